Context: an optimization exercise on an open-source flow, tuned for small area. The choices shown serve that exercise and are no tape-out recipe. At most, simulation tests tie the RTL to the original design; equivalence was not proved. Runs are listed by start time; runs that overlapped did not see each other's results, and the first one shown may already differ from the original design. The series may have gaps, and a smaller design here may also do less where the tests do not look. No functional check of the RTL was part of runs 5 and 6. Power is estimated from default activity; no workload was simulated.

==> flow/config.mk <==
export PLATFORM = sky130hd
export DESIGN_NAME = SDRAM_HAL_Base
export DESIGN_NICKNAME = SDRAM_HAL_Base
export VERILOG_FILES = /design/flow/design.v
export SDC_FILE = /design/flow/constraint.sdc
export NUM_CORES = 4
export LEC_CHECK = 0
export CAP_MARGIN = 20
export CORE_MARGIN = 2
export CORE_UTILIZATION = 40
export PLACE_DENSITY = 0.6
export SLEW_MARGIN = 20
==> flow/constraint.sdc <==
create_clock -name core_clock -period 5.0 [get_ports {CLOCK_50}]
set_input_delay 1.0000 -clock core_clock [delete_from_list [all_inputs] [get_ports {CLOCK_50}]]
set_output_delay 1.0000 -clock core_clock [all_outputs]
set_load 0.01 [all_outputs]
==> flow/design.v <==
module SDRAM_HAL_Base(CLOCK_50, reset_n, Ton_PWM, Latch_PWM, OE_PWM, GPIO_PWM, GPIO_DIV);
input CLOCK_50;
input reset_n;
input[9:0] Ton_PWM;
input[23:0] Latch_PWM;
input[23:0] OE_PWM;
output[23:0] GPIO_PWM;
output GPIO_DIV;
reg [5:0] d;
reg [9:0] cnt;
reg [23:0] lq;
reg [23:0] out;
reg [9:0] ton [0:23];
wire step = (d == 6'd48);
always @(posedge CLOCK_50) begin
	if (!reset_n) begin
		d <= 6'd0;
		cnt <= 10'd0;
	end else begin
		d <= step ? 6'd0 : d + 6'd1;
		if (step) cnt <= cnt + 10'd1;
	end
end
genvar i;
generate for (i = 0; i < 24; i = i + 1) begin: ch
	always @(posedge CLOCK_50) begin
		if (!reset_n) begin
			lq[i] <= 1'b0;
			ton[i] <= 10'd0;
			out[i] <= 1'b0;
		end else begin
			lq[i] <= Latch_PWM[i];
			if (lq[i] && !Latch_PWM[i]) ton[i] <= Ton_PWM;
			if (step) out[i] <= (cnt < ton[i]);
		end
	end
end endgenerate
assign GPIO_PWM = out & OE_PWM;
assign GPIO_DIV = (d >= 6'd24);
endmodule
==> flow/run.sh <==
#!/bin/bash
# synth_recipe.tcl (not shown) runs the flow's synth.tcl, then flattens the netlist and writes it again
# the make line also repeats each setting of config.mk as NAME=value (left out here)
make -C /OpenROAD-flow-scripts/flow DESIGN_CONFIG=/design/flow/config.mk WORK_HOME=/design/flow/orfs CLKGATE_MAP_FILE= SYNTH_SCRIPT=/design/flow/synth_recipe.tcl finish
==> out/metrics.csv, run 1 <==
stage;metric;value;unit
outcome;status;timing/DRC/antenna clean;
clocking;Clock Pin Slew Worst Setup and Hold Paths;0.05;ns
clocking;postcts setup bufs;0;
synth;post-synthesis register bit count;304;
clocking;number of hold buffers added after CTS;0;
grt;maximum number of pins on one net before global-route repair;135;
setup_path;kind of capture point of the worst setup path;output pin;
route;total routed wirelength;44600;um
synth;count of cell types in the netlist;42;
setup_path;maximum fanout along the worst path;1;
route;number of vias per cell;5.17;
setup_path;ordered cell list for the critical path;clkdlybuf4s50_1 -> and2_1 -> clkdlybuf4s50_1;
setup_path;Most common cell on crit path;sky130_fd_sc_hd__clkdlybuf4s50_1;
synth;number of enable-type register cells in the synthesized netlist;0;
sta;worst slew slack as a fraction of its limit;0.347;
clocking;Sink Count;304;
sta;Worst Max-Slew Pin Slew;0.978;ns
clocking;H-tree depth reported by CTS;2;
route;DRC violation count after routing;0;
route;number of vias in the routed layout;13798;
synth;FFs w/ async S/R, synth;0;
setup_path;data required time of the critical path;4.00;ns
sta;endpoints failing hold;0;
flow_run;maximum capacitance violations;0;
final_layout;relative area change from synthesis to final layout;14.1;%
clocking;number of buffers created by CTS;35;
clocking;# resized after CTS;0;
synth;syn nets;2371;
sta;Fin Setup TNS;0;ns
synth;sequential area share after synthesis;0.373;
final_layout;area taken by flip-flops and latches;0.00609;mm2
grt;vias in the first global route;13248;
sta;Final Cycle Share;0.621;
grt;first-pass GRT wire length;71100;um
floorplanning;cell row count;73;
power;static leakage;6.96;nW
final_layout;final-layout fill cell count;3907;
grt;Congestion Overflow GR;0;
synth;Ys Warns;2;
floorplanning;total core area;0.0400;mm2
sta;final number of setup-violating endpoints;0;
setup_path;slowest library cell on the worst path;sky130_fd_sc_hd__clkdlybuf4s50_1;
setup_path;arrival time reported for the critical path endpoint;2.11;ns
sta;Post-Route Skew;0.0113;ns
clocking;maximum number of buffers from clock root to sink;3;
final_layout;commonest cells after routing, fill and taps aside;sky130_fd_sc_hd__nand2_1, sky130_fd_sc_hd__dfxtp_1, sky130_fd_sc_hd__a21oi_1;
floorplanning;effective utilization at floorplan;0.408;
synth;most instantiated flip-flop cell in the synthesis netlist;sky130_fd_sc_hd__dfxtp_1;
clocking;clock latency reported for the late side of the worst-skew pair;0.53;ns
final_layout;Net count, final;2401;
sta;Post-Route Hold Slack;0.452;ns
grt;gr usage total;0.215;
route;initial detailed-routing violation count;826;
sta;highest clock rate;0.322;GHz
floorplanning;die extent in x;206;um
placement;number of cells after detailed placement;2610;
sta;number of max-slew violations in the final report;0;
placement;RePlAce Congestion;0.782;
floorplanning;die height;206;um
route;routed length per placed instance;16.7;um
power;Final Power;5.51;mW
floorplanning;Die Outline Area;0.0424;mm2
setup_path;peak per-stage delay on the critical path;0.53;ns
power;VDD IR-drop max;0.208;mV
sta;final period demand of the worst path;3.11;ns
final_layout;most common cell after layout, fill and taps aside;sky130_fd_sc_hd__nand2_1;
worst_hold_path;Worst Hold Class;flop to flop;
synth;mean post-synth cell area;7.79;um2
route;first-pass iteration count of the detailed router;5;
floorplanning;IO Pins;85;
final_layout;fraction of the core area covered by cells at the end of the flow;0.465;
placement;quantity of I/O buffers inserted on ports;84;
synth;post-synthesis cell count;2092;
final_layout;area of the multi-input gates;0.00885;mm2
power;cell area power density;296;mW/mm2
route;number of routed nets with antenna violations;0;
setup_path;critical path type;primary input to output pin;
grt;initial antenna violation count;1;
sta;unrepaired setup endpoints after global routing;no;
synth;Syn Std Cell Area;0.0163;mm2
clocking;clock tree from TritonCTS;yes;
final_layout;ratio of cells with drive above 1 in the final layout;0.0396;
final_layout;number of antenna repair diodes;0;
clocking;clk root buf;sky130_fd_sc_hd__clkbuf_16;
placement;HPWL after detailed placement;26700;um
final_layout;final standard cell count with taps included and fillers excluded;2671;
setup_path;startpoint kind of the worst setup timing path;primary input;
==> kinds of logic (layout without fill, tap and decap cells) <==
family | count (synthesis) | count (layout) | share of synthesized area
adder cells (fa/ha/maj) | 219 | 219 | 0.168
AO/OA/AOI/OAI | 444 | 444 | 0.162
buffers and inverters | 346 | 400 | 0.0839
AND/OR/NAND/NOR | 772 | 772 | 0.209
flip-flops | 304 | 304 | 0.373
XOR/XNOR | 7 | 7 | 0.00376
==> stage by stage <==
step,setup slack [ns],instance area [um2]
after floorplan,2.84,16300
after global placement,1.90,17500
after detailed placement,1.77,17500
after CTS,1.89,18600
after global routing,1.85,18600
final,1.89,18600
==> cell usage after synthesis (all sizes together) (2+ instances only) <==
| cell type | number | area share |
|---|---|---|
| clkbuf | 30 | 0.0069 |
| nand2b | 49 | 0.019 |
| a221oi | 15 | 0.0081 |
| buf | 81 | 0.023 |
| o2111ai | 9 | 0.0048 |
| nor2b | 24 | 0.0092 |
| xor2 | 5 | 0.0027 |
| or3 | 3 | 0.0012 |
| a2111o | 15 | 0.010 |
| a211o | 8 | 0.0043 |
| a211oi | 25 | 0.012 |
| nand2 | 535 | 0.12 |
| inv | 235 | 0.054 |
| nor2 | 14 | 0.0032 |
| a21o | 8 | 0.0037 |
| o21a | 8 | 0.0037 |
| o21ai | 54 | 0.017 |
| and2 | 49 | 0.019 |
| a21oi | 269 | 0.083 |
| nor3 | 24 | 0.0074 |
| nand3 | 39 | 0.012 |
| nand3b | 2 | 0.00092 |
| a2111oi | 8 | 0.0043 |
| a22oi | 15 | 0.0069 |
| nand4 | 26 | 0.010 |
| ha | 219 | 0.17 |
| o211ai | 8 | 0.0037 |
| dfxtp | 304 | 0.37 |
| xnor2 | 2 | 0.0011 |
==> report_power, final <==
group	leakage, nW	switching (mW)	internal [mW]
combinational	3.91	0.270	0.161
sequential	2.47	0.0358	2.50
clock	0.570	1.02	1.53
==> layer usage <==
| layer | global-route usage | wire length [um] | up-vias |
|---|---|---|---|
| met5 | 0 | 0 | - |
| met4 | 0.0622 | 997 | 0 |
| met3 | 0.0279 | 2150 | 65 |
| met2 | 0.372 | 20900 | 287 |
| met1 | 0.281 | 20500 | 6441 |
| li1 | - | - | 7005 |
==> state kept, by name, summed over array words and instances, names as in the netlist <==
| register | cells |
|---|---|
| ton | 240 |
| out | 24 |
| lq | 24 |
| cnt | 10 |
| d | 6 |
==> area by class of cell <==
type | instances | share of cell area
Sequential cell | 304 | 0.327
Inverter | 235 | 0.0477
Multi-Input combinational cell | 1442 | 0.476
Clock buffer | 56 | 0.0601
Tap cell | 525 | 0.0353
Clock inverter | 5 | 0.00155
Timing Repair Buffer | 104 | 0.0523
==> critical path: cells and delay by family <==
kind | cells | cell delay [ns]
and+or+nand+nor | 1 | 0.11
buffers and inverters | 2 | 0.99
==> worst paths after layout <==
path | from | to | slack (ns) | cells after the start
min reg2reg | ton[3][5] | ton[3][5] | 0.45 | 2
min | ton[3][5] | ton[3][5] | 0.45 | 2
max | OE_PWM[16] | GPIO_PWM[16] | 1.89 | 3
max reg2reg | cnt[8] | out[14] | 2.42 | 6
==> inputs of run 2 (changes only) <==
--- a/flow/design.v
+++ b/flow/design.v
@@ -23,14 +23,16 @@
 end
-genvar i;
+wire [9:0] tdata = Ton_PWM & {10{reset_n}};
+wire out_en = step | !reset_n;
+genvar i, k;
 generate for (i = 0; i < 24; i = i + 1) begin: ch
+	wire ld = (lq[i] & !Latch_PWM[i]) | !reset_n;
+	wire [10:0] lt;
+	assign lt[0] = 1'b0;
+	for (k = 0; k < 10; k = k + 1) begin: cmp
+		assign lt[k+1] = (ton[i][k] & lt[k]) | (!cnt[k] & (ton[i][k] | lt[k]));
+	end
 	always @(posedge CLOCK_50) begin
-		if (!reset_n) begin
-			lq[i] <= 1'b0;
-			ton[i] <= 10'd0;
-			out[i] <= 1'b0;
-		end else begin
-			lq[i] <= Latch_PWM[i];
-			if (lq[i] && !Latch_PWM[i]) ton[i] <= Ton_PWM;
-			if (step) out[i] <= (cnt < ton[i]);
-		end
+		lq[i] <= Latch_PWM[i] & reset_n;
+		if (ld) ton[i] <= tdata;
+		if (out_en) out[i] <= lt[10] & reset_n;
 	end
==> run 2 against run 1 <==
  * Still clean
  * Power rose by 9.0%
  * Cell area down 14%
  * Wire length down 32%
  * Clock skew grew 0.0018 ns
  * Core utilization increased by 1.5 points
  * First-iteration DRC count fell by 17%
  * Worst setup slack about the same
  * Worst hold slack better by 0.012 ns
  * Area after synthesis decreased by 17%
  * Count of clock-buffer cells in the layout shrank 9
  * Synthesized cell count is 49% lower
  * Critical endpoint is now GPIO_PWM[15]
==> out/metrics.csv, run 2 <==
stage;metric;value;unit
outcome;status;timing/DRC/antenna clean;
floorplanning;effective utilization at floorplan;0.404;
final_layout;Net count, final;1223;
final_layout;commonest cells after routing, fill and taps aside;sky130_fd_sc_hd__edfxtp_1, sky130_fd_sc_hd__inv_1, sky130_fd_sc_hd__clkdlybuf4s50_1;
final_layout;area of the multi-input gates;0.00371;mm2
worst_hold_path;Min-Delay Startpoint;d[0];
power;clock share of power;0.425;
placement;HPWL after detailed placement;15900;um
power;sequential share of power;0.502;
floorplanning;cell row count;67;
flow_run;maximum capacitance violations;0;
setup_path;worst reg2reg startpoint;cnt[9];
setup_path;Most common cell on crit path;sky130_fd_sc_hd__clkdlybuf4s50_1;
setup_path;internal reg-to-reg setup slack;2.53;ns
final_layout;relative area change from synthesis to final layout;18.8;%
grt;routing layer with the top usage in global route;met2;
synth;most instantiated flip-flop cell in the synthesis netlist;sky130_fd_sc_hd__edfxtp_1;
setup_path;critical path buffer and inverter count;2;
power;Sw Share;0.209;
power;static leakage;5.92;nW
clocking;clock tree from TritonCTS;yes;
synth;leading post-synthesis cells by cell area;sky130_fd_sc_hd__edfxtp_1, sky130_fd_sc_hd__dfxtp_1, sky130_fd_sc_hd__inv_1;
setup_path;slowest library cell on the worst path;sky130_fd_sc_hd__clkdlybuf4s50_1;
placement;pre-CTS setup slack;1.88;ns
grt;met1 track demand over resource in global routing;0.232;
power;net switching component of the power;1.25;mW
floorplanning;die height;188;um
synth;mean post-synth cell area;12.7;um2
clocking;clock latency reported for the late side of the worst-skew pair;0.50;ns
sta;final number of setup-violating endpoints;0;
placement;RePlAce Congestion;0.751;
clocking;number of buffers created by CTS;34;
synth;top cells by instance count after synthesis;sky130_fd_sc_hd__edfxtp_1, sky130_fd_sc_hd__inv_1, sky130_fd_sc_hd__o22ai_1;
route;initial detailed-routing violation count;686;
sta;Fin Setup TNS;0;ns
setup_path;Worst Reg-to-Reg Cells;5;
setup_path;peak per-stage delay on the critical path;0.53;ns
synth;Syn Std Cell Area;0.0135;mm2
route;routed length per placed instance;18.5;um
grt;met2 global-route usage;0.289;
synth;post-synthesis cell count;1064;
route;number of vias in the routed layout;8712;
clocking;number of hold buffers added after CTS;0;
clocking;postcts setup bufs;0;
sta;endpoints failing hold;0;
route;DRC violation count after routing;0;
setup_path;CP top delay family;buffers and inverters;
grt;initial antenna violation count;0;
synth;sequential area share after synthesis;0.648;
setup_path;kind of capture point of the worst setup path;output pin;
clocking;# resized after CTS;0;
synth;count of cell types in the netlist;42;
grt;maximum number of pins on one net before global-route repair;128;
setup_path;ordered cell list for the critical path;clkdlybuf4s50_1 -> and2_1 -> clkdlybuf4s50_1;
setup_path;startpoint kind of the worst setup timing path;primary input;
setup_path;arrival time reported for the critical path endpoint;2.11;ns
setup_path;maximum fanout along the worst path;1;
sta;highest clock rate;0.322;GHz
sta;worst slew slack as a fraction of its limit;0.285;
grt;Congestion Overflow GR;0;
synth;post-synthesis register bit count;304;
sta;Final Worst Setup Slack;1.89;ns
floorplanning;Die Outline Area;0.0352;mm2
clocking;H-tree depth reported by CTS;2;
placement;quantity of I/O buffers inserted on ports;84;
synth;top cell type by total area after synthesis;sky130_fd_sc_hd__edfxtp_1;
clocking;clk root buf;sky130_fd_sc_hd__clkbuf_16;
sta;Final Cycle Share;0.621;
grt;vias in the first global route;8666;
sta;final period demand of the worst path;3.11;ns
synth;Ys Warns;2;
floorplanning;IO Pins;85;
final_layout;flip-flop count of the largest register, all copies and words added;240;
final_layout;most common cell after layout, fill and taps aside;sky130_fd_sc_hd__edfxtp_1;
sta;Post-Route Skew;0.0131;ns
final_layout;number of antenna repair diodes;0;
power;part of the power in combinational logic;0.073;
route;total routed wirelength;30200;um
worst_hold_path;Worst Hold Class;flop to flop;
synth;syn nets;1127;
synth;FFs w/ async S/R, synth;0;
worst_hold_path;capture endpoint of the worst hold path;d[0];
sta;unrepaired setup endpoints after global routing;no;
final_layout;register with the highest flop count;ton;
grt;first-pass GRT wire length;47200;um
route;number of routed nets with antenna violations;0;
clocking;maximum number of buffers from clock root to sink;3;
setup_path;critical path type;primary input to output pin;
floorplanning;total core area;0.0334;mm2
final_layout;largest registers in the final layout;ton (240), lq (24), out (24);
floorplanning;die extent in x;188;um
final_layout;area taken by flip-flops and latches;0.00874;mm2
route;first-pass iteration count of the detailed router;7;
worst_hold_path;worst hold path cell count;1;
power;VDD IR-drop max;0.170;mV
grt;met3 Resource Use GR;0.0262;
route;number of vias per cell;5.34;
synth;count leader, synth;sky130_fd_sc_hd__edfxtp_1;
sta;Worst Max-Slew Pin Slew;1.07;ns
setup_path;data required time of the critical path;4.00;ns
synth;number of enable-type register cells in the synthesized netlist;264;
clocking;Clock Pin Slew Worst Setup and Hold Paths;0.06;ns
clocking;Sink Count;304;
power;internal power;4.76;mW
grt;gr usage total;0.172;
synth;top-area cell type share of the netlist area;0.589;
setup_path;reg-to-reg endpoint;out[0];
power;cell area power density;376;mW/mm2
final_layout;ratio of cells with drive above 1 in the final layout;0.139;
final_layout;final-layout fill cell count;2966;
sta;number of max-slew violations in the final report;0;
run 2: cell types whose count changed after synthesis, sizes merged, moves of 25 or more:
cell    before  now
a21oi      269    1
nand2      535   26
inv        235  175
o21ai       54   27
nand4       26    0
buf         81   29
ha         219    3
dfxtp      304   40
a211oi      25    0
a22oi       15   48
edfxtp       0  264
o22ai        0   72
run 2: layout make-up:
| type | count | area share |
|---|---|---|
| Clock buffer | 47 | 0.0601 |
| Clock inverter | 13 | 0.0124 |
| Inverter | 175 | 0.0411 |
| Multi-Input combinational cell | 519 | 0.232 |
| Sequential cell | 304 | 0.546 |
| Tap cell | 448 | 0.0350 |
| Timing Repair Buffer | 126 | 0.0734 |
run 2: how the worst max path moves through the flow:
stage               startpoint      endpoint  slack, ns  depth (start not counted)
global route        OE_PWM[22]  GPIO_PWM[22]       1.85                          3
detailed placement  OE_PWM[22]  GPIO_PWM[22]       1.88                          3
CTS                 OE_PWM[22]  GPIO_PWM[22]       1.88                          3
global placement     OE_PWM[8]   GPIO_PWM[8]       1.91                          3
floorplan              reset_n        out[0]       2.54                          2
finish              OE_PWM[15]  GPIO_PWM[15]       1.89                          3
run 2: cells by family after synthesis:
kind of cell               synth area share
DFF                                   0.648
AOI/OAI and AO/OA                     0.134
adders and majority gates            0.0224
buffers and inverters                0.0771
and+or+nand+nor                       0.111
xor gates and xnor gates            0.00780
run 2: worst reg2reg max path, stage by stage, from the launching register on:
cell and delay (ns):
sky130_fd_sc_hd__dfxtp_2 0.31, sky130_fd_sc_hd__buf_4 0.55, sky130_fd_sc_hd__inv_1 0.58, sky130_fd_sc_hd__buf_4 0.37
sky130_fd_sc_hd__o211ai_1 0.21, sky130_fd_sc_hd__nand3_1 0.17
run 2: metrics by stage:
step,std cells,area [um2],power [mW],util,hold slack [ns]
3_5_place_dp,1571,14800,3.51,0.444,0.467
4_1_cts,1631,16000,6.07,0.479,0.472
5_1_grt,1632,16000,6.24,0.480,0.480
2_1_floorplan,1064,13500,3.31,-,0.430
3_3_place_gp,1571,14800,3.49,0.444,0.449
6_report,1632,16000,6.01,0.480,0.465
run 2: per-layer routing:
| metal | wire length [um] | share of wire |
|---|---|---|
| met5 | 0 | 0 |
| met4 | 562 | 0.019 |
| met3 | 1630 | 0.054 |
| met2 | 14500 | 0.48 |
| met1 | 13400 | 0.45 |
run 2: power groups by stage:
stage	Clock, mW	Sequential (mW)	Combinational (mW)
after floorplan	0	3.06	0.260
after global placement	0	3.06	0.430
after detailed placement	0	3.07	0.439
after CTS	2.61	3.01	0.442
after global routing	2.73	3.03	0.486
final	2.56	3.01	0.438
==> inputs of run 3 (changes only) <==
==> flow/design.v (replaced) <==
module SDRAM_HAL_Base(CLOCK_50, reset_n, Ton_PWM, Latch_PWM, OE_PWM, GPIO_PWM, GPIO_DIV);
input CLOCK_50;
input reset_n;
input[9:0] Ton_PWM;
input[23:0] Latch_PWM;
input[23:0] OE_PWM;
output[23:0] GPIO_PWM;
output GPIO_DIV;
reg [2:0] a, b;
reg [9:0] cnt;
reg [23:0] lq;
reg [23:0] out;
reg [23:0] r;
reg [2:0] tlo [0:23];
reg [6:0] ring [0:23];
wire a6 = (a == 3'd6);
wire step = a6 && (b == 3'd6);
wire [2:0] an = a6 ? 3'd0 : a + 3'd1;
always @(posedge CLOCK_50) begin
	if (!reset_n) begin
		a <= 3'd0;
		b <= 3'd0;
		cnt <= 10'd0;
	end else begin
		a <= an;
		if (a6) b <= (b == 3'd6) ? 3'd0 : b + 3'd1;
		if (step) cnt <= cnt + 10'd1;
	end
end
wire [9:0] tdata = Ton_PWM & {10{reset_n}};
wire [13:0] tdd = {tdata[9:3], tdata[9:3]};
wire [6:0] trot = tdd >> an;
wire cbit = cnt[3 + a];
wire nc = !cbit;
wire first = (a == 3'd0);
wire [10:0] pl;
assign pl[0] = 1'b0;
genvar k;
generate for (k = 0; k < 10; k = k + 1) begin: pre
	assign pl[k+1] = (tdata[k] & !cnt[k]) | ((tdata[k] | !cnt[k]) & pl[k]);
end endgenerate
wire [6:0] pv = pl[10:4];
wire pload = pv[a];
wire out_en = step | !reset_n;
genvar i;
generate for (i = 0; i < 24; i = i + 1) begin: ch
	wire ld = (lq[i] & !Latch_PWM[i]) | !reset_n;
	wire [2:0] t = tlo[i];
	wire l1 = t[0] & !cnt[0];
	wire l2 = (t[1] & !cnt[1]) | ((t[1] | !cnt[1]) & l1);
	wire l3 = (t[2] & !cnt[2]) | ((t[2] | !cnt[2]) & l2);
	wire rin = first ? l3 : r[i];
	wire tb = ring[i][0];
	wire m = (tb & nc) | ((tb | nc) & rin);
	always @(posedge CLOCK_50) begin
		lq[i] <= Latch_PWM[i] & reset_n;
		if (ld) tlo[i] <= tdata[2:0];
		ring[i] <= ld ? trot : {ring[i][0], ring[i][6:1]};
		r[i] <= ld ? pload : m;
		if (out_en) out[i] <= m & reset_n;
	end
end endgenerate
assign GPIO_PWM = out & OE_PWM;
assign GPIO_DIV = (b > 3'd3) || (b == 3'd3 && a >= 3'd3);
endmodule
==> run 3 against run 2 <==
  * Core utilization rose by 0.58 points
  * Final cell count rose by 9.7%
  * Count of clock-buffer cells in the layout rose by 6
  * Clock power barely moved
  * Die area fell by 3.8%
  * Maximum frequency fell by 9.8%
  * Power rose by 11%
  * Synthesized cell count rose by 20%
  * First-iteration DRC count fell by 26%
  * Largest cell class unchanged
  * Global-route usage rose by 0.29 points
==> out/metrics.csv, run 3 <==
stage;metric;value;unit
sta;worst slew slack as a fraction of its limit;0.303;
power;net switching component of the power;1.64;mW
flow_run;maximum capacitance violations;0;
setup_path;data required time of the critical path;4.00;ns
synth;Syn Std Cell Area;0.0129;mm2
synth;syn nets;1337;
synth;sequential area share after synthesis;0.582;
final_layout;ratio of cells with drive above 1 in the final layout;0.102;
power;internal power;5.01;mW
sta;endpoints failing hold;0;
grt;vias in the first global route;8641;
setup_path;worst reg2reg startpoint;a[1];
floorplanning;IO Pins;85;
route;number of routed nets with antenna violations;0;
final_layout;area of all placed cells without fillers;0.0154;mm2
synth;count of cell types in the netlist;62;
final_layout;largest registers in the final layout;ring (168), tlo (72);
floorplanning;cell row count;65;
clocking;# resized after CTS;0;
setup_path;maximum fanout along the worst path;17;
grt;initial antenna violation count;0;
synth;post-synthesis cell count;1274;
sta;number of max-slew violations in the final report;0;
synth;leading post-synthesis cells by cell area;sky130_fd_sc_hd__dfxtp_1, sky130_fd_sc_hd__edfxtp_1, sky130_fd_sc_hd__o21ai_0;
power;VDD IR-drop max;0.203;mV
route;number of vias in the routed layout;9055;
sta;Fin Setup TNS;0;ns
setup_path;Worst Reg-to-Reg Cells;4;
setup_path;critical path type;flop to output pin;
setup_path;reg-to-reg endpoint;out[14];
setup_path;arrival time reported for the critical path endpoint;2.44;ns
setup_path;kind of capture point of the worst setup path;output pin;
route;number of vias per cell;5.06;
sta;Post-Route Hold Slack;0.419;ns
clocking;clock tree from TritonCTS;yes;
grt;maximum number of pins on one net before global-route repair;51;
setup_path;CP top delay family;flip-flops;
floorplanning;effective utilization at floorplan;0.408;
route;total routed wirelength;29100;um
clocking;clk root buf;sky130_fd_sc_hd__clkbuf_16;
placement;HPWL after detailed placement;17500;um
final_layout;number of antenna repair diodes;0;
floorplanning;die extent in x;184;um
clocking;H-tree depth reported by CTS;2;
final_layout;most common cell after layout, fill and taps aside;sky130_fd_sc_hd__dfxtp_1;
floorplanning;die height;184;um
synth;top cell type by total area after synthesis;sky130_fd_sc_hd__dfxtp_1;
setup_path;number of stages on the worst setup path;6;
clocking;maximum number of buffers from clock root to sink;3;
grt;Congestion Overflow GR;0;
route;routed length per placed instance;16.2;um
synth;FFs w/ async S/R, synth;0;
final_layout;Net count, final;1424;
power;clock share of power;0.384;
power;static leakage;6.13;nW
power;Final Power;6.65;mW
clocking;Clock Pin Slew Worst Setup and Hold Paths;0.06;ns
route;first-pass iteration count of the detailed router;5;
route;DRC violation count after routing;0;
placement;RePlAce Congestion;0.817;
floorplanning;Die Outline Area;0.0338;mm2
setup_path;critical path launch point;a[1];
route;initial detailed-routing violation count;511;
power;sequential share of power;0.485;
outcome;status;timing/DRC/antenna clean;
power;cell area power density;432;mW/mm2
grt;first-pass GRT wire length;46700;um
setup_path;critical path buffer and inverter count;2;
power;Sw Share;0.246;
clocking;Sink Count;328;
synth;top cells by instance count after synthesis;sky130_fd_sc_hd__dfxtp_1, sky130_fd_sc_hd__nand2_1, sky130_fd_sc_hd__o21ai_0;
grt;gr usage total;0.175;
floorplanning;total core area;0.0317;mm2
sta;final period demand of the worst path;3.44;ns
synth;most instantiated flip-flop cell in the synthesis netlist;sky130_fd_sc_hd__dfxtp_1;
clocking;clock latency reported for the late side of the worst-skew pair;0.52;ns
placement;quantity of I/O buffers inserted on ports;84;
power;part of the power in combinational logic;0.131;
final_layout;relative area change from synthesis to final layout;19.0;%
synth;mean post-synth cell area;10.2;um2
setup_path;internal reg-to-reg setup slack;1.88;ns
synth;top-area cell type share of the netlist area;0.359;
sta;Post-Route Skew;0.00966;ns
clocking;postcts setup bufs;0;
setup_path;startpoint kind of the worst setup timing path;flop;
sta;Worst Max-Slew Pin Slew;1.04;ns
synth;number of enable-type register cells in the synthesized netlist;96;
worst_hold_path;Worst Hold Class;flop to flop;
setup_path;endpoint of the worst setup timing path;GPIO_DIV;
final_layout;register with the highest flop count;ring;
final_layout;flip-flop count of the largest register, all copies and words added;168;
sta;final number of setup-violating endpoints;0;
clocking;number of hold buffers added after CTS;0;
synth;count leader, synth;sky130_fd_sc_hd__dfxtp_1;
clocking;number of buffers created by CTS;35;
final_layout;commonest cells after routing, fill and taps aside;sky130_fd_sc_hd__dfxtp_1, sky130_fd_sc_hd__nand2_1, sky130_fd_sc_hd__o21ai_0;
setup_path;ordered cell list for the critical path;nand2_4 -> inv_1 -> ha_1 -> nor2_1 -> a31oi_1 -> clkdlybuf4s50_1;
synth;Ys Warns;3;
sta;highest clock rate;0.290;GHz
sta;Final Cycle Share;0.689;
synth;post-synthesis register bit count;328;
placement;DP Area;0.0142;mm2
setup_path;slowest library cell on the worst path;sky130_fd_sc_hd__dfxtp_1;
setup_path;peak per-stage delay on the critical path;0.78;ns
sta;unrepaired setup endpoints after global routing;no;
## run 3: cell types whose count changed in the layout (fill, tap and decap cells not counted), sizes merged, moves of 63 or more
cell / before / now
nand2: 26 / 179
a21oi: 1 / 64
o22ai: 72 / 0
inv: 177 / 63
dfxtp: 40 / 232
edfxtp: 264 / 96
o21ai: 27 / 208
## run 3: worst min path at each step
| stage | start | to | slack, ns | depth (start not counted) |
|---|---|---|---|---|
| after floorplan | ring[0][1] | ring[0][0] | 0.40 | 2 |
| after global placement | ring[13][2] | ring[13][1] | 0.40 | 2 |
| after detailed placement | ring[19][4] | ring[19][3] | 0.41 | 2 |
| after CTS | ring[18][4] | ring[18][3] | 0.42 | 2 |
| after global routing | ring[15][2] | ring[15][1] | 0.44 | 2 |
| final | ring[18][4] | ring[18][3] | 0.42 | 2 |
## run 3: metrics by stage
step	util	setup slack (ns)	cells
CTS	0.485	1.56	1790
floorplan	-	2.57	1274
global route	0.485	1.42	1790
global placement	0.448	1.41	1726
finish	0.485	1.56	1790
detailed placement	0.448	1.35	1726
## run 3: cell type report
cell class	count	area, um2
multi-input combinational	806	4770
sequential	328	7530
clock inverter	11	73.8
tap	402	503
timing repair buffer	130	1200
inverter	60	225
clock buffer	53	1100
fill	2946	16300
## run 3: logic make-up (layout without fill, tap and decap cells)
group	Yosys count	count (layout)	synth area share
DFF	328	328	0.582
buffers and inverters	140	254	0.0506
adders and majority gates	53	53	0.0419
xor gates and xnor gates	9	9	0.00609
muxes	17	17	0.0182
and+or+nand+nor	356	356	0.128
AOI/OAI and AO/OA	371	371	0.174
## run 3: power groups by stage
stage          Sequential [mW]  Clock, mW  Combinational, mW
2_1_floorplan             3.24          0              0.600
3_3_place_gp              3.27          0              0.870
3_5_place_dp              3.28          0              0.879
4_1_cts                   3.23       2.62              0.885
5_1_grt                   3.26       2.74              0.982
6_report                  3.22       2.56              0.873
## run 3: routing by layer
metal / part of all wire / global-route usage / up-vias
met3: 0.051 / 0.0293 / 47
met4: 0.022 / 0.0522 / 0
li1: - / - / 4555
met2: 0.45 / 0.286 / 196
met1: 0.48 / 0.239 / 4257
met5: 0 / 0 / -
## run 3: worst reg2reg max path: stages (launching register included)
cell and delay, ns:
sky130_fd_sc_hd__dfxtp_1 0.78, sky130_fd_sc_hd__and3b_1 0.48, sky130_fd_sc_hd__and4b_1 0.50, sky130_fd_sc_hd__nand2b_1 0.57, sky130_fd_sc_hd__buf_4 0.44
==> inputs of run 4 (changes only) <==
--- a/flow/config.mk
+++ b/flow/config.mk
@@ -10,2 +10,3 @@
 export CORE_UTILIZATION = 40
+export CTS_BUF_LIST = sky130_fd_sc_hd__clkbuf_4
 export PLACE_DENSITY = 0.6
==> run 4 against run 3 <==
  * Worst setup slack lost 0.14 ns
  * Critical endpoint unchanged
  * Global-route usage is 0.43 points higher
  * Die area unchanged
  * Sequential share of layout area about the same
  * Cell area about the same
  * Worst hold slack worse by 0.021 ns
  * Critical path type unchanged
  * Via count grew 3.7%
  * Still clean
  * Final cell count is 5.0% higher
  * Clock skew rose by 0.027 ns
  * Register-to-register slack hardly changed
==> out/metrics.csv, run 4 <==
stage;metric;value;unit
power;clock share of power;0.374;
clocking;number of buffers created by CTS;84;
final_layout;most common cell after layout, fill and taps aside;sky130_fd_sc_hd__dfxtp_1;
sta;final number of setup-violating endpoints;0;
placement;HPWL after detailed placement;17500;um
sta;unrepaired setup endpoints after global routing;no;
sta;Final Cycle Share;0.717;
route;number of routed nets with antenna violations;0;
grt;Congestion Overflow GR;0;
clocking;# resized after CTS;0;
route;DRC violation count after routing;0;
synth;count of cell types in the netlist;62;
synth;top cell type by total area after synthesis;sky130_fd_sc_hd__dfxtp_1;
synth;post-synthesis cell count;1274;
floorplanning;die extent in x;184;um
power;VDD IR-drop max;0.222;mV
final_layout;commonest cells after routing, fill and taps aside;sky130_fd_sc_hd__dfxtp_1, sky130_fd_sc_hd__nand2_1, sky130_fd_sc_hd__o21ai_0;
synth;leading post-synthesis cells by cell area;sky130_fd_sc_hd__dfxtp_1, sky130_fd_sc_hd__edfxtp_1, sky130_fd_sc_hd__o21ai_0;
setup_path;kind of capture point of the worst setup path;output pin;
floorplanning;IO Pins;85;
route;routed length per placed instance;15.8;um
route;initial detailed-routing violation count;452;
floorplanning;total core area;0.0317;mm2
grt;routing layer with the top usage in global route;met2;
sta;final period demand of the worst path;3.59;ns
final_layout;final-layout fill cell count;3041;
setup_path;arrival time reported for the critical path endpoint;2.59;ns
grt;met2 global-route usage;0.288;
floorplanning;effective utilization at floorplan;0.408;
synth;Syn Std Cell Area;0.0129;mm2
power;Sw Share;0.256;
clocking;maximum number of buffers from clock root to sink;3;
floorplanning;cell row count;65;
clocking;Clock Pin Slew Worst Setup and Hold Paths;0.07;ns
setup_path;critical path type;flop to output pin;
synth;post-synthesis register bit count;328;
sta;worst slew slack as a fraction of its limit;0.286;
route;number of vias in the routed layout;9394;
clocking;postcts setup bufs;0;
final_layout;area taken by flip-flops and latches;0.00753;mm2
final_layout;area of the multi-input gates;0.00477;mm2
clocking;number of hold buffers added after CTS;0;
route;total routed wirelength;29600;um
synth;syn nets;1337;
grt;met3 Resource Use GR;0.0370;
placement;RePlAce Congestion;0.817;
sta;Post-Route Skew;0.0371;ns
clocking;H-tree depth reported by CTS;3;
grt;gr usage total;0.179;
synth;sequential area share after synthesis;0.582;
route;number of vias per cell;5.00;
floorplanning;Die Outline Area;0.0338;mm2
grt;vias in the first global route;9023;
final_layout;register with the highest flop count;ring;
grt;initial antenna violation count;1;
synth;top cells by instance count after synthesis;sky130_fd_sc_hd__dfxtp_1, sky130_fd_sc_hd__nand2_1, sky130_fd_sc_hd__o21ai_0;
route;first-pass iteration count of the detailed router;5;
grt;first-pass GRT wire length;47600;um
sta;highest clock rate;0.279;GHz
synth;top-area cell type share of the netlist area;0.359;
floorplanning;die height;184;um
sta;Worst Max-Slew Pin Slew;1.07;ns
flow_run;maximum capacitance violations;0;
sta;Post-Route Hold Slack;0.398;ns
sta;number of max-slew violations in the final report;0;
clocking;clock latency reported for the late side of the worst-skew pair;0.69;ns
power;static leakage;6.24;nW
clocking;clock tree from TritonCTS;yes;
synth;FFs w/ async S/R, synth;0;
setup_path;data required time of the critical path;4.00;ns
sta;Fin Setup TNS;0;ns
outcome;status;timing/DRC/antenna clean;
synth;Ys Warns;3;
synth;mean post-synth cell area;10.2;um2
final_layout;ratio of cells with drive above 1 in the final layout;0.150;
synth;count leader, synth;sky130_fd_sc_hd__dfxtp_1;
grt;met1 track demand over resource in global routing;0.237;
sta;endpoints failing hold;0;
clocking;clk root buf;sky130_fd_sc_hd__clkbuf_4;
grt;maximum number of pins on one net before global-route repair;51;
power;internal power;4.87;mW
power;part of the power in combinational logic;0.134;
setup_path;maximum fanout along the worst path;17;
power;net switching component of the power;1.68;mW
final_layout;relative area change from synthesis to final layout;19.0;%
clocking;Sink Count;328;
power;sequential share of power;0.492;
worst_hold_path;Worst Hold Class;flop to flop;
placement;quantity of I/O buffers inserted on ports;84;
final_layout;largest registers in the final layout;ring (168), tlo (72);
final_layout;Net count, final;1473;
power;cell area power density;425;mW/mm2
synth;most instantiated flip-flop cell in the synthesis netlist;sky130_fd_sc_hd__dfxtp_1;
setup_path;startpoint kind of the worst setup timing path;flop;
final_layout;flip-flop count of the largest register, all copies and words added;168;
synth;number of enable-type register cells in the synthesized netlist;96;
-- run 4: area by class of cell --
type	count	area share
flip-flops and latches	328	0.489
multi-input cells	806	0.310
repair buffers	130	0.0778
clock buffers	127	0.0619
well taps	402	0.0326
clock inverters	26	0.0146
inverters	60	0.0146
diodes	1	0.000162
-- run 4: worst paths after layout --
kind | start | endpoint | slack [ns] | depth (start not counted)
worst min-delay path | ring[13][1] | ring[13][0] | 0.40 | 2
worst min register to register | ring[13][1] | ring[13][0] | 0.40 | 2
worst max-delay path | a[1] | GPIO_DIV | 1.41 | 6
worst max register to register | a[1] | out[9] | 1.88 | 4
-- run 4: kinds of logic (layout without fill, tap and decap cells) --
kind of cell | count (synthesis) | after routing | share of synthesized area
AOI/OAI and AO/OA | 371 | 371 | 0.174
xor gates and xnor gates | 9 | 9 | 0.00609
adders and majority gates | 53 | 53 | 0.0419
buffers and inverters | 140 | 343 | 0.0506
DFF | 328 | 328 | 0.582
muxes | 17 | 17 | 0.0182
other | 0 | 1 | 0
and+or+nand+nor | 356 | 356 | 0.128
-- run 4: routing by layer --
metal | routed length (um) | part of all wire
met1 | 13800 | 0.47
met2 | 13400 | 0.45
met3 | 1680 | 0.057
met4 | 762 | 0.026
met5 | 0 | 0
-- run 4: power by group through the flow --
stage | combinational [mW] | sequential (mW) | clock (mW)
after floorplan | 0.600 | 3.24 | 0
after global placement | 0.870 | 3.27 | 0
after detailed placement | 0.879 | 3.28 | 0
after CTS | 0.886 | 3.22 | 2.53
after global routing | 0.982 | 3.26 | 2.68
final | 0.874 | 3.22 | 2.45
-- run 4: critical path: stages (launching register included) --
cell and delay, ns:
sky130_fd_sc_hd__dfxtp_1 0.76, sky130_fd_sc_hd__nand2_4 0.13, sky130_fd_sc_hd__inv_1 0.11, sky130_fd_sc_hd__ha_1 0.14, sky130_fd_sc_hd__nor2_1 0.04, sky130_fd_sc_hd__a31oi_1 0.18, sky130_fd_sc_hd__clkdlybuf4s50_1 0.55
-- run 4: metrics by stage --
stage          power, mW  cell area [um2]   util  setup WS (ns)  instances
2_1_floorplan       3.84            12900      -           2.57       1274
3_3_place_gp        4.14            14200  0.448           1.41       1726
3_5_place_dp        4.16            14200  0.448           1.35       1726
4_1_cts             6.64            15400  0.486           1.36       1879
5_1_grt             6.92            15400  0.486           1.21       1880
6_report            6.54            15400  0.486           1.41       1880
==> inputs of run 5 (changes only) <==
--- a/flow/design.v
+++ b/flow/design.v
@@ -10,2 +10,3 @@
 reg [9:0] cnt;
+reg z;
 reg [23:0] lq;
@@ -23,2 +24,3 @@
 		cnt <= 10'd0;
+		z <= 1'b1;
 	end else begin
@@ -26,3 +28,6 @@
 		if (a6) b <= (b == 3'd6) ? 3'd0 : b + 3'd1;
-		if (step) cnt <= cnt + 10'd1;
+		if (step) begin
+			cnt <= cnt + 10'd1;
+			z <= 1'b0;
+		end
 	end
@@ -43,3 +48,2 @@
 wire pload = pv[a];
-wire out_en = step | !reset_n;
 genvar i;
@@ -59,6 +63,6 @@
 		r[i] <= ld ? pload : m;
-		if (out_en) out[i] <= m & reset_n;
+		if (step) out[i] <= m;
 	end
 end endgenerate
-assign GPIO_PWM = out & OE_PWM;
+assign GPIO_PWM = out & OE_PWM & {24{!z}};
 assign GPIO_DIV = (b > 3'd3) || (b == 3'd3 && a >= 3'd3);
==> flow/flow/run.sh (new file) <==
#!/bin/bash
# Standard ORFS layout with smaller port buffers, smallest-drive logic cells
# after synthesis (repair steps upsize where needed) and a leaner clock tree.
set -euo pipefail
W=$PWD
cat >> config.mk <<CFG
export BUFFER_PORTS_ARGS = -buffer_cell sky130_fd_sc_hd__buf_1
export CTS_ARGS = -sink_clustering_enable -repair_clock_nets -dont_use_dummy_load -sink_clustering_size 16 -sink_clustering_max_diameter 50 -buf_list "sky130_fd_sc_hd__clkbuf_8"
export POST_FLOORPLAN_TCL = $W/flow/downsize.tcl
CFG
bash standard.sh finish > orfs_make.log 2>&1
==> flow/flow/downsize.tcl (new file) <==
# Swap every combinational cell for the smallest cell of the same function
# (same base name, other drive strength). Registers, clock cells and
# physical-only cells are left alone; later repair steps upsize where needed.
proc my_downsize {} {
  set lib [lindex [get_libs *] 0]
  set n 0
  set saved 0.0
  foreach inst [get_cells *] {
    set m [get_property $inst ref_name]
    if {![regexp {^(sky130_fd_sc_hd__([a-z0-9]+))_(\d+)$} $m -> base fn size]} { continue }
    if {[regexp {^(df|edf|sdf|dl|clk|tap|fill|decap|conb|diode|lpflow)} $fn]} { continue }
    set cur [get_lib_cells */$m]
    set best $m
    set barea [get_property $cur area]
    foreach s {0 1 2} {
      set c [get_lib_cells -quiet */${base}_$s]
      if {$c == ""} { continue }
      set a [get_property $c area]
      if {$a < $barea} { set best ${base}_$s; set barea $a }
    }
    if {$best ne $m} {
      set saved [expr {$saved + [get_property $cur area] - $barea}]
      replace_cell $inst $best
      incr n
    }
  }
  puts "my_downsize: replaced $n cells, saved [format %.1f $saved] um2"
}
my_downsize
==> flow/standard.sh (new file) <==
#!/bin/bash
# synth_recipe.tcl (not shown) runs the flow's synth.tcl, then flattens the netlist and writes it again
# the make line also repeats each setting of config.mk as NAME=value (left out here)
make -C /OpenROAD-flow-scripts/flow DESIGN_CONFIG=/design/flow/config.mk WORK_HOME=/design/flow/orfs CLKGATE_MAP_FILE= SYNTH_SCRIPT=/design/flow/synth_recipe.tcl "${@:-finish}"
--- a/flow/config.mk
+++ b/flow/config.mk
@@ -10,4 +10,6 @@
 export CORE_UTILIZATION = 40
-export CTS_BUF_LIST = sky130_fd_sc_hd__clkbuf_4
 export PLACE_DENSITY = 0.6
 export SLEW_MARGIN = 20
+export BUFFER_PORTS_ARGS = -buffer_cell sky130_fd_sc_hd__buf_1
+export CTS_ARGS = -sink_clustering_enable -repair_clock_nets -dont_use_dummy_load -sink_clustering_size 16 -sink_clustering_max_diameter 50 -buf_list "sky130_fd_sc_hd__clkbuf_8"
+export POST_FLOORPLAN_TCL = /design/flow/flow/downsize.tcl
removed: flow/run.sh
==> run 5 against run 4 <==
  * Still clean
  * Area after synthesis down 1.8%
  * Register-to-register slack better by 0.30 ns
  * Combinational power down 18%
  * Cell area down 11%
  * Die area down 1.7%
  * Clock power down 46%
  * Via count down 12%
  * Maximum frequency up 7.9%
  * First-iteration DRC count up 0.66%
  * Count of clock-buffer cells in the layout down 98
  * Critical path type is now primary input to flop
  * Largest power group unchanged
==> out/metrics.csv, run 5 <==
stage;metric;value;unit
sta;final period demand of the worst path;3.32;ns
clocking;H-tree depth reported by CTS;1;
grt;vias in the first global route;7803;
sta;worst slew slack as a fraction of its limit;0.325;
final_layout;area taken by flip-flops and latches;0.00755;mm2
clocking;Sink Count;329;
placement;DP Area;0.0133;mm2
power;Final Power;5.24;mW
sta;Worst Max-Slew Pin Slew;1.01;ns
worst_hold_path;worst hold path cell count;2;
sta;number of max-slew violations in the final report;0;
synth;Ys Warns;3;
route;number of vias per cell;4.84;
sta;highest clock rate;0.301;GHz
final_layout;area of all placed cells without fillers;0.0137;mm2
clocking;number of buffers created by CTS;29;
final_layout;area of the multi-input gates;0.00432;mm2
clocking;clk root buf;sky130_fd_sc_hd__clkbuf_8;
grt;Congestion Overflow GR;0;
clocking;Clock Pin Slew Worst Setup and Hold Paths;0.10;ns
synth;top-area cell type share of the netlist area;0.367;
route;DRC violation count after routing;0;
final_layout;register with the highest flop count;ring;
final_layout;ratio of cells with drive above 1 in the final layout;0.0632;
setup_path;startpoint kind of the worst setup timing path;primary input;
route;number of routed nets with antenna violations;0;
clocking;# resized after CTS;0;
flow_run;maximum capacitance violations;0;
sta;Fin Setup TNS;0;ns
placement;RePlAce Congestion;0.790;
route;initial detailed-routing violation count;455;
synth;top cell type by total area after synthesis;sky130_fd_sc_hd__dfxtp_1;
clocking;clock latency reported for the late side of the worst-skew pair;0.58;ns
setup_path;data required time of the critical path;5.48;ns
clocking;postcts setup bufs;0;
worst_hold_path;capture endpoint of the worst hold path;ring[21][0];
worst_hold_path;Worst Hold Class;flop to flop;
synth;count of cell types in the netlist;68;
synth;mean post-synth cell area;10.4;um2
setup_path;kind of capture point of the worst setup path;flop;
worst_hold_path;Min-Delay Startpoint;ring[21][1];
grt;first-pass GRT wire length;42300;um
synth;FFs w/ async S/R, synth;0;
placement;HPWL after detailed placement;15800;um
setup_path;Worst Reg-to-Reg Cells;7;
floorplanning;total core area;0.0314;mm2
setup_path;worst reg2reg startpoint;a[0];
synth;most instantiated flip-flop cell in the synthesis netlist;sky130_fd_sc_hd__dfxtp_1;
synth;count leader, synth;sky130_fd_sc_hd__dfxtp_1;
final_layout;flip-flop count of the largest register, all copies and words added;168;
final_layout;final-layout fill cell count;3017;
floorplanning;die height;182;um
sta;Post-Route Skew;0.0434;ns
sta;unrepaired setup endpoints after global routing;no;
synth;Syn Std Cell Area;0.0127;mm2
route;number of vias in the routed layout;8222;
setup_path;maximum fanout along the worst path;24;
grt;gr usage total;0.162;
floorplanning;effective utilization at floorplan;0.405;
final_layout;fraction of the core area covered by cells at the end of the flow;0.437;
setup_path;critical path type;primary input to flop;
power;VDD IR-drop max;0.191;mV
sta;endpoints failing hold;0;
synth;post-synthesis register bit count;329;
synth;syn nets;1288;
final_layout;relative area change from synthesis to final layout;7.99;%
final_layout;largest registers in the final layout;ring (168), tlo (72);
sta;final number of setup-violating endpoints;0;
sta;Final Worst Setup Slack;1.68;ns
synth;top cells by instance count after synthesis;sky130_fd_sc_hd__dfxtp_1, sky130_fd_sc_hd__nand2_1, sky130_fd_sc_hd__o21ai_0;
clocking;clock tree from TritonCTS;yes;
synth;post-synthesis cell count;1225;
power;static leakage;5.33;nW
grt;initial antenna violation count;0;
floorplanning;Die Outline Area;0.0332;mm2
clocking;maximum number of buffers from clock root to sink;3;
sta;Final Cycle Share;0.665;
setup_path;reg-to-reg endpoint;ring[0][3];
synth;sequential area share after synthesis;0.594;
final_layout;most common cell after layout, fill and taps aside;sky130_fd_sc_hd__dfxtp_1;
final_layout;Net count, final;1363;
synth;number of enable-type register cells in the synthesized netlist;96;
final_layout;commonest cells after routing, fill and taps aside;sky130_fd_sc_hd__dfxtp_1, sky130_fd_sc_hd__nand2_1, sky130_fd_sc_hd__o21ai_0;
setup_path;internal reg-to-reg setup slack;2.18;ns
final_layout;number of antenna repair diodes;0;
placement;pre-CTS setup slack;1.14;ns
synth;leading post-synthesis cells by cell area;sky130_fd_sc_hd__dfxtp_1, sky130_fd_sc_hd__edfxtp_1, sky130_fd_sc_hd__o21ai_0;
floorplanning;cell row count;65;
setup_path;arrival time reported for the critical path endpoint;3.80;ns
placement;quantity of I/O buffers inserted on ports;84;
grt;maximum number of pins on one net before global-route repair;58;
clocking;number of hold buffers added after CTS;0;
floorplanning;die extent in x;182;um
outcome;status;timing/DRC/antenna clean;
route;first-pass iteration count of the detailed router;5;
route;total routed wirelength;26700;um
route;routed length per placed instance;15.7;um
power;cell area power density;382;mW/mm2
floorplanning;IO Pins;85;
[run 5: cell types whose count changed in the layout (fill, tap and decap cells not counted), moves of 23 or more]
cell	delta
sky130_fd_sc_hd__clkbuf_4	-127
sky130_fd_sc_hd__buf_1	+84
sky130_fd_sc_hd__clkdlybuf4s50_1	-84
sky130_fd_sc_hd__and2_1	-49
sky130_fd_sc_hd__inv_1	+49
sky130_fd_sc_hd__mux2i_1	+48
sky130_fd_sc_hd__clkbuf_8	+29
sky130_fd_sc_hd__nor2_1	-26
sky130_fd_sc_hd__a211oi_1	-25
sky130_fd_sc_hd__and3_1	+25
sky130_fd_sc_hd__maj3_1	+25
sky130_fd_sc_hd__o211a_1	-25
sky130_fd_sc_hd__a21o_1	-24
sky130_fd_sc_hd__a21oi_1	-23
[run 5: final cells by class]
cell class / count / share of cell area
Tap cell: 402 / 0.0366
Inverter: 109 / 0.0299
Sequential cell: 329 / 0.550
Clock buffer: 29 / 0.0291
Multi-Input combinational cell: 718 / 0.314
Timing Repair Buffer: 113 / 0.0403
[run 5: cell families (layout without fill, tap and decap cells)]
group	after synthesis	count (layout)	share of synthesized area
flops	329	329	0.594
simple gates	324	324	0.118
compound gates	248	248	0.105
buf+inv	178	251	0.0596
fa+ha+maj	75	75	0.0621
mux	65	65	0.0577
xor+xnor	6	6	0.00413
[run 5: worst max-delay path by stage]
stage	start	end	slack [ns]	cells after the start
final	reset_n	r[10]	1.68	7
after global routing	reset_n	r[16]	1.50	7
after CTS	reset_n	r[11]	1.72	7
after detailed placement	reset_n	r[11]	1.14	7
after global placement	reset_n	r[0]	1.19	7
after floorplan	reset_n	r[10]	2.57	8
[run 5: per-stage QoR]
step                cells  hold slack (ns)
finish               1700            0.399
global route         1700            0.433
CTS                  1699            0.405
detailed placement   1670            0.411
global placement     1670            0.402
floorplan            1225            0.401
[run 5: per-layer routing]
layer | share of wire | GRT usage | vias to the layer above
met4 | 0.014 | 0.0323 | 0
met5 | 0 | 0 | -
met1 | 0.49 | 0.222 | 3828
met2 | 0.47 | 0.276 | 124
li1 | - | - | 4243
met3 | 0.034 | 0.0210 | 27
[run 5: where the power goes]
group	total (mW)	internal [mW]	switching, mW
combinational	0.717	0.272	0.445
clock	1.32	0.515	0.808
sequential	3.20	3.10	0.0977
[run 5: critical path, cell delays in order]
cell and delay (ns):
sky130_fd_sc_hd__buf_1 0.61, sky130_fd_sc_hd__nand2_1 0.17, sky130_fd_sc_hd__a222oi_1 0.38, sky130_fd_sc_hd__o311ai_1 0.15
sky130_fd_sc_hd__a2111oi_0 0.73, sky130_fd_sc_hd__o22ai_4 0.47, sky130_fd_sc_hd__mux2i_1 0.27
==> inputs of run 6 (changes only) <==
--- a/flow/flow/run.sh
+++ b/flow/flow/run.sh
@@ -7,3 +7,3 @@
 export BUFFER_PORTS_ARGS = -buffer_cell sky130_fd_sc_hd__buf_1
-export CTS_ARGS = -sink_clustering_enable -repair_clock_nets -dont_use_dummy_load -sink_clustering_size 16 -sink_clustering_max_diameter 50 -buf_list "sky130_fd_sc_hd__clkbuf_8"
+export CTS_ARGS = -sink_clustering_enable -repair_clock_nets -dont_use_dummy_load -sink_clustering_size 30 -sink_clustering_max_diameter 80 -buf_list "sky130_fd_sc_hd__clkbuf_16"
 export POST_FLOORPLAN_TCL = $W/flow/downsize.tcl
--- a/flow/config.mk
+++ b/flow/config.mk
@@ -13,3 +13,3 @@
 export BUFFER_PORTS_ARGS = -buffer_cell sky130_fd_sc_hd__buf_1
-export CTS_ARGS = -sink_clustering_enable -repair_clock_nets -dont_use_dummy_load -sink_clustering_size 16 -sink_clustering_max_diameter 50 -buf_list "sky130_fd_sc_hd__clkbuf_8"
+export CTS_ARGS = -sink_clustering_enable -repair_clock_nets -dont_use_dummy_load -sink_clustering_size 30 -sink_clustering_max_diameter 80 -buf_list "sky130_fd_sc_hd__clkbuf_16"
 export POST_FLOORPLAN_TCL = /design/flow/flow/downsize.tcl
==> run 6 against run 5 <==
  * Die area is the same
  * Global-route usage shrank 0.27 points
  * Clock power is essentially flat
  * Critical endpoint is now r[15]
==> out/metrics.csv, run 6 <==
stage;metric;value;unit
outcome;status;timing/DRC/antenna clean;
synth;count of cell types in the netlist;68;
flow_run;maximum capacitance violations;0;
route;number of routed nets with antenna violations;0;
grt;initial antenna violation count;0;
clocking;clock latency reported for the late side of the worst-skew pair;0.50;ns
final_layout;register with the highest flop count;ring;
grt;first-pass GRT wire length;41800;um
sta;unrepaired setup endpoints after global routing;no;
placement;HPWL after detailed placement;15800;um
clocking;clk root buf;sky130_fd_sc_hd__clkbuf_16;
clocking;maximum number of buffers from clock root to sink;3;
final_layout;most common cell after layout, fill and taps aside;sky130_fd_sc_hd__dfxtp_1;
setup_path;CP top delay family;compound AO/OA/AOI/OAI gates;
sta;Final Cycle Share;0.679;
power;internal power;3.92;mW
sta;highest clock rate;0.295;GHz
route;number of vias in the routed layout;8150;
setup_path;maximum fanout along the worst path;24;
placement;number of cells after detailed placement;1670;
floorplanning;die height;182;um
power;VDD IR-drop max;0.198;mV
synth;sequential area share after synthesis;0.594;
sta;Worst Max-Slew Pin Slew;1.04;ns
floorplanning;die extent in x;182;um
route;total routed wirelength;26600;um
grt;met3 Resource Use GR;0.0158;
floorplanning;effective utilization at floorplan;0.405;
synth;syn nets;1288;
route;first-pass iteration count of the detailed router;5;
final_layout;final-layout fill cell count;3023;
setup_path;kind of capture point of the worst setup path;flop;
synth;Ys Warns;3;
setup_path;critical path buffer and inverter count;1;
power;cell area power density;382;mW/mm2
power;Sw Share;0.251;
final_layout;area of all placed cells without fillers;0.0137;mm2
grt;maximum number of pins on one net before global-route repair;58;
route;initial detailed-routing violation count;471;
clocking;H-tree depth reported by CTS;1;
synth;top cells by instance count after synthesis;sky130_fd_sc_hd__dfxtp_1, sky130_fd_sc_hd__nand2_1, sky130_fd_sc_hd__o21ai_0;
sta;final period demand of the worst path;3.39;ns
sta;worst slew slack as a fraction of its limit;0.304;
power;sequential share of power;0.611;
route;routed length per placed instance;15.8;um
synth;post-synthesis register bit count;329;
clocking;clock tree from TritonCTS;yes;
synth;top cell type by total area after synthesis;sky130_fd_sc_hd__dfxtp_1;
synth;FFs w/ async S/R, synth;0;
worst_hold_path;Worst Hold Class;flop to flop;
clocking;number of hold buffers added after CTS;0;
final_layout;final standard cell count with taps included and fillers excluded;1686;
power;static leakage;5.30;nW
synth;Syn Std Cell Area;0.0127;mm2
sta;endpoints failing hold;0;
clocking;# resized after CTS;0;
grt;met2 global-route usage;0.276;
clocking;number of buffers created by CTS;15;
power;part of the power in combinational logic;0.137;
sta;final number of setup-violating endpoints;0;
placement;quantity of I/O buffers inserted on ports;84;
setup_path;arrival time reported for the critical path endpoint;3.80;ns
placement;RePlAce Congestion;0.790;
synth;top-area cell type share of the netlist area;0.367;
clocking;postcts setup bufs;0;
final_layout;commonest cells after routing, fill and taps aside;sky130_fd_sc_hd__dfxtp_1, sky130_fd_sc_hd__nand2_1, sky130_fd_sc_hd__o21ai_0;
synth;count leader, synth;sky130_fd_sc_hd__dfxtp_1;
synth;number of enable-type register cells in the synthesized netlist;96;
route;DRC violation count after routing;0;
final_layout;Net count, final;1349;
grt;vias in the first global route;7704;
sta;Post-Route Skew;0.0509;ns
synth;post-synthesis cell count;1225;
synth;leading post-synthesis cells by cell area;sky130_fd_sc_hd__dfxtp_1, sky130_fd_sc_hd__edfxtp_1, sky130_fd_sc_hd__o21ai_0;
final_layout;flip-flop count of the largest register, all copies and words added;168;
floorplanning;total core area;0.0314;mm2
final_layout;ratio of cells with drive above 1 in the final layout;0.0530;
floorplanning;Die Outline Area;0.0332;mm2
setup_path;slowest library cell on the worst path;sky130_fd_sc_hd__a2111oi_0;
setup_path;critical path type;primary input to flop;
placement;pre-CTS setup slack;1.14;ns
setup_path;peak per-stage delay on the critical path;0.73;ns
final_layout;number of antenna repair diodes;0;
final_layout;relative area change from synthesis to final layout;7.81;%
sta;Final Worst Setup Slack;1.61;ns
floorplanning;IO Pins;85;
route;number of vias per cell;4.83;
setup_path;data required time of the critical path;5.41;ns
power;clock share of power;0.251;
grt;Congestion Overflow GR;0;
final_layout;largest registers in the final layout;ring (168), tlo (72);
synth;most instantiated flip-flop cell in the synthesis netlist;sky130_fd_sc_hd__dfxtp_1;
clocking;Sink Count;329;
setup_path;ordered cell list for the critical path;buf_1 -> nand2_1 -> a222oi_1 -> o311ai_1 -> a2111oi_0 -> o22ai_4 -> mux2i_1;
grt;routing layer with the top usage in global route;met2;
power;net switching component of the power;1.31;mW
floorplanning;cell row count;65;
sta;number of max-slew violations in the final report;0;
clocking;Clock Pin Slew Worst Setup and Hold Paths;0.10;ns
grt;met1 track demand over resource in global routing;0.220;
synth;mean post-synth cell area;10.4;um2
grt;gr usage total;0.159;
setup_path;startpoint kind of the worst setup timing path;primary input;
placement;DP Area;0.0133;mm2
sta;Fin Setup TNS;0;ns
run 6: kinds of logic after synthesis:
logic type	after synthesis	synth area share
and+or+nand+nor	324	0.118
adders and majority gates	75	0.0621
xor gates and xnor gates	6	0.00413
DFF	329	0.594
AOI/OAI and AO/OA	248	0.105
buffers and inverters	178	0.0596
muxes	65	0.0577
run 6: worst paths after layout:
path                from  slack (ns)  depth (start not counted)          end
max              reset_n        1.61                          7        r[15]
min          ring[20][5]        0.39                          2  ring[20][4]
max reg2reg         a[0]        2.22                          7   ring[0][3]
min reg2reg  ring[20][5]        0.39                          2  ring[20][4]
run 6: worst reg2reg max path, stage by stage, from the launching register on:
cell	delay (ns)
sky130_fd_sc_hd__dfxtp_1	0.70
sky130_fd_sc_hd__nand2_1	0.22
sky130_fd_sc_hd__inv_1	0.10
sky130_fd_sc_hd__ha_1	0.23
sky130_fd_sc_hd__nor2b_2	0.57
sky130_fd_sc_hd__mux2i_2	0.29
sky130_fd_sc_hd__buf_4	0.36
sky130_fd_sc_hd__o21ai_0	0.17
run 6: power groups by stage:
stage	combinational, mW	sequential (mW)	clock (mW)
floorplan	0.538	3.23	0
global placement	0.707	3.26	0
detailed placement	0.722	3.26	0
CTS	0.726	3.20	1.35
global route	0.813	3.24	1.44
finish	0.718	3.20	1.31
run 6: cell type report:
| class | instances | area [um2] | area share |
|---|---|---|---|
| Clock buffer | 15 | 375 | 0.0274 |
| Inverter | 109 | 410 | 0.0299 |
| Multi-Input combinational cell | 718 | 4320 | 0.315 |
| Sequential cell | 329 | 7550 | 0.551 |
| Tap cell | 402 | 503 | 0.0367 |
| Timing Repair Buffer | 113 | 553 | 0.0404 |
run 6: per-stage QoR:
stage / hold slack (ns) / power (mW) / util
after floorplan: 0.401 / 3.77 / -
after global placement: 0.402 / 3.96 / 0.424
after detailed placement: 0.411 / 3.99 / 0.424
after CTS: 0.397 / 5.28 / 0.436
after global routing: 0.416 / 5.49 / 0.437
final: 0.389 / 5.23 / 0.437
run 6: layer usage:
| metal | vias up | part of all wire |
|---|---|---|
| li1 | 4213 | - |
| met5 | - | 0 |
| met3 | 21 | 0.026 |
| met4 | 0 | 0.0088 |
| met1 | 3815 | 0.50 |
| met2 | 101 | 0.47 |
==> inputs of run 7 (changes only) <==
--- a/flow/design.v
+++ b/flow/design.v
@@ -11,3 +11,3 @@
 reg z;
-reg [23:0] lq;
+reg [23:0] lqn;   
 reg [23:0] out;
@@ -50,3 +50,3 @@
 generate for (i = 0; i < 24; i = i + 1) begin: ch
-	wire ld = (lq[i] & !Latch_PWM[i]) | !reset_n;
+	wire ld = !(lqn[i] | Latch_PWM[i]) | !reset_n;
 	wire [2:0] t = tlo[i];
@@ -59,3 +59,3 @@
 	always @(posedge CLOCK_50) begin
-		lq[i] <= Latch_PWM[i] & reset_n;
+		lqn[i] <= !(Latch_PWM[i] & reset_n);
 		if (ld) tlo[i] <= tdata[2:0];
==> run 7 against run 6 <==
  * First-iteration DRC count up 45%
  * Clock skew is 0.0098 ns higher
  * Final cell count is 1.5% lower
  * Critical path depth fell by 1
  * Maximum frequency is 9.7% higher
  * Via count rose by 2.8%
  * Power grew 0.92%
  * Synthesized cell count decreased by 1.6%
  * Count of clock-buffer cells in the layout rose by 1
  * Worst setup slack gained 0.30 ns
  * Core utilization is 0.80 points higher
  * Sequential power about the same
==> out/metrics.csv, run 7 <==
stage;metric;value;unit
power;net switching component of the power;1.32;mW
synth;number of enable-type register cells in the synthesized netlist;96;
grt;maximum number of pins on one net before global-route repair;43;
synth;Syn Std Cell Area;0.0125;mm2
sta;Worst Max-Slew Pin Slew;1.09;ns
synth;leading post-synthesis cells by cell area;sky130_fd_sc_hd__dfxtp_1, sky130_fd_sc_hd__edfxtp_1, sky130_fd_sc_hd__o21ai_0;
clocking;Sink Count;329;
synth;post-synthesis cell count;1205;
sta;Fin Setup TNS;0;ns
route;number of routed nets with antenna violations;0;
route;number of vias per cell;5.05;
route;first-pass iteration count of the detailed router;4;
power;internal power;3.96;mW
final_layout;register with the highest flop count;ring;
floorplanning;IO Pins;85;
synth;count leader, synth;sky130_fd_sc_hd__dfxtp_1;
synth;sequential area share after synthesis;0.602;
synth;Ys Warns;3;
final_layout;ratio of cells with drive above 1 in the final layout;0.0752;
grt;gr usage total;0.163;
final_layout;Net count, final;1328;
flow_run;maximum capacitance violations;0;
setup_path;internal reg-to-reg setup slack;1.90;ns
power;sequential share of power;0.606;
floorplanning;die height;181;um
synth;FFs w/ async S/R, synth;0;
sta;number of max-slew violations in the final report;0;
final_layout;largest registers in the final layout;ring (168), tlo (72);
grt;first-pass GRT wire length;42600;um
sta;final period demand of the worst path;3.10;ns
worst_hold_path;Min-Delay Startpoint;ring[13][2];
route;top layer used by detailed routing;met4;
setup_path;peak per-stage delay on the critical path;0.93;ns
route;routed length per placed instance;16.2;um
final_layout;relative area change from synthesis to final layout;9.06;%
grt;Congestion Overflow GR;0;
grt;initial antenna violation count;1;
final_layout;fraction of the core area covered by cells at the end of the flow;0.445;
setup_path;reg-to-reg endpoint;ring[13][3];
placement;RePlAce Congestion;0.854;
floorplanning;Die Outline Area;0.0328;mm2
sta;worst slew slack as a fraction of its limit;0.271;
synth;mean post-synth cell area;10.4;um2
floorplanning;total core area;0.0307;mm2
clocking;number of hold buffers added after CTS;0;
route;number of vias in the routed layout;8377;
placement;quantity of I/O buffers inserted on ports;84;
setup_path;critical path buffer and inverter count;1;
setup_path;slowest library cell on the worst path;sky130_fd_sc_hd__mux2i_4;
route;wl on met1;12900;um
power;Sw Share;0.250;
clocking;postcts setup bufs;0;
setup_path;ordered cell list for the critical path;nand2_1 -> inv_1 -> ha_1 -> nand2b_1 -> mux2i_4 -> o21ai_0;
clocking;# resized after CTS;0;
floorplanning;die extent in x;181;um
synth;most instantiated flip-flop cell in the synthesis netlist;sky130_fd_sc_hd__dfxtp_1;
sta;Post-Route Skew;0.0606;ns
sta;unrepaired setup endpoints after global routing;no;
worst_hold_path;Worst Hold Class;flop to flop;
clocking;Clock Pin Slew Worst Setup and Hold Paths;0.11;ns
synth;post-synthesis register bit count;329;
route;DRC violation count after routing;0;
sta;final number of setup-violating endpoints;0;
setup_path;Worst Reg-to-Reg Cells;6;
setup_path;maximum fanout along the worst path;24;
clocking;maximum number of buffers from clock root to sink;3;
synth;syn nets;1268;
setup_path;CP top delay family;multiplexers;
clocking;clock latency reported for the late side of the worst-skew pair;0.51;ns
route;total routed wirelength;27000;um
final_layout;flip-flop count of the largest register, all copies and words added;168;
setup_path;startpoint kind of the worst setup timing path;flop;
synth;count of cell types in the netlist;58;
placement;HPWL after detailed placement;16000;um
power;static leakage;4.96;nW
power;cell area power density;386;mW/mm2
setup_path;data required time of the critical path;5.33;ns
setup_path;arrival time reported for the critical path endpoint;3.43;ns
synth;top cells by instance count after synthesis;sky130_fd_sc_hd__dfxtp_1, sky130_fd_sc_hd__nand2_1, sky130_fd_sc_hd__o21ai_0;
synth;top-area cell type share of the netlist area;0.372;
floorplanning;cell row count;64;
final_layout;commonest cells after routing, fill and taps aside;sky130_fd_sc_hd__dfxtp_1, sky130_fd_sc_hd__nand2_1, sky130_fd_sc_hd__o21ai_0;
clocking;number of buffers created by CTS;16;
worst_hold_path;capture endpoint of the worst hold path;ring[13][1];
final_layout;final-layout fill cell count;2987;
synth;top cell type by total area after synthesis;sky130_fd_sc_hd__dfxtp_1;
power;clock share of power;0.260;
clocking;clk root buf;sky130_fd_sc_hd__clkbuf_16;
sta;Final Cycle Share;0.619;
power;Final Power;5.28;mW
sta;highest clock rate;0.323;GHz
outcome;status;timing/DRC/antenna clean;
setup_path;worst reg2reg startpoint;a[0];
route;Detail Route met3 WL;1080;um
power;part of the power in combinational logic;0.134;
worst_hold_path;worst hold path cell count;2;
clocking;H-tree depth reported by CTS;1;
sta;endpoints failing hold;0;
route;routed length on met2;12700;um
clocking;clock tree from TritonCTS;yes;
power;VDD IR-drop max;0.273;mV
setup_path;kind of capture point of the worst setup path;flop;
route;initial detailed-routing violation count;684;
floorplanning;effective utilization at floorplan;0.408;
grt;vias in the first global route;7864;
setup_path;critical path type;flop to flop;
final_layout;most common cell after layout, fill and taps aside;sky130_fd_sc_hd__dfxtp_1;
## run 7: how the worst max path moves through the flow
stage                     from  cells past startpoint          end
floorplan                 a[2]                      7       cnt[7]
global placement    Ton_PWM[7]                      7   ring[9][4]
detailed placement     reset_n                      9        r[17]
CTS                       a[0]                      6  ring[21][3]
global route              a[0]                      6  ring[20][3]
finish                    a[0]                      6  ring[13][3]
## run 7: layer usage
metal,vias to the layer above,track usage
li1,4235,-
met1,3966,0.224
met2,158,0.280
met3,18,0.0202
met4,0,0.0260
met5,-,0
## run 7: worst min-delay path, delay by kind of cell (launching register included)
kind / cells / cell delay [ns]
simple gates: 1 / 0.04
compound gates: 1 / 0.05
flops: 1 / 0.32
## run 7: kinds of logic (layout without fill, tap and decap cells)
logic type               after synthesis  count (layout)  synth area share
XOR/XNOR                               7               7           0.00489
AO/OA/AOI/OAI                        272             272             0.122
flip-flops                           329             329             0.602
buffers and inverters                113             171            0.0372
AND/OR/NAND/NOR                      366             366             0.129
other                                  0               1                 0
multiplexers                          43              43            0.0385
adder cells (fa/ha/maj)               75              75            0.0668
## run 7: layout make-up
type	count	area, um2	area share
clock buffer	16	400	0.0293
multi-input combinational	763	4510	0.330
sequential	329	7550	0.552
antenna	1	2.50	0.000183
tap	396	495	0.0362
inverter	39	146	0.0107
timing repair buffer	116	564	0.0413
## run 7: stage by stage
stage | area, um2 | hold WS (ns) | cells | setup WS, ns
global route | 13700 | 0.434 | 1659 | 1.65
finish | 13700 | 0.414 | 1660 | 1.90
global placement | 13300 | 0.402 | 1642 | 1.89
CTS | 13700 | 0.417 | 1658 | 1.84
floorplan | 12500 | 0.401 | 1205 | 2.07
detailed placement | 13300 | 0.411 | 1642 | 1.81
## run 7: power groups by stage
stage	registers (mW)	clock network, mW	logic [mW]
2_1_floorplan	3.23	0	0.521
3_3_place_gp	3.25	0	0.703
3_5_place_dp	3.27	0	0.719
4_1_cts	3.20	1.42	0.723
5_1_grt	3.24	1.50	0.804
6_report	3.20	1.37	0.708
==> inputs of run 8 (changes only) <==
--- a/flow/design.v
+++ b/flow/design.v
@@ -11,3 +11,3 @@
 reg z;
-reg [23:0] lqn;   
+reg [23:0] lqn;    
 reg [23:0] out;
@@ -17,3 +17,5 @@
 wire a6 = (a == 3'd6);
-wire step = a6 && (b == 3'd6);
+wire b5 = (b == 3'd5);
+wire b6 = (b == 3'd6);
+wire step = a6 && b6;
 wire [2:0] an = a6 ? 3'd0 : a + 3'd1;
@@ -27,3 +29,3 @@
 		a <= an;
-		if (a6) b <= (b == 3'd6) ? 3'd0 : b + 3'd1;
+		if (a6) b <= b6 ? 3'd0 : b + 3'd1;
 		if (step) begin
@@ -37,13 +39,30 @@
 wire [6:0] trot = tdd >> an;
-wire cbit = cnt[3 + a];
-wire nc = !cbit;
-wire first = (a == 3'd0);
+wire [2:0] slo = {b5 && a6, b5 && (a == 3'd5), b5 && (a == 3'd4)};
+wire sring = b6;
 wire [10:0] pl;
 assign pl[0] = 1'b0;
-genvar k;
-generate for (k = 0; k < 10; k = k + 1) begin: pre
-	assign pl[k+1] = (tdata[k] & !cnt[k]) | ((tdata[k] | !cnt[k]) & pl[k]);
+genvar j;
+generate for (j = 0; j < 10; j = j + 1) begin: pre
+	assign pl[j+1] = (tdata[j] & !cnt[j]) | ((tdata[j] | !cnt[j]) & pl[j]);
 end endgenerate
-wire [6:0] pv = pl[10:4];
-wire pload = pv[a];
+reg cb_ring, cb_lo, pl_ring, pl_lo;
+always @(*) begin
+	case (a)
+	3'd0: begin cb_ring = cnt[3]; pl_ring = pl[4]; end
+	3'd1: begin cb_ring = cnt[4]; pl_ring = pl[5]; end
+	3'd2: begin cb_ring = cnt[5]; pl_ring = pl[6]; end
+	3'd3: begin cb_ring = cnt[6]; pl_ring = pl[7]; end
+	3'd4: begin cb_ring = cnt[7]; pl_ring = pl[8]; end
+	3'd5: begin cb_ring = cnt[8]; pl_ring = pl[9]; end
+	default: begin cb_ring = cnt[9]; pl_ring = pl[10]; end
+	endcase
+	case (a)
+	3'd4: begin cb_lo = cnt[0]; pl_lo = pl[1]; end
+	3'd5: begin cb_lo = cnt[1]; pl_lo = pl[2]; end
+	3'd6: begin cb_lo = cnt[2]; pl_lo = pl[3]; end
+	default: begin cb_lo = 1'b1; pl_lo = 1'b0; end
+	endcase
+end
+wire nc = !(b6 ? cb_ring : cb_lo);
+wire pload = b6 ? pl_ring : pl_lo;
 genvar i;
@@ -52,8 +71,4 @@
 	wire [2:0] t = tlo[i];
-	wire l1 = t[0] & !cnt[0];
-	wire l2 = (t[1] & !cnt[1]) | ((t[1] | !cnt[1]) & l1);
-	wire l3 = (t[2] & !cnt[2]) | ((t[2] | !cnt[2]) & l2);
-	wire rin = first ? l3 : r[i];
-	wire tb = ring[i][0];
-	wire m = (tb & nc) | ((tb | nc) & rin);
+	wire x = (t[0] & slo[0]) | (t[1] & slo[1]) | (t[2] & slo[2]) | (ring[i][0] & sring);
+	wire m = (x & nc) | ((x | nc) & r[i]);
 	always @(posedge CLOCK_50) begin
--- a/flow/config.mk
+++ b/flow/config.mk
@@ -9,4 +9,4 @@
 export CORE_MARGIN = 2
-export CORE_UTILIZATION = 40
-export PLACE_DENSITY = 0.6
+export CORE_UTILIZATION = 70
+export PLACE_DENSITY = 0.8
 export SLEW_MARGIN = 20
==> run 8 against run 7 <==
  * Critical path depth stayed put
  * Clock power down 6%
  * Power shrank 6.4%
  * Register-to-register slack worse by 0.32 ns
  * Final cell count is 10% lower
  * Critical endpoint is now ring[4][1]
==> out/metrics.csv, run 8 <==
stage;metric;value;unit
outcome;status;timing/DRC/antenna clean;
clocking;number of buffers created by CTS;15;
final_layout;commonest cells after routing, fill and taps aside;sky130_fd_sc_hd__dfxtp_1, sky130_fd_sc_hd__nor2_1, sky130_fd_sc_hd__a21oi_1;
clocking;clk root buf;sky130_fd_sc_hd__clkbuf_16;
setup_path;maximum fanout along the worst path;24;
placement;RePlAce Congestion;0.894;
floorplanning;Die Outline Area;0.0185;mm2
floorplanning;cell row count;48;
final_layout;relative area change from synthesis to final layout;7.23;%
synth;FFs w/ async S/R, synth;0;
synth;count leader, synth;sky130_fd_sc_hd__dfxtp_1;
grt;Congestion Overflow GR;0;
final_layout;largest registers in the final layout;ring (168), tlo (72);
clocking;postcts setup bufs;0;
grt;vias in the first global route;7997;
sta;Post-Route Skew;0.0377;ns
final_layout;register with the highest flop count;ring;
power;cell area power density;378;mW/mm2
floorplanning;die height;136;um
placement;pre-CTS setup slack;1.36;ns
sta;final period demand of the worst path;3.42;ns
synth;number of enable-type register cells in the synthesized netlist;96;
final_layout;ratio of cells with drive above 1 in the final layout;0.0585;
power;VDD IR-drop max;0.374;mV
clocking;clock latency reported for the late side of the worst-skew pair;0.50;ns
setup_path;critical path buffer and inverter count;0;
synth;leading post-synthesis cells by cell area;sky130_fd_sc_hd__dfxtp_1, sky130_fd_sc_hd__edfxtp_1, sky130_fd_sc_hd__a21oi_1;
sta;unrepaired setup endpoints after global routing;no;
route;first-pass iteration count of the detailed router;5;
floorplanning;total core area;0.0172;mm2
synth;top-area cell type share of the netlist area;0.383;
synth;Ys Warns;3;
route;DRC violation count after routing;0;
final_layout;fraction of the core area covered by cells at the end of the flow;0.761;
setup_path;ordered cell list for the critical path;o21ai_0 -> nand2_1 -> mux4_2 -> nand3_1 -> a21boi_4 -> a21oi_1;
synth;count of cell types in the netlist;67;
clocking;maximum number of buffers from clock root to sink;3;
clocking;H-tree depth reported by CTS;1;
setup_path;arrival time reported for the critical path endpoint;3.74;ns
grt;gr usage total;0.281;
synth;top cell type by total area after synthesis;sky130_fd_sc_hd__dfxtp_1;
sta;number of max-slew violations in the final report;0;
floorplanning;IO Pins;85;
final_layout;number of antenna repair diodes;0;
sta;Fin Setup TNS;0;ns
sta;Final Cycle Share;0.684;
synth;Syn Std Cell Area;0.0122;mm2
sta;Worst Max-Slew Pin Slew;1.07;ns
sta;worst slew slack as a fraction of its limit;0.282;
clocking;# resized after CTS;0;
floorplanning;die extent in x;136;um
sta;final number of setup-violating endpoints;0;
grt;maximum number of pins on one net before global-route repair;43;
route;total routed wirelength;25700;um
synth;post-synthesis cell count;1219;
clocking;Sink Count;329;
synth;mean post-synth cell area;9.99;um2
final_layout;flip-flop count of the largest register, all copies and words added;168;
flow_run;maximum capacitance violations;0;
synth;most instantiated flip-flop cell in the synthesis netlist;sky130_fd_sc_hd__dfxtp_1;
setup_path;kind of capture point of the worst setup path;flop;
worst_hold_path;Worst Hold Class;flop to flop;
sta;Final Worst Setup Slack;1.58;ns
setup_path;slowest library cell on the worst path;sky130_fd_sc_hd__a21boi_4;
route;initial detailed-routing violation count;634;
grt;first-pass GRT wire length;40700;um
synth;syn nets;1282;
route;number of vias per cell;5.77;
setup_path;peak per-stage delay on the critical path;0.85;ns
placement;HPWL after detailed placement;15300;um
setup_path;data required time of the critical path;5.32;ns
setup_path;critical path type;flop to flop;
clocking;number of hold buffers added after CTS;0;
route;number of vias in the routed layout;8601;
floorplanning;effective utilization at floorplan;0.709;
final_layout;most common cell after layout, fill and taps aside;sky130_fd_sc_hd__dfxtp_1;
final_layout;Net count, final;1330;
clocking;clock tree from TritonCTS;yes;
placement;quantity of I/O buffers inserted on ports;84;
synth;sequential area share after synthesis;0.619;
route;routed length per placed instance;17.2;um
synth;post-synthesis register bit count;329;
synth;top cells by instance count after synthesis;sky130_fd_sc_hd__dfxtp_1, sky130_fd_sc_hd__nor2_1, sky130_fd_sc_hd__a21oi_1;
setup_path;startpoint kind of the worst setup timing path;flop;
route;number of routed nets with antenna violations;0;
power;static leakage;5.00;nW
setup_path;CP top delay family;compound AO/OA/AOI/OAI gates;
grt;initial antenna violation count;0;
sta;endpoints failing hold;0;
clocking;Clock Pin Slew Worst Setup and Hold Paths;0.10;ns
sta;highest clock rate;0.293;GHz
[run 8: changes by cell type in the layout (fill, tap and decap cells not counted), moves of 23 or more]
| cell | previous run | this run |
|---|---|---|
| sky130_fd_sc_hd__mux2i_1 | 5 | 29 |
| sky130_fd_sc_hd__nor2_1 | 68 | 210 |
| sky130_fd_sc_hd__inv_1 | 36 | 59 |
| sky130_fd_sc_hd__o21ai_0 | 208 | 11 |
| sky130_fd_sc_hd__o2bb2ai_1 | 24 | 1 |
| sky130_fd_sc_hd__a22oi_1 | 0 | 25 |
| sky130_fd_sc_hd__nor2b_1 | 30 | 6 |
| sky130_fd_sc_hd__nand2_1 | 209 | 112 |
| sky130_fd_sc_hd__mux2_2 | 32 | 2 |
| sky130_fd_sc_hd__a21oi_1 | 16 | 186 |
| sky130_fd_sc_hd__maj3_1 | 72 | 24 |
[run 8: logic make-up (layout without fill, tap and decap cells)]
logic type               count (synthesis)  in the layout  share of synthesized area
multiplexers                            34             34                     0.0303
AND/OR/NAND/NOR                        406            406                      0.145
adder cells (fa/ha/maj)                 27             27                     0.0228
XOR/XNOR                                 6              6                    0.00431
flip-flops                             329            329                      0.619
AO/OA/AOI/OAI                          284            284                      0.132
buffers and inverters                  133            179                     0.0457
[run 8: layer usage]
metal  track usage  vias up  part of all wire
met4        0.0723        0             0.017
met2         0.488      229              0.49
met3        0.0302       35             0.051
met5             0        -                 0
li1              -     4219                 -
met1         0.381     4118              0.45
[run 8: area by class of cell]
class	count	area, um2
Clock buffer	15	375
Fill cell	1217	4110
Inverter	60	225
Multi-Input combinational cell	757	4160
Sequential cell	329	7550
Tap cell	225	282
Timing Repair Buffer	104	470
[run 8: final timing paths]
check,slack [ns],cells after the start,to,from
max reg2reg,1.58,6,ring[4][1],a[0]
min reg2reg,0.43,2,ring[23][4],ring[23][5]
min,0.43,2,ring[23][4],ring[23][5]
max,1.58,6,ring[4][1],a[0]
[run 8: worst register-to-register path, delay by kind of cell (launching register included)]
kind	cells	cell delay, ns
muxes	1	0.58
and+or+nand+nor	2	0.42
DFF	1	0.81
AOI/OAI and AO/OA	3	1.44
[run 8: power by group]
part	internal, mW	switching [mW]	leakage (nW)
clock network	0.543	0.752	0.185
logic	0.174	0.349	1.88
registers	3.03	0.0962	2.93
total	3.75	1.20	5.00
[run 8: per-stage QoR]
| stage | hold WS [ns] | cells | area (um2) | power [mW] |
|---|---|---|---|---|
| finish | 0.434 | 1490 | 13100 | 4.94 |
| global route | 0.479 | 1490 | 13100 | 5.14 |
| CTS | 0.434 | 1490 | 13000 | 4.95 |
| detailed placement | 0.453 | 1475 | 12600 | 3.70 |
| global placement | 0.447 | 1474 | 12600 | 3.66 |
| floorplan | 0.444 | 1219 | 12200 | 3.52 |
==> inputs of run 9 (changes only) <==
--- a/flow/flow/run.sh
+++ b/flow/flow/run.sh
@@ -7,3 +7,3 @@
 export BUFFER_PORTS_ARGS = -buffer_cell sky130_fd_sc_hd__buf_1
-export CTS_ARGS = -sink_clustering_enable -repair_clock_nets -dont_use_dummy_load -sink_clustering_size 30 -sink_clustering_max_diameter 80 -buf_list "sky130_fd_sc_hd__clkbuf_16"
+export CTS_ARGS = -sink_clustering_enable -repair_clock_nets -dont_use_dummy_load -sink_clustering_size 40 -sink_clustering_max_diameter 60 -buf_list "sky130_fd_sc_hd__clkbuf_16"
 export POST_FLOORPLAN_TCL = $W/flow/downsize.tcl
--- a/flow/config.mk
+++ b/flow/config.mk
@@ -13,3 +13,3 @@
 export BUFFER_PORTS_ARGS = -buffer_cell sky130_fd_sc_hd__buf_1
-export CTS_ARGS = -sink_clustering_enable -repair_clock_nets -dont_use_dummy_load -sink_clustering_size 30 -sink_clustering_max_diameter 80 -buf_list "sky130_fd_sc_hd__clkbuf_16"
+export CTS_ARGS = -sink_clustering_enable -repair_clock_nets -dont_use_dummy_load -sink_clustering_size 40 -sink_clustering_max_diameter 60 -buf_list "sky130_fd_sc_hd__clkbuf_16"
 export POST_FLOORPLAN_TCL = /design/flow/flow/downsize.tcl
==> run 9 against run 8 <==
  * Register-to-register slack better by 0.08 ns
  * Global-route usage up 0.12 points
  * First-iteration DRC count is 6.6% higher
  * Core utilization grew 0.29 points
  * Non-clock buffer count did not move
  * Largest cell class unchanged
  * Via count fell by 0.13%
  * Critical path depth increased by 3
  * Worst hold slack got worse by 0.0080 ns
  * Combinational power about the same
  * Area after synthesis stayed put
  * Worst setup slack better by 0.016 ns
  * Maximum frequency rose by 0.47%
==> out/metrics.csv, run 9 <==
stage;metric;value;unit
outcome;status;timing/DRC/antenna clean;
placement;quantity of I/O buffers inserted on ports;84;
route;number of routed nets with antenna violations;0;
synth;mean post-synth cell area;9.99;um2
final_layout;commonest cells after routing, fill and taps aside;sky130_fd_sc_hd__dfxtp_1, sky130_fd_sc_hd__nor2_1, sky130_fd_sc_hd__a21oi_1;
grt;first-pass GRT wire length;40800;um
power;VDD IR-drop max;0.359;mV
route;top layer used by detailed routing;met4;
clocking;number of buffers created by CTS;17;
synth;syn nets;1282;
final_layout;ratio of cells with drive above 1 in the final layout;0.0600;
setup_path;critical path launch point;reset_n;
route;routed length on met2;12400;um
sta;unrepaired setup endpoints after global routing;no;
final_layout;final-layout fill cell count;1210;
setup_path;critical path buffer and inverter count;3;
synth;post-synthesis cell count;1219;
power;cell area power density;383;mW/mm2
final_layout;fraction of the core area covered by cells at the end of the flow;0.763;
route;number of vias in the routed layout;8590;
clocking;clock latency reported for the late side of the worst-skew pair;0.53;ns
setup_path;worst reg2reg startpoint;a[0];
placement;RePlAce Congestion;0.894;
power;part of the power in combinational logic;0.104;
floorplanning;effective utilization at floorplan;0.709;
synth;Syn Std Cell Area;0.0122;mm2
floorplanning;total core area;0.0172;mm2
sta;number of max-slew violations in the final report;0;
floorplanning;die extent in x;136;um
route;total routed wirelength;25700;um
final_layout;largest registers in the final layout;ring (168), tlo (72);
setup_path;maximum fanout along the worst path;42;
final_layout;Net count, final;1332;
sta;Post-Route Skew;0.0756;ns
final_layout;final standard cell count with taps included and fillers excluded;1492;
final_layout;register with the highest flop count;ring;
sta;endpoints failing hold;0;
route;initial detailed-routing violation count;676;
setup_path;ordered cell list for the critical path;clkbuf_2 -> buf_4 -> or3b_1 -> a211oi_1 -> a31oi_1 -> a31oi_1 -> a311oi_4 -> buf_4 -> mux2i_1;
clocking;Sink Count;329;
setup_path;CP top delay family;buffers and inverters;
synth;count of cell types in the netlist;67;
synth;post-synthesis register bit count;329;
power;internal power;3.82;mW
setup_path;slowest library cell on the worst path;sky130_fd_sc_hd__buf_4;
synth;number of enable-type register cells in the synthesized netlist;96;
floorplanning;Die Outline Area;0.0185;mm2
final_layout;area of the multi-input gates;0.00416;mm2
sta;Fin Setup TNS;0;ns
clocking;H-tree depth reported by CTS;1;
route;Detail Route met3 WL;1660;um
setup_path;peak per-stage delay on the critical path;0.58;ns
sta;highest clock rate;0.294;GHz
floorplanning;IO Pins;85;
clocking;Clock Pin Slew Worst Setup and Hold Paths;0.11;ns
flow_run;maximum capacitance violations;0;
clocking;postcts setup bufs;0;
synth;leading post-synthesis cells by cell area;sky130_fd_sc_hd__dfxtp_1, sky130_fd_sc_hd__edfxtp_1, sky130_fd_sc_hd__a21oi_1;
sta;Final Worst Setup Slack;1.60;ns
final_layout;area taken by flip-flops and latches;0.00755;mm2
clocking;number of hold buffers added after CTS;0;
sta;Worst Max-Slew Pin Slew;1.07;ns
final_layout;flip-flop count of the largest register, all copies and words added;168;
clocking;clk root buf;sky130_fd_sc_hd__clkbuf_16;
worst_hold_path;Worst Hold Class;flop to flop;
route;first-pass iteration count of the detailed router;5;
grt;gr usage total;0.282;
power;static leakage;5.02;nW
clocking;# resized after CTS;0;
synth;FFs w/ async S/R, synth;0;
grt;Congestion Overflow GR;0;
setup_path;kind of capture point of the worst setup path;flop;
synth;count leader, synth;sky130_fd_sc_hd__dfxtp_1;
power;sequential share of power;0.622;
power;Final Power;5.03;mW
clocking;clock tree from TritonCTS;yes;
placement;HPWL after detailed placement;15300;um
power;Sw Share;0.241;
final_layout;most common cell after layout, fill and taps aside;sky130_fd_sc_hd__dfxtp_1;
synth;top cell type by total area after synthesis;sky130_fd_sc_hd__dfxtp_1;
sta;Final Cycle Share;0.680;
setup_path;data required time of the critical path;5.37;ns
clocking;maximum number of buffers from clock root to sink;3;
synth;sequential area share after synthesis;0.619;
route;number of vias per cell;5.76;
route;wl on met1;11100;um
sta;worst slew slack as a fraction of its limit;0.289;
floorplanning;die height;136;um
grt;initial antenna violation count;0;
floorplanning;cell row count;48;
setup_path;critical path type;primary input to flop;
setup_path;startpoint kind of the worst setup timing path;primary input;
synth;top cells by instance count after synthesis;sky130_fd_sc_hd__dfxtp_1, sky130_fd_sc_hd__nor2_1, sky130_fd_sc_hd__a21oi_1;
placement;pre-CTS setup slack;1.36;ns
synth;most instantiated flip-flop cell in the synthesis netlist;sky130_fd_sc_hd__dfxtp_1;
power;net switching component of the power;1.21;mW
route;DRC violation count after routing;0;
placement;number of cells after detailed placement;1475;
power;clock share of power;0.274;
final_layout;relative area change from synthesis to final layout;7.64;%
route;routed length per placed instance;17.2;um
sta;final number of setup-violating endpoints;0;
synth;Ys Warns;3;
final_layout;number of antenna repair diodes;0;
setup_path;arrival time reported for the critical path endpoint;3.78;ns
grt;maximum number of pins on one net before global-route repair;43;
worst_hold_path;Min-Delay Startpoint;ring[16][2];
grt;vias in the first global route;8009;
synth;top-area cell type share of the netlist area;0.383;
sta;final period demand of the worst path;3.40;ns
## run 9: cell types whose count changed in the layout (fill, tap and decap cells not counted), sizes merged
| cell | before | now |
|---|---|---|
| clkbuf | 16 | 18 |
## run 9: routing by layer
layer | global-route usage | vias up
met5 | 0 | -
met4 | 0.0741 | 0
met2 | 0.482 | 271
li1 | - | 4227
met1 | 0.386 | 4048
met3 | 0.0358 | 44
## run 9: per-stage QoR
step	hold WS, ns	cell area [um2]
detailed placement	0.453	12600
finish	0.426	13100
CTS	0.431	13100
floorplan	0.444	12200
global route	0.458	13100
global placement	0.447	12600
## run 9: layout make-up
type	count	share of cell area
Clock buffer	17	0.0324
Inverter	60	0.0172
Multi-Input combinational cell	757	0.318
Sequential cell	329	0.576
Tap cell	225	0.0215
Timing Repair Buffer	104	0.0359
## run 9: kinds of logic (layout without fill, tap and decap cells)
family	count (synthesis)	after routing	share of synthesized area
xor+xnor	6	6	0.00431
simple gates	406	406	0.145
fa+ha+maj	27	27	0.0228
buf+inv	133	181	0.0457
compound gates	284	284	0.132
mux	34	34	0.0303
flops	329	329	0.619
## run 9: power groups by stage
stage	logic, mW	registers, mW	clock network, mW
2_1_floorplan	0.370	3.15	0
3_3_place_gp	0.492	3.17	0
3_5_place_dp	0.514	3.18	0
4_1_cts	0.519	3.12	1.40
5_1_grt	0.577	3.15	1.50
6_report	0.523	3.13	1.38
## run 9: worst reg2reg max path, stage by stage (launching register included)
cell and delay (ns):
sky130_fd_sc_hd__dfxtp_1 0.78, sky130_fd_sc_hd__o21ai_0 0.39, sky130_fd_sc_hd__nand2_1 0.31, sky130_fd_sc_hd__mux4_2 0.57
sky130_fd_sc_hd__nand3_1 0.10, sky130_fd_sc_hd__a21boi_4 0.84, sky130_fd_sc_hd__a21oi_1 0.20
## run 9: path summary, 6_finish.rpt
check,endpoint,slack [ns],cells past startpoint
min reg2reg,ring[16][1],0.43,2
min,ring[16][1],0.43,2
max reg2reg,ring[23][1],1.66,6
max,r[20],1.60,9
==> inputs of run 10 (changes only) <==
--- a/flow/flow/run.sh
+++ b/flow/flow/run.sh
@@ -7,3 +7,3 @@
 export BUFFER_PORTS_ARGS = -buffer_cell sky130_fd_sc_hd__buf_1
-export CTS_ARGS = -sink_clustering_enable -repair_clock_nets -dont_use_dummy_load -sink_clustering_size 40 -sink_clustering_max_diameter 60 -buf_list "sky130_fd_sc_hd__clkbuf_16"
+export CTS_ARGS = -sink_clustering_enable -repair_clock_nets -dont_use_dummy_load -sink_clustering_size 20 -sink_clustering_max_diameter 40 -buf_list "sky130_fd_sc_hd__clkbuf_8"
 export POST_FLOORPLAN_TCL = $W/flow/downsize.tcl
--- a/flow/config.mk
+++ b/flow/config.mk
@@ -13,3 +13,3 @@
 export BUFFER_PORTS_ARGS = -buffer_cell sky130_fd_sc_hd__buf_1
-export CTS_ARGS = -sink_clustering_enable -repair_clock_nets -dont_use_dummy_load -sink_clustering_size 40 -sink_clustering_max_diameter 60 -buf_list "sky130_fd_sc_hd__clkbuf_16"
+export CTS_ARGS = -sink_clustering_enable -repair_clock_nets -dont_use_dummy_load -sink_clustering_size 20 -sink_clustering_max_diameter 40 -buf_list "sky130_fd_sc_hd__clkbuf_8"
 export POST_FLOORPLAN_TCL = /design/flow/flow/downsize.tcl
==> run 10 against run 9 <==
  * Flip-flop and latch count unchanged
  * Power rose by 1.4%
  * Sequential share of layout area fell by 0.25 points
  * Non-clock buffer count unchanged
  * Via count is 0.95% higher
  * Maximum frequency rose by 1.9%
  * Clock power up 4%
  * Register-to-register slack hardly changed
  * Highest routed layer unchanged
==> out/metrics.csv, run 10 <==
stage;metric;value;unit
worst_hold_path;Worst Hold Class;flop to flop;
route;DRC violation count after routing;0;
grt;Congestion Overflow GR;0;
synth;count leader, synth;sky130_fd_sc_hd__dfxtp_1;
final_layout;flip-flop count of the largest register, all copies and words added;168;
sta;endpoints failing hold;0;
final_layout;register with the highest flop count;ring;
final_layout;ratio of cells with drive above 1 in the final layout;0.0732;
final_layout;relative area change from synthesis to final layout;8.10;%
setup_path;startpoint kind of the worst setup timing path;flop;
floorplanning;total core area;0.0172;mm2
sta;highest clock rate;0.300;GHz
grt;vias in the first global route;8195;
clocking;H-tree depth reported by CTS;2;
clocking;maximum number of buffers from clock root to sink;3;
clocking;Clock Pin Slew Worst Setup and Hold Paths;0.10;ns
placement;pre-CTS setup slack;1.36;ns
power;static leakage;5.06;nW
synth;count of cell types in the netlist;67;
route;total routed wirelength;26100;um
synth;Syn Std Cell Area;0.0122;mm2
synth;most instantiated flip-flop cell in the synthesis netlist;sky130_fd_sc_hd__dfxtp_1;
floorplanning;effective utilization at floorplan;0.709;
placement;HPWL after detailed placement;15300;um
sta;Worst Max-Slew Pin Slew;1.05;ns
synth;top-area cell type share of the netlist area;0.383;
clocking;clock latency reported for the late side of the worst-skew pair;0.56;ns
synth;number of enable-type register cells in the synthesized netlist;96;
flow_run;maximum capacitance violations;0;
sta;final period demand of the worst path;3.34;ns
sta;final number of setup-violating endpoints;0;
synth;mean post-synth cell area;9.99;um2
setup_path;maximum fanout along the worst path;24;
final_layout;number of antenna repair diodes;0;
grt;gr usage total;0.289;
final_layout;final standard cell count with taps included and fillers excluded;1510;
floorplanning;die extent in x;136;um
final_layout;final-layout fill cell count;1214;
grt;first-pass GRT wire length;41300;um
setup_path;data required time of the critical path;5.36;ns
placement;quantity of I/O buffers inserted on ports;84;
route;number of routed nets with antenna violations;0;
sta;number of max-slew violations in the final report;0;
final_layout;largest registers in the final layout;ring (168), tlo (72);
floorplanning;die height;136;um
power;VDD IR-drop max;0.297;mV
placement;number of cells after detailed placement;1475;
setup_path;critical path type;flop to flop;
synth;FFs w/ async S/R, synth;0;
clocking;postcts setup bufs;0;
placement;RePlAce Congestion;0.894;
floorplanning;cell row count;48;
synth;Ys Warns;3;
grt;initial antenna violation count;0;
synth;top cell type by total area after synthesis;sky130_fd_sc_hd__dfxtp_1;
sta;unrepaired setup endpoints after global routing;no;
setup_path;arrival time reported for the critical path endpoint;3.70;ns
power;cell area power density;387;mW/mm2
final_layout;Net count, final;1350;
final_layout;most common cell after layout, fill and taps aside;sky130_fd_sc_hd__dfxtp_1;
synth;post-synthesis register bit count;329;
clocking;number of hold buffers added after CTS;0;
clocking;clock tree from TritonCTS;yes;
setup_path;kind of capture point of the worst setup path;flop;
final_layout;fraction of the core area covered by cells at the end of the flow;0.767;
sta;Post-Route Skew;0.0603;ns
sta;Final Cycle Share;0.668;
synth;syn nets;1282;
synth;top cells by instance count after synthesis;sky130_fd_sc_hd__dfxtp_1, sky130_fd_sc_hd__nor2_1, sky130_fd_sc_hd__a21oi_1;
route;initial detailed-routing violation count;612;
synth;leading post-synthesis cells by cell area;sky130_fd_sc_hd__dfxtp_1, sky130_fd_sc_hd__edfxtp_1, sky130_fd_sc_hd__a21oi_1;
synth;post-synthesis cell count;1219;
clocking;# resized after CTS;0;
floorplanning;Die Outline Area;0.0185;mm2
final_layout;commonest cells after routing, fill and taps aside;sky130_fd_sc_hd__dfxtp_1, sky130_fd_sc_hd__nor2_1, sky130_fd_sc_hd__a21oi_1;
clocking;number of buffers created by CTS;35;
outcome;status;timing/DRC/antenna clean;
sta;Final Worst Setup Slack;1.66;ns
route;first-pass iteration count of the detailed router;5;
route;number of vias per cell;5.74;
clocking;Sink Count;329;
route;number of vias in the routed layout;8672;
clocking;clk root buf;sky130_fd_sc_hd__clkbuf_8;
synth;sequential area share after synthesis;0.619;
grt;maximum number of pins on one net before global-route repair;43;
floorplanning;IO Pins;85;
sta;worst slew slack as a fraction of its limit;0.301;
route;routed length per placed instance;17.3;um
sta;Fin Setup TNS;0;ns
run 10: per-stage QoR:
step	area [um2]	hold WS [ns]	power [mW]
6_report	13200	0.424	5.09
5_1_grt	13200	0.452	5.29
4_1_cts	13100	0.424	5.10
3_5_place_dp	12600	0.453	3.70
3_3_place_gp	12600	0.447	3.66
2_1_floorplan	12200	0.444	3.52
run 10: final cells by class:
class | count | area (um2) | share of cell area
Sequential cell | 329 | 7550 | 0.573
Multi-Input combinational cell | 757 | 4160 | 0.316
Inverter | 60 | 225 | 0.0171
Clock buffer | 35 | 482 | 0.0366
Tap cell | 225 | 282 | 0.0214
Timing Repair Buffer | 104 | 470 | 0.0357
run 10: cell families (layout without fill, tap and decap cells):
kind of cell	count (synthesis)	count (layout)	share of synthesized area
AO/OA/AOI/OAI	284	284	0.132
XOR/XNOR	6	6	0.00431
adder cells (fa/ha/maj)	27	27	0.0228
buffers and inverters	133	199	0.0457
flip-flops	329	329	0.619
multiplexers	34	34	0.0303
AND/OR/NAND/NOR	406	406	0.145
run 10: path summary, 6_finish.rpt:
kind / cells past startpoint / slack [ns] / start / end
min: 2 / 0.42 / ring[8][5] / ring[8][4]
max reg2reg: 6 / 1.66 / a[0] / ring[23][1]
min reg2reg: 2 / 0.42 / ring[8][5] / ring[8][4]
max: 6 / 1.66 / a[0] / ring[23][1]
run 10: critical path: stages (launching register included):
cell	delay, ns
sky130_fd_sc_hd__dfxtp_1	0.79
sky130_fd_sc_hd__o21ai_0	0.39
sky130_fd_sc_hd__nand2_1	0.31
sky130_fd_sc_hd__mux4_2	0.57
sky130_fd_sc_hd__nand3_1	0.10
sky130_fd_sc_hd__a21boi_4	0.83
sky130_fd_sc_hd__a21oi_1	0.16
run 10: where the power goes:
group | switching [mW] | internal (mW)
Sequential | 0.0958 | 3.03
Combinational | 0.349 | 0.174
Clock | 0.819 | 0.625
Total | 1.26 | 3.83
run 10: layer usage:
metal	wire length, um	track usage	vias up
met5	0	0	-
met4	552	0.0874	0
met3	1810	0.0567	47
met2	12600	0.489	296
met1	11200	0.379	4079
li1	-	-	4250
==> inputs of run 11 (changes only) <==
==> flow/design.v (replaced) <==
module SDRAM_HAL_Base(CLOCK_50, reset_n, Ton_PWM, Latch_PWM, OE_PWM, GPIO_PWM, GPIO_DIV);
input CLOCK_50;
input reset_n;
input[9:0] Ton_PWM;
input[23:0] Latch_PWM;
input[23:0] OE_PWM;
output[23:0] GPIO_PWM;
output GPIO_DIV;
reg [5:0] d;
reg [3:0] q;
reg [9:0] cnt;
reg z;           
reg w;           
reg h;           
reg [23:0] lqn;  
reg [23:0] out;
reg [23:0] r;
reg [9:0] ring [0:23];
wire step = (d == 6'd48);
wire q9 = (q == 4'd9);
wire [3:0] qn = q9 ? 4'd0 : q + 4'd1;
always @(posedge CLOCK_50) begin
	if (!reset_n) begin
		d <= 6'd0;
		q <= 4'd0;
		cnt <= 10'd0;
		z <= 1'b1;
		w <= 1'b1;
		h <= 1'b0;
	end else begin
		d <= step ? 6'd0 : d + 6'd1;
		q <= qn;
		if (step) begin
			cnt <= cnt + 10'd1;
			z <= 1'b0;
			w <= 1'b1;
			h <= 1'b0;
		end else if (q9) begin
			w <= 1'b0;
			h <= !w;
		end
	end
end
wire [9:0] tdata = Ton_PWM & {10{reset_n}};
wire [19:0] tdd = {tdata, tdata};
wire [9:0] trot = tdd >> qn;
wire [10:0] pl;
assign pl[0] = 1'b0;
genvar j;
generate for (j = 0; j < 10; j = j + 1) begin: pre
	assign pl[j+1] = (tdata[j] & !cnt[j]) | ((tdata[j] | !cnt[j]) & pl[j]);
end endgenerate
wire [15:0] plx = {5'd0, pl};
wire sel = !w && !h;
wire nc = h || (!w && !cnt[q]);
wire pload = w ? 1'b0 : h ? pl[10] : plx[q + 4'd1];
genvar i;
generate for (i = 0; i < 24; i = i + 1) begin: ch
	wire ld = !(lqn[i] | Latch_PWM[i]) | !reset_n;
	wire x = ring[i][0] & sel;
	wire m = (x & nc) | ((x | nc) & r[i]);
	always @(posedge CLOCK_50) begin
		lqn[i] <= !(Latch_PWM[i] & reset_n);
		ring[i] <= ld ? trot : {ring[i][0], ring[i][9:1]};
		r[i] <= ld ? pload : m;
		if (step) out[i] <= m;
	end
end endgenerate
assign GPIO_PWM = out & OE_PWM & {24{!z}};
assign GPIO_DIV = (d >= 6'd24);
endmodule
--- a/flow/flow/run.sh
+++ b/flow/flow/run.sh
@@ -7,3 +7,3 @@
 export BUFFER_PORTS_ARGS = -buffer_cell sky130_fd_sc_hd__buf_1
-export CTS_ARGS = -sink_clustering_enable -repair_clock_nets -dont_use_dummy_load -sink_clustering_size 20 -sink_clustering_max_diameter 40 -buf_list "sky130_fd_sc_hd__clkbuf_8"
+export CTS_ARGS = -sink_clustering_enable -repair_clock_nets -dont_use_dummy_load -sink_clustering_size 30 -sink_clustering_max_diameter 80 -buf_list "sky130_fd_sc_hd__clkbuf_16"
 export POST_FLOORPLAN_TCL = $W/flow/downsize.tcl
--- a/flow/config.mk
+++ b/flow/config.mk
@@ -7,2 +7,3 @@
 export LEC_CHECK = 0
+export ABC_AREA = 1
 export CAP_MARGIN = 20
@@ -13,3 +14,3 @@
 export BUFFER_PORTS_ARGS = -buffer_cell sky130_fd_sc_hd__buf_1
-export CTS_ARGS = -sink_clustering_enable -repair_clock_nets -dont_use_dummy_load -sink_clustering_size 20 -sink_clustering_max_diameter 40 -buf_list "sky130_fd_sc_hd__clkbuf_8"
+export CTS_ARGS = -sink_clustering_enable -repair_clock_nets -dont_use_dummy_load -sink_clustering_size 30 -sink_clustering_max_diameter 80 -buf_list "sky130_fd_sc_hd__clkbuf_16"
 export POST_FLOORPLAN_TCL = /design/flow/flow/downsize.tcl
==> run 11 against run 10 <==
  * Worst hold slack worse by 0.027 ns
  * Largest power group unchanged
  * Non-clock buffer count down 9
  * Count of clock-buffer cells in the layout down 20
  * Core utilization down 2.3 points
  * Maximum frequency down 5.6%
  * Power up 8.9%
  * Critical path depth up 6
  * Critical endpoint is now ring[20][8]
==> out/metrics.csv, run 11 <==
stage;metric;value;unit
synth;count of cell types in the netlist;36;
synth;FFs w/ async S/R, synth;0;
final_layout;final standard cell count with taps included and fillers excluded;1736;
setup_path;critical path launch point;q[0];
placement;number of cells after detailed placement;1721;
setup_path;maximum fanout along the worst path;19;
grt;maximum number of pins on one net before global-route repair;44;
route;number of routed nets with antenna violations;0;
final_layout;ratio of cells with drive above 1 in the final layout;0.0304;
flow_run;maximum capacitance violations;0;
grt;vias in the first global route;8316;
worst_hold_path;Worst Hold Class;flop to flop;
power;clock share of power;0.236;
synth;top-area cell type share of the netlist area;0.510;
power;internal power;4.02;mW
setup_path;Worst Reg-to-Reg Cells;12;
sta;worst slew slack as a fraction of its limit;0.275;
final_layout;flip-flop count of the largest register, all copies and words added;240;
power;static leakage;5.31;nW
grt;Congestion Overflow GR;0;
sta;number of max-slew violations in the final report;0;
placement;HPWL after detailed placement;15800;um
setup_path;critical path type;flop to flop;
setup_path;arrival time reported for the critical path endpoint;3.97;ns
synth;post-synthesis register bit count;335;
placement;quantity of I/O buffers inserted on ports;84;
final_layout;register with the highest flop count;ring;
clocking;Clock Pin Slew Worst Setup and Hold Paths;0.11;ns
route;total routed wirelength;25700;um
route;wl on met1;12100;um
setup_path;ordered cell list for the critical path;ha_1 -> nand3_1 -> nand2_1 -> inv_1 -> o21ai_0 -> inv_1 -> o21ai_1 -> o21ai_1 -> o21ai_2 -> buf_4 -> nand2_1 -> nand2_1;
synth;sequential area share after synthesis;0.569;
route;Detail Route met3 WL;1250;um
final_layout;area of the multi-input gates;0.00441;mm2
setup_path;kind of capture point of the worst setup path;flop;
synth;Ys Warns;2;
worst_hold_path;Min-Delay Startpoint;ring[2][4];
sta;Worst Max-Slew Pin Slew;1.08;ns
synth;top cell type by total area after synthesis;sky130_fd_sc_hd__dfxtp_1;
sta;Final Cycle Share;0.707;
floorplanning;die height;136;um
power;sequential share of power;0.605;
clocking;clock tree from TritonCTS;yes;
setup_path;startpoint kind of the worst setup timing path;flop;
sta;Fin Setup TNS;0;ns
setup_path;internal reg-to-reg setup slack;1.46;ns
clocking;H-tree depth reported by CTS;1;
synth;top cells by instance count after synthesis;sky130_fd_sc_hd__nand2_1, sky130_fd_sc_hd__dfxtp_1, sky130_fd_sc_hd__o21ai_0;
floorplanning;total core area;0.0172;mm2
placement;DP Area;0.0124;mm2
synth;count leader, synth;sky130_fd_sc_hd__nand2_1;
clocking;clk root buf;sky130_fd_sc_hd__clkbuf_16;
final_layout;area of all placed cells without fillers;0.0128;mm2
synth;leading post-synthesis cells by cell area;sky130_fd_sc_hd__dfxtp_1, sky130_fd_sc_hd__nand2_1, sky130_fd_sc_hd__o21ai_0;
sta;Final Worst Setup Slack;1.46;ns
sta;endpoints failing hold;0;
sta;final period demand of the worst path;3.54;ns
sta;Post-Route Skew;0.0412;ns
synth;syn nets;1536;
route;routed length on met2;11900;um
setup_path;reg-to-reg endpoint;ring[20][8];
route;first-pass iteration count of the detailed router;7;
power;cell area power density;434;mW/mm2
route;routed length per placed instance;14.8;um
route;top layer used by detailed routing;met4;
clocking;postcts setup bufs;0;
clocking;number of hold buffers added after CTS;0;
grt;first-pass GRT wire length;41000;um
sta;unrepaired setup endpoints after global routing;no;
setup_path;slowest library cell on the worst path;sky130_fd_sc_hd__o21ai_2;
final_layout;fraction of the core area covered by cells at the end of the flow;0.744;
synth;post-synthesis cell count;1471;
power;VDD IR-drop max;0.316;mV
route;number of vias in the routed layout;9365;
final_layout;most common cell after layout, fill and taps aside;sky130_fd_sc_hd__nand2_1;
final_layout;commonest cells after routing, fill and taps aside;sky130_fd_sc_hd__nand2_1, sky130_fd_sc_hd__dfxtp_1, sky130_fd_sc_hd__o21ai_0;
clocking;# resized after CTS;0;
synth;number of enable-type register cells in the synthesized netlist;24;
synth;Syn Std Cell Area;0.0122;mm2
sta;final number of setup-violating endpoints;0;
clocking;number of buffers created by CTS;15;
route;DRC violation count after routing;0;
final_layout;Net count, final;1578;
power;Final Power;5.55;mW
clocking;Sink Count;335;
sta;Post-Route Hold Slack;0.396;ns
worst_hold_path;worst hold path cell count;2;
clocking;maximum number of buffers from clock root to sink;3;
power;part of the power in combinational logic;0.159;
worst_hold_path;capture endpoint of the worst hold path;ring[2][3];
clocking;clock latency reported for the late side of the worst-skew pair;0.49;ns
setup_path;data required time of the critical path;5.44;ns
route;initial detailed-routing violation count;643;
grt;gr usage total;0.278;
floorplanning;cell row count;48;
placement;pre-CTS setup slack;1.18;ns
placement;RePlAce Congestion;0.951;
sta;highest clock rate;0.283;GHz
final_layout;number of antenna repair diodes;0;
outcome;status;timing/DRC/antenna clean;
grt;initial antenna violation count;0;
setup_path;worst reg2reg startpoint;q[0];
final_layout;relative area change from synthesis to final layout;4.70;%
final_layout;area taken by flip-flops and latches;0.00695;mm2
final_layout;final-layout fill cell count;1355;
setup_path;peak per-stage delay on the critical path;0.70;ns
setup_path;Most common cell on crit path;sky130_fd_sc_hd__nand2_1;
floorplanning;die extent in x;136;um
floorplanning;effective utilization at floorplan;0.710;
power;net switching component of the power;1.53;mW
floorplanning;Die Outline Area;0.0185;mm2
synth;most instantiated flip-flop cell in the synthesis netlist;sky130_fd_sc_hd__dfxtp_1;
synth;mean post-synth cell area;8.30;um2
power;Sw Share;0.275;
floorplanning;IO Pins;85;
route;number of vias per cell;5.39;
==> run 11: changes by cell type in the layout (fill, tap and decap cells not counted), moves of 24 or more <==
cell,delta
sky130_fd_sc_hd__a21oi_1,-169
sky130_fd_sc_hd__o21ai_0,+215
sky130_fd_sc_hd__nand3_1,+51
sky130_fd_sc_hd__mux2i_1,-29
sky130_fd_sc_hd__o21ai_1,+43
sky130_fd_sc_hd__clkbuf_8,-35
sky130_fd_sc_hd__nand2_1,+373
sky130_fd_sc_hd__a22oi_1,-25
sky130_fd_sc_hd__edfxtp_1,-72
sky130_fd_sc_hd__nor2_1,-140
sky130_fd_sc_hd__and3_1,-27
sky130_fd_sc_hd__dfxtp_1,+78
sky130_fd_sc_hd__inv_1,+24
==> run 11: cell families (layout without fill, tap and decap cells) <==
family / Yosys count / count (layout) / share of synthesized area
flip-flops: 335 / 335 / 0.569
buffers and inverters: 164 / 204 / 0.0611
XOR/XNOR: 4 / 4 / 0.00287
AO/OA/AOI/OAI: 306 / 306 / 0.131
AND/OR/NAND/NOR: 633 / 633 / 0.211
adder cells (fa/ha/maj): 29 / 29 / 0.0248
==> run 11: worst max-delay path by stage <==
stage,cells past startpoint,slack [ns],to
after floorplan,19,2.55,r[0]
after global placement,14,1.27,ring[16][8]
after detailed placement,14,1.18,ring[16][8]
after CTS,12,1.52,ring[14][8]
after global routing,13,1.13,ring[23][3]
final,12,1.46,ring[20][8]
==> run 11: layer usage <==
layer | GRT usage | vias to the layer above
li1 | - | 4804
met5 | 0 | -
met3 | 0.0268 | 35
met4 | 0.0613 | 0
met2 | 0.466 | 241
met1 | 0.394 | 4285
==> run 11: power groups by stage <==
stage          registers (mW)  clock network (mW)  logic [mW]
5_1_grt                  3.40                1.42        1.00
3_5_place_dp             3.41                   0       0.871
2_1_floorplan            3.37                   0       0.652
6_report                 3.36                1.31       0.883
3_3_place_gp             3.40                   0       0.840
4_1_cts                  3.36                1.33       0.880
==> run 11: worst max-delay path, delay by kind of cell, from the launching register on <==
family / cells / cell delay [ns]
simple gates: 4 / 0.80
buf+inv: 3 / 0.59
compound gates: 4 / 1.23
flops: 1 / 0.64
fa+ha+maj: 1 / 0.23
==> run 11: area by class of cell <==
type                            instances  share of cell area
Timing Repair Buffer                   95              0.0322
Multi-Input combinational cell        972               0.345
Clock buffer                           15              0.0294
Inverter                               94              0.0276
Tap cell                              225              0.0220
Sequential cell                       335               0.544
==> inputs of run 12 (changes only) <==
--- a/flow/flow/run.sh
+++ b/flow/flow/run.sh
@@ -7,3 +7,3 @@
 export BUFFER_PORTS_ARGS = -buffer_cell sky130_fd_sc_hd__buf_1
-export CTS_ARGS = -sink_clustering_enable -repair_clock_nets -dont_use_dummy_load -sink_clustering_size 30 -sink_clustering_max_diameter 80 -buf_list "sky130_fd_sc_hd__clkbuf_16"
+export CTS_ARGS = -sink_clustering_enable -repair_clock_nets -dont_use_dummy_load -sink_clustering_size 30 -sink_clustering_max_diameter 80 -buf_list "sky130_fd_sc_hd__clkbuf_16" -root_buf sky130_fd_sc_hd__clkbuf_8 -tree_buf sky130_fd_sc_hd__clkbuf_8
 export POST_FLOORPLAN_TCL = $W/flow/downsize.tcl
--- a/flow/config.mk
+++ b/flow/config.mk
@@ -14,3 +14,3 @@
 export BUFFER_PORTS_ARGS = -buffer_cell sky130_fd_sc_hd__buf_1
-export CTS_ARGS = -sink_clustering_enable -repair_clock_nets -dont_use_dummy_load -sink_clustering_size 30 -sink_clustering_max_diameter 80 -buf_list "sky130_fd_sc_hd__clkbuf_16"
+export CTS_ARGS = -sink_clustering_enable -repair_clock_nets -dont_use_dummy_load -sink_clustering_size 30 -sink_clustering_max_diameter 80 -buf_list "sky130_fd_sc_hd__clkbuf_16" -root_buf sky130_fd_sc_hd__clkbuf_8 -tree_buf sky130_fd_sc_hd__clkbuf_8
 export POST_FLOORPLAN_TCL = /design/flow/flow/downsize.tcl
==> run 12 against run 11 <==
  * Still clean on timing, DRC and antenna
  * First-iteration DRC count rose by 3.9%
  * Critical path depth did not move
  * Flip-flop and latch count did not move
  * Largest cell class unchanged
  * Largest power group unchanged
==> out/metrics.csv, run 12 <==
stage;metric;value;unit
outcome;status;timing/DRC/antenna clean;
synth;post-synthesis register bit count;335;
route;first-pass iteration count of the detailed router;7;
placement;HPWL after detailed placement;15800;um
clocking;# resized after CTS;0;
setup_path;kind of capture point of the worst setup path;flop;
placement;quantity of I/O buffers inserted on ports;84;
placement;number of cells after detailed placement;1721;
final_layout;most common cell after layout, fill and taps aside;sky130_fd_sc_hd__nand2_1;
floorplanning;total core area;0.0172;mm2
synth;top-area cell type share of the netlist area;0.510;
grt;routing layer with the top usage in global route;met2;
final_layout;register with the highest flop count;ring;
synth;FFs w/ async S/R, synth;0;
final_layout;flip-flop count of the largest register, all copies and words added;240;
sta;endpoints failing hold;0;
grt;gr usage total;0.277;
synth;Ys Warns;2;
grt;maximum number of pins on one net before global-route repair;44;
synth;number of enable-type register cells in the synthesized netlist;24;
clocking;number of hold buffers added after CTS;0;
flow_run;maximum capacitance violations;0;
setup_path;arrival time reported for the critical path endpoint;4.02;ns
route;total routed wirelength;25600;um
placement;RePlAce Congestion;0.951;
setup_path;data required time of the critical path;5.48;ns
synth;post-synthesis cell count;1471;
floorplanning;die extent in x;136;um
grt;Congestion Overflow GR;0;
floorplanning;cell row count;48;
synth;mux cell area share after synthesis;0;
synth;most instantiated flip-flop cell in the synthesis netlist;sky130_fd_sc_hd__dfxtp_1;
setup_path;internal reg-to-reg setup slack;1.46;ns
setup_path;peak per-stage delay on the critical path;0.70;ns
synth;syn nets;1536;
setup_path;critical path buffer and inverter count;3;
sta;highest clock rate;0.282;GHz
final_layout;ratio of cells with drive above 1 in the final layout;0.0304;
final_layout;final-layout fill cell count;1362;
setup_path;Worst Reg-to-Reg Cells;12;
grt;initial antenna violation count;0;
synth;leading post-synthesis cells by cell area;sky130_fd_sc_hd__dfxtp_1, sky130_fd_sc_hd__nand2_1, sky130_fd_sc_hd__o21ai_0;
synth;synthesized-area fraction occupied by xor and xnor cells;0.00287;
final_layout;commonest cells after routing, fill and taps aside;sky130_fd_sc_hd__nand2_1, sky130_fd_sc_hd__dfxtp_1, sky130_fd_sc_hd__o21ai_0;
final_layout;number of antenna repair diodes;0;
sta;final period demand of the worst path;3.54;ns
setup_path;CP top delay family;compound AO/OA/AOI/OAI gates;
synth;Syn Std Cell Area;0.0122;mm2
synth;top cells by instance count after synthesis;sky130_fd_sc_hd__nand2_1, sky130_fd_sc_hd__dfxtp_1, sky130_fd_sc_hd__o21ai_0;
setup_path;critical path type;flop to flop;
final_layout;final standard cell count with taps included and fillers excluded;1736;
floorplanning;die height;136;um
route;number of vias in the routed layout;9369;
floorplanning;effective utilization at floorplan;0.710;
clocking;number of buffers created by CTS;15;
clocking;maximum number of buffers from clock root to sink;3;
setup_path;maximum fanout along the worst path;19;
clocking;Clock Pin Slew Worst Setup and Hold Paths;0.11;ns
setup_path;critical path launch point;q[0];
setup_path;ordered cell list for the critical path;ha_1 -> nand3_1 -> nand2_1 -> inv_1 -> o21ai_0 -> inv_1 -> o21ai_1 -> o21ai_1 -> o21ai_2 -> buf_4 -> nand2_1 -> nand2_1;
setup_path;worst reg2reg startpoint;q[0];
clocking;Sink Count;335;
grt;first-pass GRT wire length;40800;um
floorplanning;IO Pins;85;
setup_path;slowest library cell on the worst path;sky130_fd_sc_hd__o21ai_2;
route;DRC violation count after routing;0;
worst_hold_path;worst hold path cell count;2;
grt;met1 track demand over resource in global routing;0.396;
sta;Worst Max-Slew Pin Slew;1.09;ns
clocking;clock latency reported for the late side of the worst-skew pair;0.55;ns
setup_path;reg-to-reg endpoint;ring[20][8];
setup_path;startpoint kind of the worst setup timing path;flop;
route;number of routed nets with antenna violations;0;
setup_path;Most common cell on crit path;sky130_fd_sc_hd__nand2_1;
sta;Fin Setup TNS;0;ns
synth;adder-cell area share of the yosys netlist;0.0248;
sta;number of max-slew violations in the final report;0;
power;VDD IR-drop max;0.308;mV
synth;share of synthesized cell area in and, or, nand and nor gates;0.211;
grt;vias in the first global route;8225;
worst_hold_path;Worst Hold Class;flop to flop;
clocking;clk root buf;sky130_fd_sc_hd__clkbuf_8;
route;number of vias per cell;5.40;
synth;largest family of logic cells by synthesized area;simple AND/OR/NAND/NOR gates;
route;routed length per placed instance;14.7;um
sta;final number of setup-violating endpoints;0;
grt;met2 global-route usage;0.463;
sta;Final Cycle Share;0.708;
final_layout;Net count, final;1578;
worst_hold_path;capture endpoint of the worst hold path;ring[2][3];
clocking;clock tree from TritonCTS;yes;
sta;worst slew slack as a fraction of its limit;0.273;
clocking;postcts setup bufs;0;
worst_hold_path;Min-Delay Startpoint;ring[2][4];
sta;Post-Route Skew;0.0412;ns
route;initial detailed-routing violation count;668;
final_layout;relative area change from synthesis to final layout;4.42;%
sta;unrepaired setup endpoints after global routing;no;
synth;count leader, synth;sky130_fd_sc_hd__nand2_1;
grt;met3 Resource Use GR;0.0272;
final_layout;fraction of the core area covered by cells at the end of the flow;0.742;
clocking;H-tree depth reported by CTS;1;
power;Final Power;5.48;mW
synth;compound-gate portion of the synthesized area;0.131;
synth;count of cell types in the netlist;36;
synth;sequential area share after synthesis;0.569;
power;cell area power density;430;mW/mm2
synth;mean post-synth cell area;8.30;um2
synth;top cell type by total area after synthesis;sky130_fd_sc_hd__dfxtp_1;
floorplanning;Die Outline Area;0.0185;mm2
power;static leakage;5.29;nW
-- run 12: cell count changes in the layout (fill, tap and decap cells not counted) --
cell,previous run,this run
sky130_fd_sc_hd__clkbuf_8,0,3
sky130_fd_sc_hd__clkbuf_16,15,12
-- run 12: worst reg2reg max path, delay by kind of cell, from the launching register on --
family          cells  cell delay (ns)
simple gates        4             0.77
compound gates      4             1.24
buf+inv             3             0.60
flops               1             0.64
fa+ha+maj           1             0.23
-- run 12: cell families after synthesis --
logic type,Yosys count
simple gates,633
buf+inv,164
fa+ha+maj,29
flops,335
xor+xnor,4
compound gates,306
-- run 12: worst max path at each step --
stage             endpoint  slack, ns  cells past startpoint
2_1_floorplan         r[0]       2.55                     19
3_3_place_gp   ring[16][8]       1.27                     14
3_5_place_dp   ring[16][8]       1.18                     14
4_1_cts        ring[20][8]       1.52                     12
5_1_grt        ring[23][3]       1.13                     13
6_report       ring[20][8]       1.46                     12
-- run 12: layout make-up --
cell class	count	area, um2	share of cell area
Sequential cell	335	6950	0.545
Timing Repair Buffer	95	412	0.0323
Inverter	94	353	0.0277
Clock buffer	15	342	0.0268
Multi-Input combinational cell	972	4410	0.346
Tap cell	225	282	0.0221
-- run 12: routing by layer --
metal	up-vias	share of wire	routed length (um)
li1	4800	-	-
met1	4276	0.47	12000
met2	265	0.46	11800
met3	28	0.055	1400
met4	0	0.014	362
met5	-	0	0
-- run 12: report_power, final --
group	leakage [nW]	total (mW)	internal (mW)	switching, mW
combinational	2.26	0.881	0.261	0.620
sequential	2.86	3.36	3.22	0.140
clock	0.169	1.24	0.488	0.755
total	5.29	5.48	3.97	1.52
-- run 12: through the flow --
stage          area (um2)  setup WS (ns)  hold WS, ns
5_1_grt             12700           1.13        0.426
4_1_cts             12700           1.52        0.401
6_report            12700           1.46        0.398
2_1_floorplan       12200           2.55        0.403
3_5_place_dp        12400           1.18        0.410
3_3_place_gp        12400           1.27        0.407
==> inputs of run 13 (changes only) <==
==> flow/flow/run.sh (replaced) <==
#!/bin/bash
# Standard ORFS layout with smaller port buffers, smallest-drive logic cells
# after synthesis (repair steps upsize where needed) and a leaner clock tree.
set -euo pipefail
W=$PWD
cat >> config.mk <<CFG
export BUFFER_PORTS_ARGS = -buffer_cell sky130_fd_sc_hd__buf_1
export CTS_ARGS = -sink_clustering_enable -repair_clock_nets -dont_use_dummy_load -sink_clustering_size 30 -sink_clustering_max_diameter 80 -buf_list "sky130_fd_sc_hd__clkbuf_16" -root_buf sky130_fd_sc_hd__clkbuf_4 -tree_buf sky130_fd_sc_hd__clkbuf_4
export POST_FLOORPLAN_TCL = $W/flow/downsize.tcl
CFG
bash standard.sh finish > orfs_make.log 2>&1
--- a/flow/config.mk
+++ b/flow/config.mk
@@ -14,3 +14,3 @@
 export BUFFER_PORTS_ARGS = -buffer_cell sky130_fd_sc_hd__buf_1
-export CTS_ARGS = -sink_clustering_enable -repair_clock_nets -dont_use_dummy_load -sink_clustering_size 30 -sink_clustering_max_diameter 80 -buf_list "sky130_fd_sc_hd__clkbuf_16" -root_buf sky130_fd_sc_hd__clkbuf_8 -tree_buf sky130_fd_sc_hd__clkbuf_8
+export CTS_ARGS = -sink_clustering_enable -repair_clock_nets -dont_use_dummy_load -sink_clustering_size 30 -sink_clustering_max_diameter 80 -buf_list "sky130_fd_sc_hd__clkbuf_16" -root_buf sky130_fd_sc_hd__clkbuf_4 -tree_buf sky130_fd_sc_hd__clkbuf_4
 export POST_FLOORPLAN_TCL = /design/flow/flow/downsize.tcl
==> run 13 against run 12 <==
  * Still clean on timing, DRC and antenna
  * Area after synthesis unchanged
  * First-iteration DRC count is 2.5% lower
  * Clock power hardly changed
  * Wire length fell by 0.28%
  * Count of clock-buffer cells in the layout stayed put
  * Largest cell class unchanged
  * Highest routed layer unchanged
==> out/metrics.csv, run 13 <==
stage;metric;value;unit
floorplanning;IO Pins;85;
synth;synthesized-area fraction occupied by xor and xnor cells;0.00287;
final_layout;Net count, final;1578;
power;internal power;3.93;mW
setup_path;maximum fanout along the worst path;24;
clocking;number of buffers created by CTS;15;
power;part of the power in combinational logic;0.162;
setup_path;arrival time reported for the critical path endpoint;4.02;ns
synth;number of enable-type register cells in the synthesized netlist;24;
final_layout;final-layout fill cell count;1363;
power;static leakage;5.28;nW
floorplanning;cell row count;48;
outcome;status;timing/DRC/antenna clean;
placement;quantity of I/O buffers inserted on ports;84;
final_layout;flip-flop count of the largest register, all copies and words added;240;
final_layout;most common cell after layout, fill and taps aside;sky130_fd_sc_hd__nand2_1;
clocking;# resized after CTS;0;
route;initial detailed-routing violation count;651;
power;sequential share of power;0.616;
grt;Congestion Overflow GR;0;
setup_path;startpoint kind of the worst setup timing path;flop;
power;cell area power density;428;mW/mm2
floorplanning;die height;136;um
sta;Worst Max-Slew Pin Slew;1.09;ns
route;number of vias per cell;5.39;
sta;final period demand of the worst path;3.54;ns
final_layout;relative area change from synthesis to final layout;4.31;%
power;Sw Share;0.278;
synth;mux cell area share after synthesis;0;
sta;endpoints failing hold;0;
power;Final Power;5.45;mW
floorplanning;effective utilization at floorplan;0.710;
synth;share of synthesized cell area in and, or, nand and nor gates;0.211;
setup_path;data required time of the critical path;5.48;ns
synth;adder-cell area share of the yosys netlist;0.0248;
final_layout;ratio of cells with drive above 1 in the final layout;0.0304;
synth;post-synthesis cell count;1471;
synth;Syn Std Cell Area;0.0122;mm2
power;VDD IR-drop max;0.310;mV
grt;initial antenna violation count;1;
clocking;H-tree depth reported by CTS;1;
synth;top cell type by total area after synthesis;sky130_fd_sc_hd__dfxtp_1;
sta;Post-Route Skew;0.0460;ns
clocking;clock latency reported for the late side of the worst-skew pair;0.68;ns
route;number of routed nets with antenna violations;0;
sta;unrepaired setup endpoints after global routing;no;
sta;number of max-slew violations in the final report;0;
route;number of vias in the routed layout;9360;
clocking;Sink Count;335;
worst_hold_path;Worst Hold Class;flop to flop;
synth;compound-gate portion of the synthesized area;0.131;
synth;sequential area share after synthesis;0.569;
clocking;postcts setup bufs;0;
placement;RePlAce Congestion;0.951;
synth;Ys Warns;2;
synth;largest family of logic cells by synthesized area;simple AND/OR/NAND/NOR gates;
clocking;number of hold buffers added after CTS;0;
grt;gr usage total;0.276;
synth;top cells by instance count after synthesis;sky130_fd_sc_hd__nand2_1, sky130_fd_sc_hd__dfxtp_1, sky130_fd_sc_hd__o21ai_0;
power;net switching component of the power;1.52;mW
clocking;maximum number of buffers from clock root to sink;3;
route;first-pass iteration count of the detailed router;7;
floorplanning;total core area;0.0172;mm2
final_layout;register with the highest flop count;ring;
route;DRC violation count after routing;0;
sta;Final Cycle Share;0.708;
synth;FFs w/ async S/R, synth;0;
sta;worst slew slack as a fraction of its limit;0.270;
route;total routed wirelength;25500;um
synth;syn nets;1536;
clocking;clk root buf;sky130_fd_sc_hd__clkbuf_4;
sta;Fin Setup TNS;0;ns
synth;post-synthesis register bit count;335;
placement;HPWL after detailed placement;15800;um
clocking;Clock Pin Slew Worst Setup and Hold Paths;0.11;ns
clocking;clock tree from TritonCTS;yes;
sta;highest clock rate;0.283;GHz
floorplanning;Die Outline Area;0.0185;mm2
floorplanning;die extent in x;136;um
setup_path;critical path type;flop to flop;
setup_path;kind of capture point of the worst setup path;flop;
grt;vias in the first global route;8192;
setup_path;internal reg-to-reg setup slack;1.46;ns
sta;final number of setup-violating endpoints;0;
synth;most instantiated flip-flop cell in the synthesis netlist;sky130_fd_sc_hd__dfxtp_1;
route;routed length per placed instance;14.7;um
grt;maximum number of pins on one net before global-route repair;44;
final_layout;commonest cells after routing, fill and taps aside;sky130_fd_sc_hd__nand2_1, sky130_fd_sc_hd__dfxtp_1, sky130_fd_sc_hd__o21ai_0;
flow_run;maximum capacitance violations;0;
synth;count leader, synth;sky130_fd_sc_hd__nand2_1;
synth;count of cell types in the netlist;36;
power;clock share of power;0.222;
synth;top-area cell type share of the netlist area;0.510;
synth;leading post-synthesis cells by cell area;sky130_fd_sc_hd__dfxtp_1, sky130_fd_sc_hd__nand2_1, sky130_fd_sc_hd__o21ai_0;
synth;mean post-synth cell area;8.30;um2
grt;first-pass GRT wire length;40700;um
==> run 13: changes by cell type in the layout (fill, tap and decap cells not counted) <==
cell                       change
sky130_fd_sc_hd__clkbuf_4      +3
sky130_fd_sc_hd__diode_2       +2
sky130_fd_sc_hd__clkbuf_8      -3
==> run 13: metal layers <==
layer	track usage	share of wire	wire length [um]
met2	0.460	0.46	11800
met1	0.396	0.48	12200
met3	0.0265	0.044	1120
met4	0.0556	0.015	384
met5	0	0	0
==> run 13: power groups by stage <==
stage,Clock (mW),Sequential [mW],Combinational [mW]
5_1_grt,1.32,3.40,1.00
3_5_place_dp,0,3.41,0.871
3_3_place_gp,0,3.40,0.840
4_1_cts,1.24,3.35,0.878
2_1_floorplan,0,3.37,0.652
6_report,1.21,3.36,0.882
==> run 13: metrics by stage <==
| step | std cells | hold slack [ns] | utilization | worst slack (ns) | area, um2 |
|---|---|---|---|---|---|
| 3_3_place_gp | 1721 | 0.407 | 0.722 | 1.27 | 12400 |
| 6_report | 1738 | 0.395 | 0.741 | 1.46 | 12700 |
| 2_1_floorplan | 1471 | 0.403 | - | 2.55 | 12200 |
| 3_5_place_dp | 1721 | 0.410 | 0.722 | 1.18 | 12400 |
| 4_1_cts | 1736 | 0.401 | 0.740 | 1.51 | 12700 |
| 5_1_grt | 1738 | 0.426 | 0.741 | 1.13 | 12700 |
==> run 13: cells by family after synthesis <==
logic type / Yosys count
AO/OA/AOI/OAI: 306
XOR/XNOR: 4
adder cells (fa/ha/maj): 29
buffers and inverters: 164
flip-flops: 335
AND/OR/NAND/NOR: 633
==> run 13: critical path: stages (launching register included) <==
cell	delay (ns)
sky130_fd_sc_hd__dfxtp_1	0.64
sky130_fd_sc_hd__ha_1	0.25
sky130_fd_sc_hd__xnor2_1	0.13
sky130_fd_sc_hd__nor2_1	0.74
sky130_fd_sc_hd__inv_2	0.28
sky130_fd_sc_hd__o21ai_1	0.24
sky130_fd_sc_hd__nand2_1	0.07
sky130_fd_sc_hd__nand2_1	0.81
sky130_fd_sc_hd__o21ai_0	0.19
==> run 13: layout make-up <==
| class | instances | area [um2] | share of cell area |
|---|---|---|---|
| clock buffer | 15 | 323 | 0.0254 |
| timing repair buffer | 95 | 412 | 0.0323 |
| tap | 225 | 282 | 0.0221 |
| multi-input combinational | 972 | 4410 | 0.346 |
| antenna | 2 | 5.00 | 0.000393 |
| inverter | 94 | 353 | 0.0277 |
| sequential | 335 | 6950 | 0.546 |
==> run 13: worst paths after layout <==
path              start           to  depth (start not counted)
max                q[0]  ring[20][3]                          8
min          ring[2][4]   ring[2][3]                          2
max reg2reg        q[0]  ring[20][3]                          8
min reg2reg  ring[2][4]   ring[2][3]                          2

separate check: timing with driven ports:
In the flow no input, the clock included, has a driving cell. The finished layouts below were timed again as built, in two steps. Step 1 (the two cells are an assumption about what drives the block):
set clk [get_ports {CLOCK_50}]
set_driving_cell -lib_cell sky130_fd_sc_hd__clkbuf_16 $clk
set_driving_cell -lib_cell sky130_fd_sc_hd__buf_2 [delete_from_list [all_inputs] $clk]
Step 2 moves the port delays by t, midway between the first and last clock arrival at a register: inputs arrive t later, outputs are due t later. That takes back most of the time a late clock gives input paths. Three values: ideal, step 1, step 2; two values: the first two.
run | shift t [ns] | slack for setup (ns) | clock arrival spread, ns | worst register clock-pin slew, ns
run 1 | 0.574 | 1.895 / 1.871 / 1.813 | 0.012 / 0.012 | 0.07 / 0.07
run 2 | 0.545 | 1.894 / 1.867 / 1.867 | 0.024 / 0.024 | 0.06 / 0.06
run 3 | 0.562 | 1.556 / 1.507 / 1.270 | 0.010 / 0.010 | 0.06 / 0.06
run 4 | 0.713 | 1.415 / 1.370 / 1.255 | 0.042 / 0.042 | 0.07 / 0.07
run 5 | 0.609 | 1.677 / 1.698 / 1.090 | 0.044 / 0.043 | 0.10 / 0.10
run 6 | 0.520 | 1.605 / 1.627 / 1.106 | 0.051 / 0.051 | 0.11 / 0.11
run 7 | 0.526 | 1.904 / 1.883 / 1.813 | 0.061 / 0.061 | 0.11 / 0.11
run 8 | 0.520 | 1.582 / 1.582 / 1.183 | 0.038 / 0.038 | 0.11 / 0.11
run 9 | 0.535 | 1.598 / 1.617 / 1.081 | 0.075 / 0.075 | 0.12 / 0.12
run 10 | 0.570 | 1.661 / 1.661 / 1.152 | 0.061 / 0.060 | 0.10 / 0.10
run 11 | 0.521 | 1.463 / 1.463 / 1.112 | 0.042 / 0.042 | 0.11 / 0.11
run 12 | 0.569 | 1.459 / 1.459 / 1.106 | 0.042 / 0.043 | 0.11 / 0.11
run 13 | 0.697 | 1.461 / 1.461 / 1.108 | 0.047 / 0.047 | 0.11 / 0.11
After both steps setup and hold are still met in every run listed. The setup slack of run 5, which loses most, moves by +0.021 ns with the drivers and by -0.587 ns with both steps.
